What follows belongs to an exercise in optimizing a design on an open flow for small area, a short achievable clock period and few clock cycles; a production flow would make more cautious choices.
Only simulation tests tie the RTL to the original design; equivalence was not proved.
The runs stand in the order in which they began. Some may have run side by side, so a run need not build on the results above it, and the first need not be the original design.
Some runs may be left out. An edit can pass the tests and still lose a function that they never use.
No activity file was given, so power comes from the tool's default toggle rates.

==> flow/config.mk <==
export PLATFORM = sky130hd
export DESIGN_NAME = CPU
export DESIGN_NICKNAME = CPU
export VERILOG_FILES = /design/flow/design.v
export SDC_FILE = /design/flow/constraint.sdc
export NUM_CORES = 4
export LEC_CHECK = 0
export CAP_MARGIN = 20
export CORE_MARGIN = 2
export CORE_UTILIZATION = 40
export PLACE_DENSITY = 0.6
export SLEW_MARGIN = 20
==> flow/constraint.sdc <==
create_clock -name core_clock -period 125.0 [get_ports {clk}]
set_input_delay 25.0000 -clock core_clock [delete_from_list [all_inputs] [get_ports {clk}]]
set_output_delay 25.0000 -clock core_clock [all_outputs]
set_load 0.01 [all_outputs]
==> flow/design.v <==
`timescale 1ns / 1ps
module MUX_Alu (in2_muxcontrol, alu_reg2, imm_ext, alu_in2);
    input wire in2_muxcontrol;
    input wire [31:0] alu_reg2, imm_ext;
    output wire [31:0] alu_in2;
    assign alu_in2 = (in2_muxcontrol) ? alu_reg2 : imm_ext;      
endmodule
`timescale 1ns / 1ps
module MUX_Mem (wv_muxcontrol, read_data, alu_result, write_value);
    input wire wv_muxcontrol;
    input wire [31:0] read_data, alu_result;
    output wire [31:0] write_value;
    assign write_value = (wv_muxcontrol) ? read_data : alu_result;      
endmodule
`timescale 1ns / 1ps
module ALU(reset, alu_control, alu_in1, alu_in2, en_exe_pulse, alu_result, flag, alu_result_reg, flag_reg);
    input reset;
    input wire [4:0] alu_control;
    input wire [31:0] alu_in1, alu_in2;
    input wire en_exe_pulse;
    input wire [31:0] alu_result_reg;
    input wire [1:0] flag_reg;
    output reg [31:0] alu_result;
    output reg [1:0] flag;              
    parameter ADD = 5'b00010;            
    parameter ADDI = 5'b00011;
    parameter SUB = 5'b00100;            
    parameter SUBI = 5'b00101;
    parameter MUL = 5'b00110;            
    parameter MULI = 5'b00111;
    parameter MOD = 5'b01000;            
    parameter MODI = 5'b01001;
    parameter AND = 5'b01010;            
    parameter OR = 5'b01011;             
    parameter XOR = 5'b01100;            
    parameter NOT = 5'b01101;            
    parameter LSFT = 5'b11100;           
    parameter RSFT = 5'b11101;           
    parameter LAD = 5'b10110;            
    parameter STR = 5'b10111;            
    parameter MOV = 5'b01110;            
    parameter MOVEQ = 5'b10000;          
    parameter MOVL = 5'b10010;           
    parameter MOVG = 5'b10100;           
    parameter MOVI = 5'b01111;           
    parameter MOVIEQ = 5'b10001;         
    parameter MOVIL = 5'b10011;          
    parameter MOVIG = 5'b10101;          
    always @(*) begin
        alu_result = alu_result_reg;
        flag = flag_reg;
        if (en_exe_pulse) begin
            case (alu_control)
                ADD, ADDI: begin
                    alu_result = alu_in1 + alu_in2;
                end
                SUB, SUBI: begin
                    alu_result = alu_in1 - alu_in2;
                    if (reset) begin
                        flag = 2'b00;
                    end
                    else begin
                        if (alu_in1 > alu_in2) begin             
                            flag = 2'b11;
                        end
                        else if (alu_in1 == alu_in2) begin       
                            flag = 2'b01;
                        end
                        else begin                               
                            flag = 2'b10;
                        end
                    end
                end
                MUL, MULI: begin
                    alu_result = alu_in1 * alu_in2;
                end
                MOD, MODI: begin
                    alu_result = (alu_in2 == 32'd0) ? alu_in1 : alu_in1 % alu_in2;    
                end
                AND: begin
                    alu_result = alu_in1 & alu_in2;
                end
                OR: begin
                    alu_result = alu_in1 | alu_in2;
                end
                XOR: begin
                    alu_result = alu_in1 ^ alu_in2;
                end
                NOT: begin
                    alu_result = ~alu_in1;
                end
                LSFT: begin
                    alu_result = alu_in1 << alu_in2;
                end
                RSFT: begin
                    alu_result = alu_in1 >> alu_in2;
                end
                LAD: begin
                    alu_result = alu_in1 + alu_in2;
                end
                STR: begin
                    alu_result = alu_in1 + alu_in2;
                end
                MOV, MOVI: begin
                    alu_result = alu_in2;
                end
                MOVEQ, MOVIEQ: begin
                    if(flag_reg == 2'b01) alu_result = alu_in2;
                    else alu_result = alu_result_reg;
                end
                MOVL, MOVIL: begin
                    if(flag_reg == 2'b10) alu_result = alu_in2;
                    else alu_result = alu_result_reg;
                end
                MOVG, MOVIG: begin
                    if(flag_reg == 2'b11) alu_result = alu_in2;
                    else alu_result = alu_result_reg;
                end
                default: begin
                    alu_result = alu_result_reg;
                end
            endcase
        end
    end 
endmodule
`timescale 1ns / 1ps
module PC (clk, reset, opcode, imm_ext, flag, en_exe_pulse, ins_address);
    input clk, reset;
    input wire [4:0] opcode;
    input wire [31:0] imm_ext;
    input wire [1:0] flag;                                       
    input wire en_exe_pulse;                                     
    output reg [31:0] ins_address;                               
    parameter JMP = 5'b11000;
    parameter BEQ = 5'b11001;
    parameter BL = 5'b11010;
    parameter BG = 5'b11011;
    always @(posedge clk) begin
        if (reset) begin
            ins_address <= 32'b0;                                
        end
        else begin
            if(en_exe_pulse) begin
                case (opcode)
                JMP: begin
                    ins_address <= imm_ext;   
                end
                BEQ: begin
                    if (flag == 2'b01) begin
                        ins_address <= imm_ext;  
                    end
                    else begin
                        ins_address <= ins_address + 32'd4;      
                    end
                end
                BL: begin
                    if (flag == 2'b10) begin
                        ins_address <= imm_ext;  
                    end
                    else begin
                        ins_address <= ins_address + 32'd4;      
                    end
                end
                BG: begin
                    if (flag == 2'b11) begin
                        ins_address <= imm_ext;  
                    end
                    else begin
                        ins_address <= ins_address + 32'd4;      
                    end
                end
                default: begin
                    ins_address <= ins_address + 32'd4;          
                end
                endcase
            end
        end    
    end
endmodule
`timescale 1ns / 1ps
module Register_File (clk, reset, Rs, Rt, Rd, write_value, regwrite, read_value1, read_value2);
    input clk, reset;
    input wire [3:0] Rs, Rt;                                     
    input wire [3:0] Rd;                                         
    input wire [31:0] write_value;
    input wire regwrite;
    output reg [31:0] read_value1, read_value2;
    reg [31:0] Register [0:15];                                  
    integer i;
    always @(posedge clk) begin
        if (reset) begin
            for (i = 0; i < 16; i = i + 1) begin
                Register[i] <= 32'b0;                           
            end
        end else if (regwrite && Rd != 4'b0000) begin
            Register[Rd] <= write_value;                        
        end
    end
    always @(*) begin
        read_value1 = Register[Rs];                              
        read_value2 = Register[Rt];                              
    end
endmodule
`timescale 1ns / 1ps
module Datapath (clk, reset, opcode, imm_ext, en_exe_pulse, in2_muxcontrol, wv_muxcontrol, Rd, Rs, Rt, read_data, regwrite, ins_address, flag, read_value2, alu_result);
    input clk, reset;
    input wire [4:0] opcode;                 
    input wire [31:0] imm_ext;               
    input wire en_exe_pulse;                 
    input wire in2_muxcontrol;               
    input wire wv_muxcontrol;                
    input wire [3:0] Rd;                     
    input wire [3:0] Rs, Rt;                 
    input wire [31:0] read_data;             
    input wire regwrite;                     
    output wire [31:0] ins_address;          
    output wire [1:0] flag;                  
    output wire [31:0] alu_result;           
    output wire [31:0] read_value2;          
    wire [31:0] alu_in2;                     
    wire [31:0] read_value1;                 
    wire [31:0] write_value;                 
    reg [31:0] alu_result_reg;
    reg [1:0] flag_reg;
    PC PC_inst(
        .clk(clk), 
        .reset(reset), 
        .opcode(opcode), 
        .imm_ext(imm_ext),
        .flag(flag_reg), 
        .en_exe_pulse(en_exe_pulse),
        .ins_address(ins_address)
    );
    MUX_Alu MUX_Alu_inst (
        .in2_muxcontrol(in2_muxcontrol),
        .alu_reg2(read_value2),
        .imm_ext(imm_ext),
        .alu_in2(alu_in2)
    );
    ALU ALU_inst (
        .reset(reset),
        .alu_control(opcode),
        .alu_in1(read_value1),
        .alu_in2(alu_in2),
        .en_exe_pulse(en_exe_pulse),
        .alu_result(alu_result),
        .flag(flag),
        .alu_result_reg(alu_result_reg),
        .flag_reg(flag_reg)
    );
    MUX_Mem MUX_Mem_inst (
        .wv_muxcontrol(wv_muxcontrol),
        .read_data(read_data),
        .alu_result(alu_result),
        .write_value(write_value)
    );
    Register_File Register_File_inst (
        .clk(clk),
        .reset(reset),
        .Rs(Rs),
        .Rt(Rt),
        .Rd(Rd),
        .write_value(write_value),
        .regwrite(regwrite),
        .read_value1(read_value1),
        .read_value2(read_value2)
    );
    always @(posedge clk) begin
        if (reset) begin
            alu_result_reg <= 32'b0;
            flag_reg <= 2'b00;
        end
        else begin
            alu_result_reg <= alu_result;
            flag_reg <= flag;
        end
    end
endmodule
`timescale 1ns / 1ps
module Control_Unit(clk, reset, Instruction, opcode, Rd, Rs, Rt, imm_ext, flag, in2_muxcontrol, wv_muxcontrol, alu_control, regwrite, mem_load, mem_store, en_fetch_pulse, en_exe_pulse);
    input clk, reset;
    input [1:0] flag;                    
    input [31:0] Instruction;            
    output reg [4:0] opcode;
    output reg [3:0] Rd, Rs, Rt;
    output reg [31:0] imm_ext;
    output reg in2_muxcontrol;           
    output reg wv_muxcontrol;            
    output reg [4:0] alu_control;        
    output reg regwrite;                 
    output reg mem_store;                
    output reg mem_load;                 
    output reg en_fetch_pulse;
    reg en_fetch, en_fetch_reg;
    output reg en_exe_pulse;
    reg en_exe, en_exe_reg;
    reg [4:0] Current_state, Next_state; 
    parameter Initial = 5'b00000;
    parameter Fetch = 5'b00001;
    parameter Decode = 5'b11110;
    parameter Write_back = 5'b11111;
    parameter ADD = 5'b00010;            
    parameter ADDI = 5'b00011;
    parameter SUB = 5'b00100;            
    parameter SUBI = 5'b00101;
    parameter MUL = 5'b00110;            
    parameter MULI = 5'b00111;
    parameter MOD = 5'b01000;            
    parameter MODI = 5'b01001;
    parameter AND = 5'b01010;            
    parameter OR = 5'b01011;             
    parameter XOR = 5'b01100;            
    parameter NOT = 5'b01101;            
    parameter MOV = 5'b01110;            
    parameter MOVI = 5'b01111;           
    parameter MOVEQ = 5'b10000;          
    parameter MOVIEQ = 5'b10001;         
    parameter MOVL = 5'b10010;           
    parameter MOVIL = 5'b10011;          
    parameter MOVG = 5'b10100;           
    parameter MOVIG = 5'b10101;          
    parameter LAD = 5'b10110;            
    parameter STR = 5'b10111;            
    parameter JMP = 5'b11000;            
    parameter BEQ = 5'b11001;            
    parameter BL = 5'b11010;             
    parameter BG = 5'b11011;             
    parameter LSFT = 5'b11100;           
    parameter RSFT = 5'b11101;           
    always @ (posedge clk) begin
	    if(reset)
		    Current_state <= Initial;
	    else 
		    Current_state <= Next_state;
    end
    always @ (*) begin
        case (Current_state)
		    Initial: begin
			    Next_state = Fetch;
		    end
		    Fetch: begin
			    Next_state = Decode;
		    end
		    Decode: begin
                case (opcode)
                    ADD:    Next_state = ADD;
                    ADDI:   Next_state = ADDI;
                    SUB:    Next_state = SUB;
                    SUBI:   Next_state = SUBI;
                    MUL:    Next_state = MUL;
                    MULI:   Next_state = MULI;
                    MOD:    Next_state = MOD;
                    MODI:   Next_state = MODI;
                    AND:    Next_state = AND;
                    OR:     Next_state = OR;
                    XOR:    Next_state = XOR;
                    NOT:    Next_state = NOT;
                    MOV:    Next_state = MOV;
                    MOVI:   Next_state = MOVI;
                    MOVEQ:  Next_state = MOVEQ;
                    MOVIEQ: Next_state = MOVIEQ;
                    MOVL:   Next_state = MOVL;
                    MOVIL:  Next_state = MOVIL;
                    MOVG:   Next_state = MOVG;
                    MOVIG:  Next_state = MOVIG;
                    LAD:    Next_state = LAD;
                    STR:    Next_state = STR;
                    JMP:    Next_state = JMP;
                    BEQ:    Next_state = BEQ;
                    BL:     Next_state = BL;
                    BG:     Next_state = BG;
                    LSFT:   Next_state = LSFT;
                    RSFT:   Next_state = RSFT;
                    default: Next_state = Current_state;
                endcase
			    Next_state = opcode;
		    end
            Write_back: begin
			    Next_state = Fetch;
		    end
            ADD: begin
                Next_state = Write_back;
            end
            ADDI: begin
                Next_state = Write_back;
            end
            SUB: begin
                Next_state = Write_back;
            end
            SUBI: begin
                Next_state = Write_back;
            end
            MUL: begin
                Next_state = Write_back;
            end
            MULI: begin
                Next_state = Write_back;
            end
            MOD: begin
                Next_state = Write_back;
            end
            MODI: begin
                Next_state = Write_back;
            end
            AND: begin
                Next_state = Write_back;
            end
            OR: begin
                Next_state = Write_back;
            end
            XOR: begin
                Next_state = Write_back;
            end
            NOT: begin
                Next_state = Write_back;
            end
            LSFT: begin
                Next_state = Write_back;
            end
            RSFT: begin
                Next_state = Write_back;
            end
            MOV: begin
                Next_state = Write_back;
            end
            MOVEQ: begin
                Next_state = Write_back;
            end
            MOVL: begin
                Next_state = Write_back;
            end
            MOVG: begin
                Next_state = Write_back;
            end
            MOVI: begin
                Next_state = Write_back;
            end
            MOVIEQ: begin
                Next_state = Write_back;
            end
            MOVIL: begin
                Next_state = Write_back;
            end
            MOVIG: begin
                Next_state = Write_back;
            end
            JMP: begin
                Next_state = Fetch;
            end
            BEQ: begin
                Next_state = Fetch;
            end
            BL: begin
                Next_state = Fetch;
            end
            BG: begin
                Next_state = Fetch;
            end
            LAD: begin
                Next_state = Fetch;                      
            end
            STR: begin
                Next_state = Fetch;                      
            end
            default: begin
                Next_state = Current_state;
            end
        endcase
    end
    always @ (posedge clk) begin
        if (en_fetch_pulse) begin
            opcode <= Instruction[31:27];         
            Rd <= Instruction[26:23];             
            Rs <= Instruction[22:19];             
            Rt <= Instruction[18:15];             
            imm_ext <= {{17{Instruction[14]}}, Instruction[14:0]};      
        end
    end
    reg cond_fail;
    always @ (*) begin
        case (opcode)
            MOVEQ, MOVIEQ: cond_fail = (flag != 2'b01);
            MOVL, MOVIL:   cond_fail = (flag != 2'b10);
            MOVG, MOVIG:   cond_fail = (flag != 2'b11);
            default:       cond_fail = 1'b0;
        endcase
    end
    always @ (posedge clk) begin
        if(reset) begin
            en_fetch_reg <= 1'b0;
            en_exe_reg <= 1'b0;
        end
        else begin
            en_fetch_reg <= en_fetch;
            en_exe_reg <= en_exe;
        end
    end
    always @ (en_fetch or en_fetch_reg) begin
        en_fetch_pulse = en_fetch & (~en_fetch_reg);
    end
    always @ (en_exe or en_exe_reg) begin
        en_exe_pulse = en_exe & (~en_exe_reg);
    end
    always @ (*) begin
	    if(reset) begin                                  
            en_fetch = 1'b0;                            
            en_exe = 1'b0;                              
		    alu_control = 5'b00000;                     
            regwrite = 1'b0;                            
            in2_muxcontrol = 1'b0;                      
            wv_muxcontrol = 1'b0;                       
            mem_store = 1'b0;                           
            mem_load = 1'b0;                            
	    end
	    else begin
            case (Current_state)
                Initial: begin
                    en_fetch = 1'b0;                    
                    en_exe = 1'b0;                      
                    alu_control = 5'b00000;             
                    regwrite = 1'b0;                    
                    in2_muxcontrol = 1'b0;              
                    wv_muxcontrol = 1'b0;               
                    mem_store = 1'b0;                   
                    mem_load = 1'b0;                    
                end
                Fetch: begin
                    en_fetch = 1'b1;                    
                    en_exe = 1'b0;
                    alu_control = Fetch;                
                    regwrite = 1'b0;
                    in2_muxcontrol = 1'b0;              
                    wv_muxcontrol = 1'b0;               
                    mem_store = 1'b0;
                    mem_load = 1'b0;
                end
                Decode: begin
                    en_fetch = 1'b0;
                    en_exe = 1'b0;
                    alu_control = Decode;               
                    regwrite = 1'b0;
                    in2_muxcontrol = 1'b0;              
                    wv_muxcontrol = 1'b0;               
                    mem_store = 1'b0;
                    mem_load = 1'b0;
                end
                Write_back: begin
                    en_fetch = 1'b0;
                    en_exe = 1'b0;
                    alu_control = Write_back;           
                    regwrite = ~cond_fail;
                    in2_muxcontrol = 1'b0;              
                    wv_muxcontrol = 1'b0;               
                    mem_store = 1'b0;
                    mem_load = 1'b0;
                end
                ADD: begin
                    en_fetch = 1'b0;
                    en_exe = 1'b1;                      
                    alu_control = ADD;                  
                    regwrite = 1'b0;                    
                    in2_muxcontrol = 1'b1;              
                    wv_muxcontrol = 1'b0;               
                    mem_load = 1'b0;
                    mem_store = 1'b0;
                end
                ADDI: begin
                    en_fetch = 1'b0;
                    en_exe = 1'b1;                      
                    alu_control = ADDI;                 
                    regwrite = 1'b0;                    
                    in2_muxcontrol = 1'b0;              
                    wv_muxcontrol = 1'b0;               
                    mem_load = 1'b0;
                    mem_store = 1'b0;
                end
                SUB: begin
                    en_fetch = 1'b0;
                    en_exe = 1'b1;                      
                    alu_control = SUB;                  
                    regwrite = 1'b0;                    
                    in2_muxcontrol = 1'b1;              
                    wv_muxcontrol = 1'b0;               
                    mem_load = 1'b0;
                    mem_store = 1'b0;
                end
                SUBI: begin
                    en_fetch = 1'b0;
                    en_exe = 1'b1;                      
                    alu_control = SUBI;                 
                    regwrite = 1'b0;                    
                    in2_muxcontrol = 1'b0;              
                    wv_muxcontrol = 1'b0;               
                    mem_load = 1'b0;
                    mem_store = 1'b0;
                end
                MUL: begin
                    en_fetch = 1'b0;
                    en_exe = 1'b1;                      
                    alu_control = MUL;                  
                    regwrite = 1'b0;                    
                    in2_muxcontrol = 1'b1;              
                    wv_muxcontrol = 1'b0;               
                    mem_load = 1'b0;
                    mem_store = 1'b0;
                end
                MULI: begin
                    en_fetch = 1'b0;
                    en_exe = 1'b1;                      
                    alu_control = MULI;                 
                    regwrite = 1'b0;                    
                    in2_muxcontrol = 1'b0;              
                    wv_muxcontrol = 1'b0;               
                    mem_load = 1'b0;
                    mem_store = 1'b0;
                end
                MOD: begin
                    en_fetch = 1'b0;
                    en_exe = 1'b1;                      
                    alu_control = MOD;                  
                    regwrite = 1'b0;                    
                    in2_muxcontrol = 1'b1;              
                    wv_muxcontrol = 1'b0;               
                    mem_load = 1'b0;
                    mem_store = 1'b0;
                end
                MODI: begin
                    en_fetch = 1'b0;
                    en_exe = 1'b1;                      
                    alu_control = MODI;                 
                    regwrite = 1'b0;                    
                    in2_muxcontrol = 1'b0;              
                    wv_muxcontrol = 1'b0;               
                    mem_load = 1'b0;
                    mem_store = 1'b0;
                end
                AND: begin
                    en_fetch = 1'b0;
                    en_exe = 1'b1;                      
                    alu_control = AND;                  
                    regwrite = 1'b0;                    
                    in2_muxcontrol = 1'b1;              
                    wv_muxcontrol = 1'b0;               
                    mem_load = 1'b0;
                    mem_store = 1'b0;
                end
                OR: begin
                    en_fetch = 1'b0;
                    en_exe = 1'b1;                      
                    alu_control = OR;                   
                    regwrite = 1'b0;                    
                    in2_muxcontrol = 1'b1;              
                    wv_muxcontrol = 1'b0;               
                    mem_load = 1'b0;
                    mem_store = 1'b0;
                end
                XOR: begin
                    en_fetch = 1'b0;
                    en_exe = 1'b1;                      
                    alu_control = XOR;                  
                    regwrite = 1'b0;                    
                    in2_muxcontrol = 1'b1;              
                    wv_muxcontrol = 1'b0;               
                    mem_load = 1'b0;
                    mem_store = 1'b0;
                end
                NOT: begin
                    en_fetch = 1'b0;
                    en_exe = 1'b1;                      
                    alu_control = NOT;                  
                    regwrite = 1'b0;                    
                    in2_muxcontrol = 1'b0;              
                    wv_muxcontrol = 1'b0;               
                    mem_load = 1'b0;
                    mem_store = 1'b0;
                end
                LSFT: begin
                    en_fetch = 1'b0;
                    en_exe = 1'b1;                      
                    alu_control = LSFT;                 
                    regwrite = 1'b0;                    
                    in2_muxcontrol = 1'b0;              
                    wv_muxcontrol = 1'b0;               
                    mem_load = 1'b0;
                    mem_store = 1'b0;
                end
                RSFT: begin
                    en_fetch = 1'b0;
                    en_exe = 1'b1;                      
                    alu_control = RSFT;                 
                    regwrite = 1'b0;                    
                    in2_muxcontrol = 1'b0;              
                    wv_muxcontrol = 1'b0;               
                    mem_load = 1'b0;
                    mem_store = 1'b0;
                end
                MOV: begin
                    en_fetch = 1'b0;
                    en_exe = 1'b1;                      
                    alu_control = MOV;                  
                    regwrite = 1'b0;                    
                    in2_muxcontrol = 1'b1;              
                    wv_muxcontrol = 1'b0;               
                    mem_load = 1'b0;
                    mem_store = 1'b0;
                end
                MOVI: begin
                    en_fetch = 1'b0;
                    en_exe = 1'b1;                      
                    alu_control = MOVI;                 
                    regwrite = 1'b0;                    
                    in2_muxcontrol = 1'b0;              
                    wv_muxcontrol = 1'b0;               
                    mem_load = 1'b0;
                    mem_store = 1'b0;
                end
                MOVEQ: begin
                    en_fetch = 1'b0;
                    en_exe = 1'b1;                       
                    alu_control = MOVEQ;                
                    regwrite = 1'b0;                    
                    in2_muxcontrol = 1'b1;              
                    wv_muxcontrol = 1'b0;               
                    mem_load = 1'b0;
                    mem_store = 1'b0;
                end
                MOVL: begin
                    en_fetch = 1'b0;
                    en_exe = 1'b1;                       
                    alu_control = MOVL;                 
                    regwrite = 1'b0;                    
                    in2_muxcontrol = 1'b1;              
                    wv_muxcontrol = 1'b0;               
                    mem_load = 1'b0;
                    mem_store = 1'b0;
                end
                MOVG: begin
                    en_fetch = 1'b0;
                    en_exe = 1'b1;                       
                    alu_control = MOVG;                 
                    regwrite = 1'b0;                    
                    in2_muxcontrol = 1'b1;              
                    wv_muxcontrol = 1'b0;               
                    mem_load = 1'b0;
                    mem_store = 1'b0;
                end
                MOVIEQ: begin
                    en_fetch = 1'b0;
                    en_exe = 1'b1;                       
                    alu_control = MOVIEQ;               
                    regwrite = 1'b0;                    
                    in2_muxcontrol = 1'b0;              
                    wv_muxcontrol = 1'b0;               
                    mem_load = 1'b0;
                    mem_store = 1'b0;
                end
                MOVIL: begin
                    en_fetch = 1'b0;
                    en_exe = 1'b1;                       
                    alu_control = MOVIL;                
                    regwrite = 1'b0;                    
                    in2_muxcontrol = 1'b0;              
                    wv_muxcontrol = 1'b0;               
                    mem_load = 1'b0;
                    mem_store = 1'b0;
                end
                MOVIG: begin
                    en_fetch = 1'b0;
                    en_exe = 1'b1;                       
                    alu_control = MOVIG;                
                    regwrite = 1'b0;                    
                    in2_muxcontrol = 1'b0;              
                    wv_muxcontrol = 1'b0;               
                    mem_load = 1'b0;
                    mem_store = 1'b0;
                end
                LAD: begin
                    en_fetch = 1'b0;
                    en_exe = 1'b1;                      
                    alu_control = LAD;                  
                    regwrite = 1'b1;
                    in2_muxcontrol = 1'b0;              
                    wv_muxcontrol = 1'b1;               
                    mem_load = 1'b1;                    
                    mem_store = 1'b0;
                end
                STR: begin
                    en_fetch = 1'b0;
                    en_exe = 1'b1;                      
                    alu_control = STR;                  
                    regwrite = 1'b0;
                    in2_muxcontrol = 1'b0;              
                    wv_muxcontrol = 1'b0;               
                    mem_load = 1'b0;
                    mem_store = 1'b1;                   
                end
                JMP: begin
                    en_fetch = 1'b0;
                    en_exe = 1'b1;                      
                    alu_control = JMP;                  
                    mem_load = 1'b0;
                    mem_store = 1'b0;
                    regwrite = 1'b0;
                    in2_muxcontrol = 1'b0;
                    wv_muxcontrol = 1'b0;
                end
                BEQ: begin
                    en_fetch = 1'b0;
                    en_exe = 1'b1;                      
                    alu_control = BEQ;                  
                    regwrite = 1'b0;
                    in2_muxcontrol = 1'b0;
                    wv_muxcontrol = 1'b0;
                    mem_load = 1'b0;
                    mem_store = 1'b0;
                end
                BL: begin
                    en_fetch = 1'b0;
                    en_exe = 1'b1;                      
                    alu_control = BL;                   
                    regwrite = 1'b0;
                    in2_muxcontrol = 1'b0;
                    wv_muxcontrol = 1'b0;
                    mem_load = 1'b0;
                    mem_store = 1'b0;
                end
                BG: begin
                    en_fetch = 1'b0;
                    en_exe = 1'b1;                      
                    alu_control = BG;                   
                    regwrite = 1'b0;
                    in2_muxcontrol = 1'b0;
                    wv_muxcontrol = 1'b0;
                    mem_load = 1'b0;
                    mem_store = 1'b0;
                end
                default: begin                           
                    en_fetch = 1'b0;                    
                    en_exe = 1'b0;                      
                    alu_control = 5'b00000;
                    regwrite = 1'b0;
                    in2_muxcontrol = 1'b0;
                    wv_muxcontrol = 1'b0;
                    mem_store = 1'b0;
                    mem_load = 1'b0;
                end       
            endcase
        end
    end
endmodule
module CPU (clk, reset, Instruction, read_data, mem_load, mem_store, ins_address, read_value2, alu_result, en_fetch_pulse, en_exe_pulse);
    input clk, reset;                            
    input wire [31:0] Instruction;               
    input wire [31:0] read_data;                 
    output wire mem_load;                        
    output wire mem_store;                       
    output wire [31:0] ins_address;              
    output wire [31:0] read_value2;              
    output wire [31:0] alu_result;               
    output wire en_fetch_pulse;
    output wire en_exe_pulse;                    
    wire [4:0] opcode;                           
    wire [3:0] Rd, Rs, Rt;                       
    wire [31:0] imm_ext;                         
    wire [4:0] alu_control;                      
    wire regwrite;                               
    wire in2_muxcontrol;                         
    wire wv_muxcontrol;                          
    wire [1:0] flag;                             
    Control_Unit Control_Unit_inst (
        .clk(clk),
        .reset(reset),
        .Instruction(Instruction),
        .opcode(opcode),
        .Rd(Rd),
        .Rs(Rs),
        .Rt(Rt),
        .imm_ext(imm_ext),
        .flag(flag),
        .in2_muxcontrol(in2_muxcontrol),
        .wv_muxcontrol(wv_muxcontrol),
        .alu_control(alu_control),
        .regwrite(regwrite),
        .mem_load(mem_load),
        .mem_store(mem_store),
        .en_fetch_pulse(en_fetch_pulse), 
        .en_exe_pulse(en_exe_pulse)
    );
    Datapath Datapath_inst (
        .clk(clk),
        .reset(reset),
        .opcode(opcode),
        .imm_ext(imm_ext),
        .en_exe_pulse(en_exe_pulse),
        .in2_muxcontrol(in2_muxcontrol),
        .wv_muxcontrol(wv_muxcontrol),
        .Rd(Rd),
        .Rs(Rs),
        .Rt(Rt),
        .read_data(read_data),
        .regwrite(regwrite),
        .ins_address(ins_address), 
        .flag(flag),  
        .read_value2(read_value2),
        .alu_result(alu_result)
    );
endmodule
==> flow/run.sh <==
#!/bin/bash
# synth_recipe.tcl (not shown) runs the flow's synth.tcl, then flattens the netlist and writes it again
# the make line also repeats each setting of config.mk as NAME=value (left out here)
make -C /OpenROAD-flow-scripts/flow DESIGN_CONFIG=/design/flow/config.mk WORK_HOME=/design/flow/orfs CLKGATE_MAP_FILE= SYNTH_SCRIPT=/design/flow/synth_recipe.tcl finish
==> flow_summary.toml, run 1 <==
[floorplan]
start_util = 0.4012
std_cell_rows = 172
die_w_um = 472.8
coreArea_sq_um = 219100
die_h_um = 472.8
ios = 166
die_area_sq_um = 223500

[clock_tree]
clock_sinks = 625
clk_latency_ns = 0.64
clk_pin_slew_ns = 0.05
clockRootBuffer = "clkbuf_16"
cts_hold_buffers = 0
htree_levels = 3
cts_buffer_depth = 3
cts_made_buffers = 74
cts_tree = "built"

[critical_path]
crit_start = "reset"
crit_type = "in -> out"
cp_max_fo = 29
cp_common_cell = "buf_4"
worstSetupStartpointType = "primary input"
cp.arrival_ns = 97.26
crit_path_end_kind = "output port"
slowest_delay_ns = 0.66
cp_data_required_time_ns = 100.00
rr_worst_depth = 346
cp_slowest_cell = "a2111oi_4"

[routing]
wl_per_cell_um = 34.49
ant_nets = 0
wl_mm = 487.0
via_count = 91319
firstDrtPassIters = 8
first_iter_violations = 12309
viasPerCell = 6.466
drcViolationCount = 0

[synthesis]
synth_seq_cells = 625
ys_types = 132
avgSynthCellArea_sq_um = 8.513
synth_warnings = 5
async_reset_ff_frac = 0
synth_most_common_cell = "nor2_1"
ys.flop_type = "edfxtp_1"
synth_top_area_frac = 0.1858
synthCells = 10326
synth_seq_area_share = 0.2043
synth_commonest_cells = "nor2_1 (1372), nand2_1 (1098), inv_1 (765), ha_1 (752), a21oi_1 (643)"
synth_enable_flop_cells = 544
ys_top_cells_by_area = "edfxtp_1 (19%), ha_1 (11%), fa_1 (9.4%), mux4_2 (7.5%), nor2_1 (5.9%)"
synth_area_leader_cell = "edfxtp_1"
synthesis.area_sq_um = 87900

[placed_design]
dp.cells = 13925
hpwl_mm = 372.0
gp_congestion = 1.081
place_area_sq_um = 99900
portBuffers = 165

[final_layout]
stdcell_area_sq_um = 104100
fillCellCount = 21265
instances_no_fill = 14123
drive_gt1_frac = 0.1929
syn_to_final_growth_pct = 18.48
utilization = 0.4754
nets = 12416
largest_reg_flops = 512

[worst_hold_path]
hold_start = "Control_Unit_inst.Rt[1]"
hold_class = "reg -> reg"
hold_depth = 1

[global_routing]
grt-busiest-layer = "met2"
first_global_vias = 88715
grt_use_met1 = 0.5512
globalRouteMet3Util = 0.1139
grt.total_usage = 0.4233
grt_pass1_wl_mm = 675.8
grt_remaining_overflow = 0
grt_max_degree = 74
grt_use_met2 = 0.6188
antenna_found_initial = 35

[timing]
setup_viol = 0
slew_viol_final = 0
final_hold_viol_count = 0
fin_skew_ns = 0.02660
fmax_mhz = 8.179
maxSlewHeadroom = 0.1752
setup_tns_ns = 0
period_share = 0.9781
finalCriticalPeriod_ns = 122.26
tightest_slew_ns = 1.234

[flow_run]
cap_violations = 0

[status]
status = "complete, no violations"
[cell usage in the layout (no fill, tap or decap), types with 75 or more instances in the layout]
master           count
a21oi_1            602
mux2i_1            179
clkbuf_16           75
xor2_1             171
nand2_1           1063
o21a_1             148
clkdlybuf4s50_1    159
mux2_2              87
o211ai_1            86
o21ai_0            470
nand3_1            150
nor2b_1             87
nor3_1             277
a31oi_1             87
a21o_1             177
nor2_1            1352
and3_1              80
inv_1              759
xnor2_1            294
mux4_2             293
buf_4             1134
ha_1               746
edfxtp_1           544
fa_1               411
[layout make-up]
type | instances | area, sq um | share of cell area
antenna | 10 | 25.02 | 0.0002403
clock buffer | 87 | 1922 | 0.01845
clock inverter | 44 | 473.0 | 0.004541
inverter | 785 | 2952 | 0.02834
multi-input combinational | 8357 | 66250 | 0.6362
sequential | 625 | 17980 | 0.1727
tap | 2871 | 3592 | 0.03449
timing repair buffer | 1344 | 10940 | 0.1051
[repair_timing]
action / in CTS / in global routing
pin swaps: 5 / 64
resized for setup: 56 / 254
setup buffers: 1 / 53
cloned: 0 / 2
endpoints found under the setup margin: 32 / 32
[through the flow]
| stage | setup slack [ns] | hold WS [ns] |
|---|---|---|
| 3_3_place_gp | -4.133 | 0.4544 |
| 3_5_place_dp | -3.734 | 0.4605 |
| 5_1_grt | -0.3079 | 0.4927 |
| 4_1_cts | 0.02009 | 0.4781 |
| 6_report | 2.743 | 0.4727 |
| 2_1_floorplan | 0.05502 | 0.4495 |
[worst max-delay path: cells and delay by family]
kind | cells | cell delay (ns)
buf+inv | 46 | 8.12
xor+xnor | 2 | 0.35
simple gates | 80 | 14.34
compound gates | 177 | 37.79
mux | 6 | 1.83
fa+ha+maj | 32 | 9.57
[path summary, 6_finish.rpt]
check	end	slack, ns
min reg2reg	flop	0.47
min	flop	0.47
max	alu_result[31]	2.74
max reg2reg	flop	48.35
[routing by layer]
layer,vias to the layer above,share of wire
met2,5871,0.41
met1,45143,0.39
met5,-,0.00061
met3,1377,0.12
li1,38886,-
met4,42,0.080
[cell families after synthesis]
kind of cell             Yosys count  synth area share
AO/OA/AOI/OAI                   2576            0.1978
flip-flops                       625            0.2043
multiplexers                     579            0.1100
other                              1        0.00004266
XOR/XNOR                         466           0.04643
AND/OR/NAND/NOR                 3539            0.1777
adder cells (fa/ha/maj)         1163            0.2006
buffers and inverters           1377           0.06309
Testbench counts, summed over its fixed seeds: cycles 44,598.
Power of run 1 is not shown: default switching activity piles up to over one toggle a cycle in this logic, so the estimate is an artifact.
==> run 2, diff against run 1 <==
==> flow/design.v (replaced) <==
`timescale 1ns / 1ps
module AddrAdder (a, imm, sn, sum);
    input  wire [31:0] a;
    input  wire [14:0] imm;
    input  wire        sn;                
    output wire [31:0] sum;
    assign sum = a + {{8{~sn}}, {9{imm[14]}}, imm};
endmodule
`timescale 1ns / 1ps
module CPU (clk, reset, Instruction, read_data, mem_load, mem_store, ins_address, read_value2, alu_result, en_fetch_pulse, en_exe_pulse);
    input clk, reset;
    input wire [31:0] Instruction;
    input wire [31:0] read_data;
    output wire mem_load;
    output wire mem_store;
    output wire [31:0] ins_address;
    output wire [31:0] read_value2;
    output wire [31:0] alu_result;
    output wire en_fetch_pulse;
    output wire en_exe_pulse;
    localparam [4:0] ADD=5'b00010, ADDI=5'b00011, SUB=5'b00100, SUBI=5'b00101,
                     MUL=5'b00110, MULI=5'b00111, MOD=5'b01000, MODI=5'b01001,
                     AND=5'b01010, OR=5'b01011, XOR=5'b01100, NOT=5'b01101,
                     MOV=5'b01110, MOVI=5'b01111, MOVEQ=5'b10000, MOVIEQ=5'b10001,
                     MOVL=5'b10010, MOVIL=5'b10011, MOVG=5'b10100, MOVIG=5'b10101,
                     LAD=5'b10110, STR=5'b10111, JMP=5'b11000, BEQ=5'b11001,
                     BL=5'b11010, BG=5'b11011, LSFT=5'b11100, RSFT=5'b11101;
    localparam ROWS = 4;                  
    localparam NCH  = 32 / ROWS;          
    localparam CW   = 3;                  
    reg [31:0] pc;
    reg        fq;                        
    reg        ev;                        
    reg [31:0] ir;                        
    reg [31:0] A, B;                      
    reg [14:0] aimm;                      
    reg        asn;                       
    reg        is_ld, is_st;
    reg [1:0]  flags;
    reg        mbusy;                     
    reg        m_mod;                     
    reg [3:0]  m_rd;
    reg [CW-1:0] mcnt;
    reg [31:0] acc;
    reg [31:0] rf [1:15];
    wire [4:0]  op  = ir[31:27];
    wire [3:0]  rd  = ir[26:23];
    wire [14:0] imm = ir[14:0];
    wire [31:0] imm_ext = {{17{imm[14]}}, imm};
    wire [31:0] addr;
    AddrAdder u_addr (.a(A), .imm(aimm), .sn(asn), .sum(addr));
    wire        alu  = ~mbusy & ((op == ADD) | (op == ADDI) | (op == SUB) | (op == SUBI) |
                                 (op == MOD) | (op == MODI));
    wire        sub  = ~((op == ADD) | (op == ADDI));
    wire [33:0] as;
    wire lt = ~as[33];                    
    wire eq = ~|as[31:0];
    wire [1:0] new_flags = lt ? 2'b10 : (eq ? 2'b01 : 2'b11);
    wire is_sub = ~mbusy & ((op == SUB) | (op == SUBI));
    function [31:0] rev(input [31:0] v);
        integer k;
        for (k = 0; k < 32; k = k + 1) rev[k] = v[31 - k];
    endfunction
    wire shbig = |imm[14:5];
    wire [31:0] shin = (op == LSFT) ? rev(A) : A;
    wire [31:0] sht  = shbig ? 32'd0 : (shin >> imm[4:0]);
    reg [3:0] tt;
    always @(*) begin
        case (op)
            AND:     tt = 4'b1000;
            OR:      tt = 4'b1110;
            XOR:     tt = 4'b0110;
            NOT:     tt = 4'b0011;
            default: tt = 4'b1010;       
        endcase
    end
    reg [31:0] lu;
    integer q;
    always @(*) begin
        for (q = 0; q < 32; q = q + 1) lu[q] = tt[{A[q], B[q]}];
    end
    wire is_mod = mbusy ? m_mod  : ((op == MOD) | (op == MODI));
    wire is_mul = mbusy ? ~m_mod : ((op == MUL) | (op == MULI));
    function [CW-1:0] hichunk(input [31:0] v);
        integer k;
        begin
            hichunk = 0;
            for (k = 1; k < NCH; k = k + 1)
                if (|v[ROWS*k +: ROWS]) hichunk = k;
        end
    endfunction
    wire [CW-1:0] hia = hichunk(A);
    wire [CW-1:0] hib = hichunk(B);
    wire ser_a = is_mod | alu | (hia < hib);     
    wire [31:0] ser = ser_a ? A : B;
    wire [31:0] par = ser_a ? B : A;
    wire [CW-1:0] mc = mbusy ? mcnt : (ser_a ? hia : hib);
    wire [ROWS-1:0] sbits = ser[ROWS*mc +: ROWS];
    wire neg = is_mod | (alu & sub);
    wire [32:0] addend = neg ? {1'b1, ~par} : {1'b0, par};
    reg  [31:0] r;
    reg  [32:0] s, opd;
    reg  [33:0] y, as0;
    integer j;
    always @(*) begin
        r = mbusy ? acc : 32'd0;
        as0 = 34'd0;
        for (j = 0; j < ROWS; j = j + 1) begin
            s = {r, is_mod & sbits[ROWS-1-j]};
            opd = (is_mod | sbits[ROWS-1-j]) ? addend : 33'd0;
            if (j == 0 && alu) begin
                s = {1'b0, A};
                opd = addend;
            end
            y = {1'b0, s} + {1'b0, opd} + {33'd0, neg};
            if (j == 0) as0 = y;
            r = (is_mod & ~y[33]) ? s[31:0] : y[31:0];
        end
    end
    assign as = as0;
    wire mtrivial = lt | (B == 32'd0);
    wire mfirst_done = is_mod ? mtrivial : (mc == 0);
    wire mlastc = mbusy ? (mcnt == 0) : mfirst_done;
    wire mod_wait = ev & (is_mod | is_mul) & ~mlastc;
    wire [31:0] mod_res = (~mbusy & mtrivial) ? A : r;
    reg cond;
    always @(*) begin
        case (op[2:1])
            2'b00: cond = (flags == 2'b01);
            2'b01: cond = (flags == 2'b10);
            default: cond = (flags == 2'b11);
        endcase
    end
    reg [31:0] res;
    reg        wr;
    always @(*) begin
        res = 32'd0;
        wr  = 1'b1;
        if (mbusy) res = r;
        else case (op)
            ADD, ADDI, SUB, SUBI: res = as[31:0];
            MUL, MULI:         res = r;
            MOD, MODI:         res = mod_res;
            AND, OR, XOR, NOT, MOV, MOVI: res = lu;
            MOVEQ, MOVIEQ, MOVL, MOVIL, MOVG, MOVIG: begin res = lu; wr = cond; end
            LAD:               res = read_data;
            LSFT:              res = rev(sht);
            RSFT:              res = sht;
            default:           wr = 1'b0;
        endcase
    end
    wire [3:0] wrd = mbusy ? m_rd : rd;
    wire we = ev & ~mod_wait & wr & (wrd != 4'd0);
    wire fetch = fq;
    wire [4:0] iop = Instruction[31:27];
    wire [1:0] fl = (ev & is_sub) ? new_flags : flags;
    reg taken;
    always @(*) begin
        case (iop)
            JMP: taken = 1'b1;
            BEQ: taken = (fl == 2'b01);
            BL:  taken = (fl == 2'b10);
            BG:  taken = (fl == 2'b11);
            default: taken = 1'b0;
        endcase
    end
    wire [31:0] src = mbusy ? ir : Instruction;
    wire [4:0]  sop = src[31:27];
    wire [3:0]  srs = src[22:19];
    wire [3:0]  srt = src[18:15];
    wire b_imm = (sop == ADDI) | (sop == SUBI) | (sop == MULI) | (sop == MODI) |
                 (sop == MOVI) | (sop == MOVIEQ) | (sop == MOVIL) | (sop == MOVIG);
    wire [31:0] ra = (srs == 4'd0) ? 32'd0 : (we & (wrd == srs)) ? res : rf[srs];
    wire [31:0] rb = (srt == 4'd0) ? 32'd0 : (we & (wrd == srt)) ? res : rf[srt];
    wire load_ab = (fetch | mbusy) & ~mod_wait;
    always @(posedge clk) begin
        if (reset) begin
            pc <= 32'd0;
            fq <= 1'b0;
            ev <= 1'b0;
            flags <= 2'b00;
            mbusy <= 1'b0;
        end else begin
            fq <= ~mod_wait;
            ev <= fq | mbusy;
            mbusy <= mod_wait;
            if (ev & is_sub) flags <= new_flags;
            if (fetch)
                pc <= taken ? {{17{Instruction[14]}}, Instruction[14:0]} : pc + 32'd4;
        end
    end
    always @(posedge clk) begin
        mcnt <= (is_mod & ~mbusy) ? hia : mc - 1'b1;
        acc <= (is_mod & ~mbusy) ? 32'd0 : r;     
        if (~mbusy) begin
            m_mod <= is_mod;
            m_rd <= rd;
        end
        if (fetch) ir <= Instruction;
        aimm <= src[14:0];                    
        asn <= ~src[14];
        if (load_ab) begin
            A <= ra;
            B <= b_imm ? {{17{src[14]}}, src[14:0]} : rb;
            is_ld <= (sop == LAD);
            is_st <= (sop == STR);
        end
    end
    wire [31:0] wd = reset ? 32'd0 : res;
    genvar g;
    generate
        for (g = 1; g < 16; g = g + 1) begin : regs
            always @(posedge clk) begin
                if (reset | (we & (wrd == g))) rf[g] <= wd;
            end
        end
    endgenerate
    assign ins_address    = pc;
    assign en_fetch_pulse = fetch;
    assign en_exe_pulse   = ev & ~mbusy & (is_ld | is_st);
    assign mem_load       = is_ld;
    assign mem_store      = is_st;
    assign alu_result     = addr;
    assign read_value2    = B;
endmodule
==> flow/flow/run.sh (new file) <==
#!/bin/bash
# The standard layout (standard.sh, every ORFS step unchanged), with
# one difference: the buffers that buffer_ports puts on every input and
# output port are buf_2 cells instead of the default choice, a slow
# clock-delay buffer. make's full output goes to flow_make.log; ORFS keeps
# each step's own log under orfs/logs/.
set -euo pipefail
export BUFFER_PORTS_ARGS="-buffer_cell sky130_fd_sc_hd__buf_2"
bash standard.sh > flow_make.log 2>&1
==> flow/standard.sh (new file) <==
#!/bin/bash
# synth_recipe.tcl (not shown) runs the flow's synth.tcl, then flattens the netlist and writes it again
# the make line also repeats each setting of config.mk as NAME=value (left out here)
make -C /OpenROAD-flow-scripts/flow DESIGN_CONFIG=/design/flow/config.mk WORK_HOME=/design/flow/orfs CLKGATE_MAP_FILE= SYNTH_SCRIPT=/design/flow/synth_recipe.tcl "${@:-finish}"
--- a/flow/config.mk
+++ b/flow/config.mk
@@ -9,4 +9,6 @@
 export CORE_MARGIN = 2
-export CORE_UTILIZATION = 40
-export PLACE_DENSITY = 0.6
+export CORE_UTILIZATION = 65
+export PLACE_DENSITY = 0.75
 export SLEW_MARGIN = 20
+export SYNTH_HIERARCHICAL = 1
+export SYNTH_MINIMUM_KEEP_SIZE = 0
removed: flow/run.sh
==> run 2 against run 1 <==
- core utilization up 25 points
- critical endpoint is now alu_result[30]
- critical path type is now reg -> out
- final area shrank 52%
- die area fell by 67%
- highest routed layer unchanged
- critical path depth is 333 lower
- still clean
- sequential share of layout area increased by 21 points
- worst hold slack worse by 0.0082 ns
==> flow_summary.toml, run 2 <==
[status]
status = "complete, no violations"

[synthesis]
synth_compound_area_frac = 0.2590
synth_top_family_by_area = "compound AO/OA/AOI/OAI gates"
synth_enable_flop_cells = 579
synth_area_leader_cell = "edfxtp_1"
ys.flop_type = "edfxtp_1"
ys_types = 113
synth_seq_cells = 671
ys_top_cells_by_area = "edfxtp_1 (38%), ha_1 (4.4%), a22oi_1 (4.4%), mux2i_1 (4.1%), a21oi_1 (4.0%)"
synthSimpleGateAreaFrac = 0.1401
avgSynthCellArea_sq_um = 9.620
synth_seq_area_share = 0.4196
async_reset_ff_frac = 0
synth_top_area_frac = 0.3794
synth_fa_ha_area_frac = 0.05460
synth_commonest_cells = "edfxtp_1 (579), nor2_1 (403), nand2_1 (377), a21oi_1 (370), clkbuf_1 (282)"
synth_warnings = 40
synthCells = 4764
synthMuxAreaShare = 0.05558
synth_most_common_cell = "edfxtp_1"
synthXorXnorAreaFrac = 0.03650
synthesis.area_sq_um = 45830

[final_layout]
syn_to_final_growth_pct = 10.09
nets = 5050
regMostFlops = "rf"
largest_reg_flops = 480
final_cell_mix = "edfxtp_1 (579), nand2_1 (377), nor2_1 (370)"
fillCellCount = 5116
instances_no_fill = 5823
drive_gt1_frac = 0.1279
utilization = 0.7217
final_common_cell = "edfxtp_1"

[timing]
timing.hold.ws_ns = 0.4645
slew_viol_final = 0
maxSlewHeadroom = 0.1031
tightest_slew_ns = 1.345
fin_skew_ns = 0.03559
fmax_mhz = 35.06
period_share = 0.2282
finalCriticalPeriod_ns = 28.52
setup_viol = 0
rsz0062_at_grt = "no"
setup_tns_ns = 0
final_hold_viol_count = 0

[global_routing]
first_global_vias = 43653
grt_max_degree = 80
grt.total_usage = 0.5409
antenna_found_initial = 20
grt_pass1_wl_mm = 290.5
grt_remaining_overflow = 0

[routing]
firstDrtPassIters = 17
viasPerCell = 7.962
first_iter_violations = 9225
ant_nets = 0
drcViolationCount = 0
wl_mm = 202.6
via_count = 46363
wl_per_cell_um = 34.79

[critical_path]
r2r_slack_ns = 102.71
rr_worst_depth = 74
crit_family = "compound AO/OA/AOI/OAI gates"
worstSetupStartpointType = "flop"
reg2reg_to = "rf[10][3]"
crit_path_end_kind = "output port"
cp_max_fo = 12
crit_buf_inv = 2
worst-path-stages = 10
crit_chain = "buf_4, ha_1, a21oi_1, o21ai_1, o311ai_1, o221ai_1, nor3b_1, a21oi_1, o311ai_1, buf_2"
cp.arrival_ns = 3.52
critical_path.endpoint = "alu_result[30]"
crit_type = "reg -> out"
crit_start = "A[15]"
slowest_delay_ns = 0.45
crit-reg2reg-launch = "A[28]"
cp_slowest_cell = "ha_1"
cp_data_required_time_ns = 100.00

[clock_tree]
htree_levels = 3
clk_latency_ns = 0.65
clock_sinks = 671
cts_hold_buffers = 0
cts_made_buffers = 70
cts_setup_buffers = 0
cts_resized = 0
cts_buffer_depth = 3
clockRootBuffer = "clkbuf_16"
cts_tree = "built"
clk_pin_slew_ns = 0.07

[floorplan]
coreArea_sq_um = 69910
die_h_um = 269.5
start_util = 0.6556
std_cell_rows = 97
die_w_um = 269.5
die_area_sq_um = 72650
ios = 166

[placed_design]
gp_congestion = 1.068
hpwl_mm = 132.7
portBuffers = 165
dp.cells = 5682

[pwr]
power_mw = 1.100
powerDensity_nw_per_um2 = 21.80
power.leakage_nw = 19.54
peakVddDrop_v = 0.00001588

[flow_run]
cap_violations = 0

[worst_hold_path]
hold_class = "reg -> reg"
==> run 2: per-layer routing <==
| metal | up-vias | share of wire | global-route usage |
|---|---|---|---|
| met5 | - | 0.00068 | 0 |
| met4 | 22 | 0.11 | 0.4550 |
| met3 | 1647 | 0.16 | 0.2338 |
| met2 | 4755 | 0.41 | 0.7741 |
| met1 | 21240 | 0.32 | 0.6247 |
| li1 | 18699 | - | - |
==> run 2: worst min path at each step <==
stage	startpoint	to	slack, ns	cells past startpoint
after global placement	pc[0]	pc[0]	0.44	2
final	pc[0]	pc[0]	0.46	2
after floorplan	ir[14]	asn	0.48	1
after detailed placement	pc[0]	pc[0]	0.45	2
after CTS	pc[0]	pc[0]	0.46	2
after global routing	pc[0]	pc[0]	0.50	2
==> run 2: area by class of cell <==
class | instances | area [sq um] | area share
clock buffer | 86 | 1873 | 0.03712
clock inverter | 41 | 588.1 | 0.01166
inverter | 69 | 259.0 | 0.005133
timing repair buffer | 318 | 1972 | 0.03908
multi-input combinational | 3685 | 25320 | 0.5018
sequential | 671 | 19230 | 0.3812
antenna | 13 | 32.53 | 0.0006448
tap | 940 | 1176 | 0.02331
==> run 2: Yosys stat by module, one instance, submodules excluded <==
module     area [sq um]  flip-flops and latches
CPU               44070                     671
AddrAdder          1760                       0
==> run 2: report_power, final <==
part,total [mW],leakage [nW],internal (mW),switching (mW)
Combinational,0.567,11.7,0.194,0.372
Sequential,0.309,6.70,0.285,0.0244
Clock,0.224,1.18,0.129,0.0949
Total,1.10,19.5,0.608,0.492
==> run 2: worst min-delay path, cell delays in order (launching register included) <==
cell and delay, ns:
dfxtp_1 0.31, nand2_1 0.05, a21oi_1 0.06
==> run 2: logic make-up after synthesis <==
group / count (synthesis)
AOI/OAI and AO/OA: 1696
xor gates and xnor gates: 191
adders and majority gates: 201
buffers and inverters: 408
DFF: 671
muxes: 244
and+or+nand+nor: 1353
==> run 2: stage by stage <==
stage / setup WS [ns] / cell area, sq um
global placement: 96.85 / 47950
global route: 96.31 / 50420
floorplan: 97.56 / 45830
CTS: 96.52 / 50420
detailed placement: 96.67 / 47950
finish: 96.48 / 50450
Testbench counts for the RTL of run 2, summed over its fixed seeds: cycles 13,996.
==> run 3, diff against run 2 <==
--- a/flow/design.v
+++ b/flow/design.v
@@ -6,3 +6,8 @@
     output wire [31:0] sum;
-    assign sum = a + {{8{~sn}}, {9{imm[14]}}, imm};
+    wire [15:0] lo = {1'b0, a[14:0]} + {1'b0, imm};
+    wire        c  = lo[15];
+    wire [16:0] inc = a[31:15] + 17'd1;
+    wire [16:0] dec = a[31:15] - 17'd1;
+    assign sum[14:0]  = lo[14:0];
+    assign sum[31:15] = (c & sn) ? inc : (~c & ~sn) ? dec : a[31:15];
 endmodule
==> flow/run.sh (new file) <==
#!/bin/bash
# synth_recipe.tcl (not shown) runs the flow's synth.tcl, then flattens the netlist and writes it again
# the make line also repeats each setting of config.mk as NAME=value (left out here)
make -C /OpenROAD-flow-scripts/flow DESIGN_CONFIG=/design/flow/config.mk WORK_HOME=/design/flow/orfs CLKGATE_MAP_FILE= SYNTH_SCRIPT=/design/flow/synth_recipe.tcl finish
--- a/flow/config.mk
+++ b/flow/config.mk
@@ -9,4 +9,4 @@
 export CORE_MARGIN = 2
-export CORE_UTILIZATION = 65
-export PLACE_DENSITY = 0.75
+export CORE_UTILIZATION = 50
+export PLACE_DENSITY = 0.6
 export SLEW_MARGIN = 20
removed: flow/flow/run.sh
removed: flow/standard.sh
==> run 3 against run 2 <==
- final cell count rose by 3.5%
- sequential power fell by 1%
- global-route usage fell by 11 points
- first-iteration DRC count fell by 20%
- via count fell by 5.6%
- total power fell by 0.85%
- critical path depth fell by 3
- wire length rose by 2.9%
- core utilization fell by 15 points
- setup slack got worse by 0.90 ns
- worst hold slack improved by 0.0031 ns
==> flow_summary.toml, run 3 <==
[clock_tree]
clk_pin_slew_ns = 0.07
clk_latency_ns = 0.67
cts_resized = 0
htree_levels = 3
cts_buffer_depth = 3
cts_hold_buffers = 0
cts_made_buffers = 74
cts_tree = "built"
cts_setup_buffers = 0
clock_sinks = 671
clockRootBuffer = "clkbuf_16"

[final_layout]
nets = 5014
largest_reg_flops = 480
final_cell_mix = "edfxtp_1 (579), nor2_1 (373), nand2_1 (370)"
syn_to_final_growth_pct = 13.02
regMostFlops = "rf"
final_common_cell = "edfxtp_1"
drive_gt1_frac = 0.09777

[timing]
setup_tns_ns = 0
finalCriticalPeriod_ns = 29.43
setup_viol = 0
tightest_slew_ns = 1.253
rsz0062_at_grt = "no"
slew_viol_final = 0
timing.hold.ws_ns = 0.4676
final_hold_viol_count = 0
maxSlewHeadroom = 0.1588
fmax_mhz = 33.98
period_share = 0.2354
fin_skew_ns = 0.04705
layout_setup_ws_ns = 95.57

[synthesis]
synth_seq_cells = 671
synth_most_common_cell = "edfxtp_1"
synth_enable_flop_cells = 579
synthMuxAreaShare = 0.05914
synth_top_area_frac = 0.3826
synthXorXnorAreaFrac = 0.03681
synth_warnings = 40
synth_area_leader_cell = "edfxtp_1"
ys_types = 109
synthesis.area_sq_um = 45450
synthSimpleGateAreaFrac = 0.1434
synth_compound_area_frac = 0.2519
synth_seq_area_share = 0.4231
synth_commonest_cells = "edfxtp_1 (579), nor2_1 (407), nand2_1 (370), a21oi_1 (353), clkbuf_1 (277)"
synthCells = 4717
synth_fa_ha_area_frac = 0.05121
ys.flop_type = "edfxtp_1"
ys_top_cells_by_area = "edfxtp_1 (38%), mux2i_1 (4.5%), a22oi_1 (4.4%), dfxtp_1 (4.1%), ha_1 (4.0%)"
async_reset_ff_frac = 0
synth_top_family_by_area = "compound AO/OA/AOI/OAI gates"
avgSynthCellArea_sq_um = 9.635

[critical_path]
crit_type = "reg -> out"
cp_slowest_cell = "edfxtp_1"
cp_data_required_time_ns = 100.00
crit_path_end_kind = "output port"
cp.arrival_ns = 4.43
crit_chain = "ha_1, and3_1, a2111oi_0, o2bb2ai_2, mux2i_1, xor2_1, clkdlybuf4s50_1"
slowest_delay_ns = 0.78
worstSetupStartpointType = "flop"
cp_max_fo = 11

[placed_design]
portBuffers = 165
gp_congestion = 1.030
hpwl_mm = 138.4
dp_slack_ns = 96.34

[pwr]
power_frac_clock = 0.203
powerDensity_nw_per_um2 = 21.23
power_mw = 1.091
power.leakage_nw = 19.30
swShare = 0.4464
switching_power_mw = 0.4869
peakVddDrop_v = 0.00001382
internal_power_mw = 0.6038
power_frac_comb = 0.518
pwr-share-seq = 0.279

[floorplan]
start_util = 0.5049
ios = 166
die_area_sq_um = 93320
coreArea_sq_um = 90010
std_cell_rows = 110
die_h_um = 305.5
die_w_um = 305.5

[status]
status = "complete, no violations"

[global_routing]
first_global_vias = 40343
grt_max_degree = 79
grt.total_usage = 0.4320
antenna_found_initial = 9
grt_pass1_wl_mm = 293.5
grt_remaining_overflow = 0

[routing]
drcViolationCount = 0
ant_nets = 0
firstDrtPassIters = 9
wl_mm = 208.3
wl_per_cell_um = 34.56
via_count = 43755
first_iter_violations = 7386
viasPerCell = 7.259

[worst_hold_path]
hold_class = "reg -> reg"

[flow_run]
cap_violations = 0
run 3: critical path: cells and delay by family (launching register included):
family          cells  cell delay [ns]
compound gates      2             0.97
xor+xnor            1             0.37
fa+ha+maj           1             0.41
buf+inv             1             0.65
flops               1             0.78
mux                 1             0.34
simple gates        1             0.25
run 3: worst paths after layout:
path	from	end	slack, ns	cells past startpoint
max	A[12]	alu_result[19]	95.57	7
min	pc[0]	pc[0]	0.47	2
max reg2reg	A[28]	rf[11][6]	101.52	78
min reg2reg	pc[0]	pc[0]	0.47	2
run 3: modules after synthesis (local to each module, per instance):
module / flops+latches / cells
CPU: 671 / 4523
AddrAdder: 0 / 194
run 3: power groups by stage:
stage | Sequential (mW) | Clock [mW] | Combinational (mW)
floorplan | 0.301 | 0 | 0.361
global placement | 0.308 | 0 | 0.543
detailed placement | 0.308 | 0 | 0.545
CTS | 0.303 | 0.222 | 0.548
global route | 0.306 | 0.231 | 0.599
finish | 0.305 | 0.221 | 0.565
run 3: logic make-up after synthesis:
logic type	count (synthesis)
xor gates and xnor gates	191
buffers and inverters	403
and+or+nand+nor	1365
DFF	671
adders and majority gates	187
AOI/OAI and AO/OA	1642
muxes	258
run 3: metal layers:
layer	routed length [um]	share of wire	track usage	up-vias
met5	79	0.00038	0	-
met4	15360	0.074	0.2593	10
met3	26550	0.13	0.1187	937
met2	89780	0.43	0.6571	3349
met1	76570	0.37	0.5496	20940
li1	-	-	-	18519
run 3: area by class of cell:
cell class | count | area (sq um)
inverters | 70 | 262.8
well taps | 1176 | 1471
multi-input cells | 3643 | 25070
clock inverters | 45 | 465.4
fillers | 7976 | 38650
repair buffers | 333 | 2910
flip-flops and latches | 671 | 19230
diodes | 4 | 10.01
clock buffers | 86 | 1939
run 3: metrics by stage:
stage	instances	utilization	area, sq um
floorplan	4717	-	45450
global placement	5893	0.5436	48930
detailed placement	5893	0.5436	48930
CTS	6024	0.5703	51340
global route	6024	0.5705	51350
finish	6028	0.5706	51360
Testbench counts for the RTL of run 3, summed over its fixed seeds: cycles 13,996.
==> run 4, diff against run 3 <==
==> flow/flow/run.sh (new file) <==
#!/bin/bash
# The standard layout (standard.sh, every ORFS step unchanged), with
# one difference: the buffers that buffer_ports puts on every input and
# output port are buf_2 cells instead of the default choice, a slow
# clock-delay buffer. make's full output goes to flow_make.log; ORFS keeps
# each step's own log under orfs/logs/.
set -euo pipefail
export BUFFER_PORTS_ARGS="-buffer_cell sky130_fd_sc_hd__buf_2"
bash standard.sh > flow_make.log 2>&1
==> flow/standard.sh (new file) <==
#!/bin/bash
# synth_recipe.tcl (not shown) runs the flow's synth.tcl, then flattens the netlist and writes it again
# the make line also repeats each setting of config.mk as NAME=value (left out here)
make -C /OpenROAD-flow-scripts/flow DESIGN_CONFIG=/design/flow/config.mk WORK_HOME=/design/flow/orfs CLKGATE_MAP_FILE= SYNTH_SCRIPT=/design/flow/synth_recipe.tcl "${@:-finish}"
removed: flow/run.sh
==> run 4 against run 3 <==
- die area unchanged
- final area decreased by 1.2%
- largest cell class unchanged
- synthesized area unchanged
- highest routed layer unchanged
- flip-flop and latch count unchanged
==> flow_summary.toml, run 4 <==
[critical_path]
crit_type = "reg -> out"
cp_max_fo = 14
crit_path_end_kind = "output port"
worstSetupStartpointType = "flop"
rr_worst_depth = 78
cp.arrival_ns = 4.04
r2r_slack_ns = 101.95
cp_data_required_time_ns = 100.00

[clock_tree]
clockRootBuffer = "clkbuf_16"
cts_setup_buffers = 0
cts_buffer_depth = 3
clock_sinks = 671
clk_pin_slew_ns = 0.06
cts_hold_buffers = 0
clk_latency_ns = 0.67
cts_tree = "built"
cts_made_buffers = 75
htree_levels = 3
cts_resized = 0

[worst_hold_path]
hold_depth = 2
hold_class = "reg -> reg"

[synthesis]
synth_commonest_cells = "edfxtp_1 (579), nor2_1 (407), nand2_1 (370), a21oi_1 (353), clkbuf_1 (277)"
ys.flop_type = "edfxtp_1"
synthesis.area_sq_um = 45450
async_reset_ff_frac = 0
synth_most_common_cell = "edfxtp_1"
synth_top_area_frac = 0.3826
ys_top_cells_by_area = "edfxtp_1 (38%), mux2i_1 (4.5%), a22oi_1 (4.4%), dfxtp_1 (4.1%), ha_1 (4.0%)"
avgSynthCellArea_sq_um = 9.635
synth_seq_cells = 671
synth_seq_area_share = 0.4231
ys_types = 109
synth_enable_flop_cells = 579
synth_warnings = 40
synth_area_leader_cell = "edfxtp_1"
synthCells = 4717

[timing]
fin_skew_ns = 0.07104
period_share = 0.2324
final_hold_viol_count = 0
setup_tns_ns = 0
fmax_mhz = 34.43
maxSlewHeadroom = 0.1816
setup_viol = 0
layout_setup_ws_ns = 95.96
rsz0062_at_grt = "no"
tightest_slew_ns = 1.219
slew_viol_final = 0
finalCriticalPeriod_ns = 29.04

[pwr]
power.leakage_nw = 19.52
peakVddDrop_v = 0.00001445
power_mw = 1.095
powerDensity_nw_per_um2 = 21.56

[routing]
viasPerCell = 7.266
firstDrtPassIters = 10
ant_nets = 0
wl_mm = 206.0
wl_per_cell_um = 34.08
drcViolationCount = 0
first_iter_violations = 7046
via_count = 43924

[placed_design]
dp_slack_ns = 96.57
portBuffers = 165
gp_congestion = 1.029
hpwl_mm = 136.8
dp.cells = 5904

[global_routing]
grt.total_usage = 0.4280
grt_remaining_overflow = 0
first_global_vias = 40861
grt_pass1_wl_mm = 291.7
antenna_found_initial = 13
grt_max_degree = 81

[final_layout]
regMostFlops = "rf"
drive_gt1_frac = 0.1340
syn_to_final_growth_pct = 11.71
final_cell_mix = "edfxtp_1 (579), nor2_1 (373), nand2_1 (370)"
final_common_cell = "edfxtp_1"
instances_no_fill = 6045
nets = 5027
utilization = 0.5641
largest_reg_flops = 480

[floorplan]
ios = 166
die_w_um = 305.5
coreArea_sq_um = 90010
start_util = 0.5049
die_h_um = 305.5
std_cell_rows = 110
die_area_sq_um = 93320

[flow_run]
cap_violations = 0

[status]
status = "complete, no violations"
run 4: cell type report:
cell class | instances | area [sq um]
diodes | 2 | 5.005
clock buffers | 88 | 1926
clock inverters | 50 | 629.4
fillers | 7999 | 39240
inverters | 70 | 262.8
multi-input cells | 3643 | 25060
flip-flops and latches | 671 | 19230
well taps | 1176 | 1471
repair buffers | 345 | 2180
run 4: logic make-up (layout without fill, tap and decap cells):
logic type / count (synthesis) / count (layout) / share of synthesized area
simple gates: 1365 / 1365 / 0.1434
fa+ha+maj: 187 / 187 / 0.05121
mux: 258 / 258 / 0.05914
flops: 671 / 671 / 0.4231
buf+inv: 403 / 553 / 0.03452
compound gates: 1642 / 1642 / 0.2519
xor+xnor: 191 / 191 / 0.03681
other cells: 0 / 2 / 0
run 4: worst max-delay path, cell delays in order, from the launching register on:
cell       delay [ns]
edfxtp_1         0.67
ha_1             0.52
nand2_1          0.07
o21ai_0          0.37
a2111oi_0        0.22
o2bb2ai_2        0.61
buf_4            0.36
mux2i_1          0.24
xor2_1           0.18
buf_2            0.16
run 4: per-module statistics from Yosys (local to each module, per instance):
module	copies in the design	cell area (sq um)	cells	flops+latches
AddrAdder	1	1378	194	0
CPU	1	44070	4523	671
run 4: path summary, 6_finish.rpt:
check / from / end
worst max-delay path: A[10] / alu_result[25]
worst min-delay path: pc[31] / pc[31]
worst max register to register: A[28] / rf[12][6]
worst min register to register: pc[31] / pc[31]
run 4: power by group:
group / leakage [nW] / internal [mW] / total [mW] / switching (mW)
clock network: 1.24 / 0.133 / 0.232 / 0.0988
registers: 6.70 / 0.284 / 0.304 / 0.0192
logic: 11.6 / 0.190 / 0.559 / 0.369
total: 19.5 / 0.608 / 1.09 / 0.487
run 4: metrics by stage:
step	hold slack, ns	cell area, sq um
floorplan	0.4767	45450
global placement	0.4467	48190
detailed placement	0.4646	48190
CTS	0.4767	50740
global route	0.4919	50770
finish	0.4760	50770
run 4: per-layer routing:
layer | up-vias | track usage | part of all wire
li1 | 18555 | - | -
met1 | 21097 | 0.5393 | 0.36
met2 | 3344 | 0.6501 | 0.43
met3 | 914 | 0.1170 | 0.13
met4 | 14 | 0.2725 | 0.077
met5 | - | 0 | 0.00039
==> run 5, diff against run 4 <==
--- a/flow/config.mk
+++ b/flow/config.mk
@@ -9,4 +9,6 @@
 export CORE_MARGIN = 2
-export CORE_UTILIZATION = 50
-export PLACE_DENSITY = 0.6
+export CORE_UTILIZATION = 58
+export CTS_CLUSTER_DIAMETER = 60
+export CTS_CLUSTER_SIZE = 25
+export PLACE_DENSITY = 0.68
 export SLEW_MARGIN = 20
==> run 5 against run 4 <==
- still clean on timing, DRC and antenna
- count of clock-buffer cells in the layout decreased by 37
- sequential share of layout area is 0.90 points higher
- fmax grew 0.35%
- final cell count shrank 3.5%
- core utilization increased by 7.6 points
- first-iteration DRC count is 15% higher
- synthesized area is the same
==> flow_summary.toml, run 5 <==
[worst_hold_path]
hold_start = "pc[0]"
hold_depth = 2
hold_class = "reg -> reg"
whs_endpoint = "pc[0]"

[timing]
finalCriticalPeriod_ns = 28.94
period_share = 0.2315
final_hold_viol_count = 0
fmax_mhz = 34.55
layout_setup_ws_ns = 96.06
maxSlewHeadroom = 0.09254
rsz0062_at_grt = "no"
timing.hold.ws_ns = 0.4663
fin_skew_ns = 0.05571
tightest_slew_ns = 1.355
setup_tns_ns = 0
slew_viol_final = 0
setup_viol = 0

[floorplan]
die_h_um = 283.9
coreArea_sq_um = 77470
std_cell_rows = 102
ios = 166
start_util = 0.5867
die_w_um = 283.9
die_area_sq_um = 80610

[final_layout]
largest_reg_flops = 480
nets = 4970
drive_gt1_frac = 0.1233
final_cell_mix = "edfxtp_1 (579), nor2_1 (374), nand2_1 (370)"
instances_no_fill = 5834
regMostFlops = "rf"
final_common_cell = "edfxtp_1"
syn_to_final_growth_pct = 9.129
fillCellCount = 6483

[synthesis]
synth_area_leader_cell = "edfxtp_1"
synthSimpleGateAreaFrac = 0.1434
synth_most_common_cell = "edfxtp_1"
synth_compound_area_frac = 0.2519
synth_seq_area_share = 0.4231
synthCells = 4717
synth_commonest_cells = "edfxtp_1 (579), nor2_1 (407), nand2_1 (370), a21oi_1 (353), clkbuf_1 (277)"
synth_top_family_by_area = "compound AO/OA/AOI/OAI gates"
synth_enable_flop_cells = 579
synthesis.area_sq_um = 45450
ys.flop_type = "edfxtp_1"
synth_top_area_frac = 0.3826
ys_types = 109
synth_seq_cells = 671
synth_fa_ha_area_frac = 0.05121
synthMuxAreaShare = 0.05914
synthXorXnorAreaFrac = 0.03681
async_reset_ff_frac = 0
avgSynthCellArea_sq_um = 9.635
ys_top_cells_by_area = "edfxtp_1 (38%), mux2i_1 (4.5%), a22oi_1 (4.4%), dfxtp_1 (4.1%), ha_1 (4.0%)"
synth_warnings = 40

[clock_tree]
clock_sinks = 671
cts_buffer_depth = 3
cts_tree = "built"
clk_latency_ns = 0.67
clk_pin_slew_ns = 0.08
cts_hold_buffers = 0
cts_resized = 0
cts_made_buffers = 48
htree_levels = 2
clockRootBuffer = "clkbuf_16"
cts_setup_buffers = 0

[routing]
drcViolationCount = 0
wl_per_cell_um = 33.24
ant_nets = 0
wl_mm = 193.9
via_count = 43852
first_iter_violations = 8076
firstDrtPassIters = 10
viasPerCell = 7.517

[critical_path]
reg2reg_to = "rf[3][6]"
rr_worst_depth = 78
cp.arrival_ns = 3.94
cp_data_required_time_ns = 100.00
crit_path_end_kind = "output port"
crit-reg2reg-launch = "A[28]"
crit_type = "reg -> out"
cp_max_fo = 20
r2r_slack_ns = 102.56
worstSetupStartpointType = "flop"

[global_routing]
grt_remaining_overflow = 0
first_global_vias = 40478
grt_pass1_wl_mm = 275.8
antenna_found_initial = 16
grt.total_usage = 0.4628
grt_max_degree = 85

[pwr]
power.leakage_nw = 18.98
power_mw = 1.036
peakVddDrop_v = 0.00001747
powerDensity_nw_per_um2 = 20.89

[placed_design]
dp.cells = 5738
hpwl_mm = 127.8
portBuffers = 165
gp_congestion = 1.065
dp_slack_ns = 96.42

[flow_run]
cap_violations = 0

[status]
status = "complete, no violations"
run 5: cell counts after synthesis:
No cell type changed its count.
run 5: cells by family (layout without fill, tap and decap cells):
logic type | Yosys count | count (layout)
fa+ha+maj | 187 | 187
flops | 671 | 671
buf+inv | 403 | 471
other cells | 0 | 9
xor+xnor | 191 | 191
compound gates | 1642 | 1642
simple gates | 1365 | 1365
mux | 258 | 258
run 5: worst max path at each step:
| stage | start | slack [ns] | to |
|---|---|---|---|
| floorplan | Instruction[16] | 97.56 | B[16] |
| global placement | Instruction[16] | 96.30 | B[30] |
| detailed placement | Instruction[16] | 96.42 | B[30] |
| global route | A[9] | 95.86 | alu_result[17] |
| finish | A[7] | 96.06 | alu_result[17] |
| CTS | A[8] | 96.15 | alu_result[17] |
run 5: final cells by class:
class                           instances  area (sq um)  area share
Multi-Input combinational cell       3643         25040      0.5048
Antenna cell                            9         22.52   0.0004541
Timing Repair Buffer                  315          1952     0.03936
Sequential cell                       671         19230      0.3878
Clock buffer                           51          1212     0.02445
Clock inverter                         35         574.3     0.01158
Tap cell                             1040          1301     0.02624
Inverter                               70         262.8    0.005298
run 5: per-module statistics from Yosys, one instance, submodules excluded:
module / area [sq um] / flops+latches / cells inside / copies in the design
CPU: 44070 / 671 / 4523 / 1
AddrAdder: 1378 / 0 / 194 / 1
run 5: metal layers:
metal  GRT usage  routed length (um)  up-vias  share of wire
li1            -                   -    18435              -
met1      0.5787               68070    20732           0.35
met2      0.6885               82350     3681           0.42
met3      0.1486               27920      992           0.14
met4      0.3030               15500       12          0.080
met5   0.0005952                  83        -        0.00043
run 5: critical path, cell delays in order (launching register included):
cell and delay (ns):
edfxtp_1 0.75, ha_1 0.50, a21bo_2 0.24, nor3_1 0.41, o2bb2ai_2 0.16, buf_4 0.32
mux2i_1 0.30, xor2_1 0.37, buf_2 0.24
run 5: stage by stage:
| stage | cell area [sq um] | utilization |
|---|---|---|
| after floorplan | 45450 | - |
| after global routing | 49580 | 0.6400 |
| after global placement | 47760 | 0.6166 |
| final | 49600 | 0.6402 |
| after CTS | 49560 | 0.6397 |
| after detailed placement | 47770 | 0.6167 |
run 5: where the power goes:
part / switching (mW) / leakage, nW / internal [mW]
combinational: 0.366 / 11.4 / 0.188
sequential: 0.0209 / 6.70 / 0.284
clock: 0.0933 / 0.848 / 0.0836

-- re-timing with driven ports --
The results above use ideal ports. As a check the final layouts listed here were re-extracted and re-timed, cells and wires unchanged.
Step 1 assumes that a clkbuf_16 drives the clock port and a buf_2 every other input.
Step 2 moves the port delays by t, midway between the first and last clock arrival at a register: inputs arrive t later, outputs are due t later. That takes back most of the time a late clock gives input paths.
Three values: no drivers, after step 1, after step 2; two values: the first two.
run	shift t [ns]	slack for setup (ns)	worst hold slack (ns)	worst setup path at the end	latest minus earliest clock arrival (ns)
run 1	0.696	2.743 / 2.716 / 2.716	0.473 / 0.473 / 0.473	input to output	0.026 / 0.026
run 2	0.704	96.479 / 96.406 / 96.381	0.465 / 0.465 / 0.465	input to register	0.037 / 0.038
run 3	0.715	95.574 / 95.506 / 96.221	0.468 / 0.468 / 0.468	register to output	0.047 / 0.048
run 4	0.708	95.955 / 95.885 / 96.413	0.476 / 0.476 / 0.476	input to register	0.071 / 0.071
run 5	0.719	96.057 / 95.982 / 96.572	0.466 / 0.466 / 0.466	input to register	0.055 / 0.056
After both steps setup and hold are still met in every run listed. For run 2, which loses most, drivers alone change the setup slack by -0.073 ns; drivers and shift together by -0.098 ns.
